Context: an optimization exercise on an open-source flow, tuned for a short achievable clock period and few clock cycles. The choices shown serve that exercise and are no tape-out recipe. In this exercise RTL edits were held to simulation tests only and were not proved equivalent to the original. Order is by start time. A run may have started before the one above it ended, and the first run may already hold edits. Some runs may be left out. An edit can pass the tests and still lose a function that they never use. No activity file was given, so power comes from the tool's default toggle rates.

==> design/flow/design.v <==
module dummydecoder(
    input [31:0] instr,       
    output reg [5:0] op,      
    output reg [4:0] rs1,     
    output reg [4:0] rs2,     
    output reg [4:0] rd,      
    input  [31:0] r_rv2,      
    output reg [31:0] rv2,    
    output reg we             
);
    always @* begin
        case({instr[14:12], instr[6:0]})
            10'b0000010011 : begin op = 0; rv2 = {{20{instr[31]}},instr[31:20]}; we = 1;end			 
            10'b0100010011 : begin op = 1; rv2 = {{20{instr[31]}},instr[31:20]}; we = 1;end			 
            10'b0110010011 : begin op = 2; rv2 = {{20{instr[31]}},instr[31:20]}; we = 1;end			 
            10'b1000010011 : begin op = 3; rv2 = {{20{instr[31]}},instr[31:20]}; we = 1;end			 
            10'b1100010011 : begin op = 4; rv2 = {{20{instr[31]}},instr[31:20]}; we = 1;end			 
            10'b1110010011 : begin op = 5; rv2 = {{20{instr[31]}},instr[31:20]}; we = 1;end			 
            10'b0010010011 : begin op = 6; rv2 = {{20{instr[31]}},instr[31:20]}; we = 1;end			 
            10'b1010010011 : begin op = instr[30] ? 8 : 7;  rv2 = instr[24:20]; we = 1;end	 
            10'b0000110011 : begin op = instr[30] ? 10 : 9; rv2 = r_rv2; we = 1;end	 
		    10'b0010110011 : begin op = 11; rv2 = r_rv2; we = 1;end			    
		    10'b0100110011 : begin op = 12; rv2 = r_rv2; we = 1;end			    
		    10'b0110110011 : begin op = 13; rv2 = r_rv2; we = 1;end			    
		    10'b1000110011 : begin op = 14; rv2 = r_rv2; we = 1;end			    
            10'b1010110011 : begin op = instr[30] ? 16 : 15; rv2 = r_rv2; we = 1;end	 
		    10'b1100110011 : begin op = 17; rv2 = r_rv2; we = 1;end			    
		    10'b1110110011 : begin op = 18; rv2 = r_rv2; we = 1;end			    
            10'b0000000011 : begin op = 19; rv2 = r_rv2; we = 1;end             
            10'b0010000011 : begin op = 20; rv2 = r_rv2; we = 1;end             
            10'b0100000011 : begin op = 21; rv2 = r_rv2; we = 1;end             
            10'b1000000011 : begin op = 22; rv2 = r_rv2; we = 1;end             
            10'b1010000011 : begin op = 23; rv2 = r_rv2; we = 1;end             
            10'b0000100011 : begin op = 24; rv2 = r_rv2; we = 0;end             
            10'b0010100011 : begin op = 25; rv2 = r_rv2; we = 0;end             
            10'b0100100011 : begin op = 26; rv2 = r_rv2; we = 0;end             
            10'b0001100011 : begin op = 31; rv2 = r_rv2; we = 0;end             
            10'b0011100011 : begin op = 32; rv2 = r_rv2; we = 0;end             
            10'b1001100011 : begin op = 33; rv2 = r_rv2; we = 0;end             
            10'b1011100011 : begin op = 34; rv2 = r_rv2; we = 0;end             
            10'b1101100011 : begin op = 35; rv2 = r_rv2; we = 0;end             
            10'b1111100011 : begin op = 36; rv2 = r_rv2; we = 0;end             
            10'b0001100111 : begin op = 30; rv2 = r_rv2; we = 1;end             
            default:begin
                 case (instr[6:0])
            7'b1101111 : begin op = 29; rv2 = r_rv2; we = 1;end             
            7'b0110111 : begin op = 27; rv2 = r_rv2; we = 1;end             
            7'b0010111 : begin op = 28; rv2 = r_rv2; we = 1;end             
                     default:begin op = 0; we = 0;rv2=r_rv2; end
        endcase
            end
	endcase
     rs1 = instr [19:15];
     rs2 = instr [24:20];
     rd  = instr [11:7];
    end
endmodule
module alu32(
    input [5:0] op,       
    input [31:0] rv1,     
    input [31:0] rv2,     
    output reg [31:0] rvout,   
    input [31:0] drdata,
    output reg [31:0] dwdata,
    output reg [3:0] dwe,
    input [31:0] daddr,
    input [31:0] iaddr,
    input [31:0] instr
);
    always @* begin
        case(op)
            0 : begin rvout = rv1 + rv2; dwe = 0; dwdata = 0; end   
            1 : begin rvout = $signed(rv1) < $signed(rv2); dwe = 0; dwdata = 0;end  
            2 : begin rvout = rv1 < rv2; dwe = 0; dwdata = 0;end  
            3 : begin rvout = rv1 ^ rv2; dwe = 0; dwdata = 0;end  
            4 : begin rvout = rv1 | rv2; dwe = 0; dwdata = 0;end  
            5 : begin rvout = rv1 & rv2; dwe = 0; dwdata = 0;end  
            6 : begin rvout = rv1 << rv2[4:0]; dwe = 0; dwdata = 0;end  
            7 : begin rvout = rv1 >> rv2[4:0]; dwe = 0; dwdata = 0;end  
            8 : begin rvout = $signed(rv1) >>> rv2[4:0]; dwe = 0; dwdata = 0;end  
            9 : begin rvout = rv1 + rv2; dwe = 0; dwdata = 0;end  
            10: begin rvout = rv1 - rv2; dwe = 0; dwdata = 0;end  
            11: begin rvout = rv1 << rv2[4:0]; dwe = 0; dwdata = 0;end  
            12: begin rvout = $signed(rv1) < $signed(rv2); dwe = 0; dwdata = 0;end  
            13: begin rvout = rv1 < rv2; dwe = 0; dwdata = 0;end  
            14: begin rvout = rv1 ^ rv2; dwe = 0; dwdata = 0;end  
            15: begin rvout = rv1 >> rv2[4:0]; dwe = 0; dwdata = 0;end  
            16: begin rvout = $signed(rv1) >>> rv2[4:0]; dwe = 0; dwdata = 0;end  
            17: begin rvout = rv1 | rv2; dwe = 0; dwdata = 0;end  
            18: begin rvout = rv1 & rv2; dwe = 0; dwdata = 0;end  
            19 : begin dwe = 0;dwdata = 0;            
            case (daddr[1:0])
                2'b00: rvout = {{24{drdata[7]}}, drdata[7:0]};    
                2'b01: rvout = {{24{drdata[15]}}, drdata[15:8]};  
                2'b10: rvout = {{24{drdata[23]}}, drdata[23:16]};
                2'b11: rvout = {{24{drdata[31]}}, drdata[31:24]};
                default : rvout = {{24{drdata[7]}}, drdata[7:0]};
            endcase
                end                                                      
            20 : begin  dwe = 0; dwdata = 0;
                case (daddr[1:0])
                    2'b00: rvout = {{16{drdata[15]}}, drdata[15:0]};
                    2'b10: rvout = {{16{drdata[31]}}, drdata[31:16]};
                    default : rvout = {{16{drdata[15]}}, drdata[15:0]};
                endcase
                end                                                      
            21 : begin rvout = drdata; dwe = 0; dwdata = 0; end                          
            22 : begin dwe = 0;dwdata = 0; 
                case (daddr[1:0])
                    2'b00: rvout = {{24{1'b0}}, drdata[7:0]};
                    2'b01: rvout = {{24{1'b0}}, drdata[15:8]};
                    2'b10: rvout = {{24{1'b0}}, drdata[23:16]};
                    2'b11: rvout = {{24{1'b0}}, drdata[31:24]};
                    default : rvout = {{24{1'b0}}, drdata[7:0]};
                endcase
                end                                                      
            23 : begin dwe = 0; dwdata = 0; 
                case (daddr[1:0])
                    2'b00: rvout = {{16{1'b0}}, drdata[15:0]};
                    2'b10: rvout = {{16{1'b0}}, drdata[31:16]};
                    default : rvout = {{16{1'b0}}, drdata[15:0]};
                endcase
                end                                                     
            24 : begin dwdata = {4{rv2[7:0]}}; rvout = 0;
                case(daddr[1:0])
                    2'b00: dwe = 4'b0001;         
                    2'b01: dwe = 4'b0010;         
                    2'b10: dwe = 4'b0100;         
                    2'b11: dwe = 4'b1000;         
                    default : dwe = 4'b0001; 
                endcase 
            end                                                             
            25 : begin dwdata = {2{rv2[15:0]}}; rvout = 0;
                case(daddr[1:0])
                    2'b00: dwe = 4'b0011;        
                    2'b10: dwe = 4'b1100;
                    default : dwe = 4'b0011;
                endcase
            end                                                              
            26 : begin dwdata = rv2; dwe = 4'b1111; rvout = 0; end                      
            27: begin rvout = {instr[31:12],{12{1'b0}}}; dwe = 0; dwdata = 0;end  
            28: begin rvout = iaddr + {instr[31:12],{12{1'b0}}}; dwe = 0; dwdata = 0;end  
            29: begin rvout = iaddr +4; dwe = 0; dwdata = 0;end  
            30: begin rvout = iaddr +4; dwe = 0; dwdata = 0;end  
            31: begin dwe = 0; dwdata = 0; rvout = 0; end       
            32: begin dwe = 0; rvout = 0; dwdata = 0; end  
            33: begin dwe = 0; rvout = 0; dwdata = 0; end  
            34: begin dwe = 0; rvout = 0; dwdata = 0; end  
            35: begin dwe = 0; rvout = 0; dwdata = 0; end  
            36: begin dwe = 0; rvout = 0; dwdata = 0; end  
            default : begin rvout =0; dwe = 0; dwdata = 0; end 
        endcase
    end
endmodule
module regfile(
    input [4:0] rs1,      
    input [4:0] rs2,      
    input [4:0] rd,       
    input we,             
    input [31:0] wdata,   
    output reg [31:0] rv1,    
    output reg [31:0] rv2,    
    input clk,             
    input [5:0] op,
    input [31:0] instr,
    output reg [31:0] daddr,
    input [31:0] iaddr
);
    reg [31:0] memory [0:31];
    always @* begin
        rv1 = (rs1 == 0) ? 32'd0 : memory[rs1];
        rv2 = (rs2 == 0) ? 32'd0 : memory[rs2];
        case(op)
            19,20,21,22,
            23: daddr = rv1 + {{20{instr[31]}},instr[31:20]};
            24,25,
            26: daddr = rv1 + {{ 20{instr[31]}},instr[31:25],instr[11:7]};
            default : daddr = 0;   
        endcase 
    end
    always @(posedge clk) begin   
        if(we == 1 & rd!= 0) begin
            memory[rd] <= wdata;
         end
    end
endmodule
module cpu (
    input clk, 
    input reset,
    output reg [31:0] iaddr,
    input [31:0] idata,
    output reg [31:0] daddr,
    input [31:0] drdata,
    output reg [31:0] dwdata,
    output reg [3:0] dwe
);
    wire [31:0] daddr1, dwdata1;  
    wire [3:0] dwe1;
    wire [5:0] op;
    wire [31:0] rv1, rv2, rvout, r_rv2, wdata;
    wire [4:0] rs1, rs2, rd;
    wire we;
    alu32 u1(
        .op(op),
        .rv1(rv1),            
        .rv2(rv2),
        .rvout(rvout),
        .drdata(drdata),      
        .dwdata(dwdata1),     
        .dwe(dwe1),
        .daddr(daddr1),
        .iaddr(iaddr),
        .instr(idata)
    );
    regfile u2(
        .rs1(rs1),
        .rs2(rs2),
        .rd(rd),
        .we(we),
        .wdata(rvout),
        .rv1(rv1),
        .rv2(r_rv2),
        .clk(clk),
        .op(op),
        .instr(idata),
        .daddr(daddr1)
    );
    dummydecoder u3(
        .instr(idata),
        .op(op),
        .rs1(rs1),
        .rs2(rs2),
        .rd(rd),
        .r_rv2(r_rv2),
        .rv2(rv2),
        .we(we)
    );
    always @* begin
        if (reset) begin
           daddr = 0;
           dwdata = 0;
           dwe = 0;
        end
        else begin
           daddr = daddr1;
           dwdata = dwdata1;
           dwe = dwe1;
        end
    end
    wire [31:0] imm_j = {{12{idata[31]}},idata[19:12],idata[20],idata[30:21],1'b0};
    wire [31:0] imm_b = {{20{idata[31]}},idata[7],idata[30:25],idata[11:8],1'b0};
    wire [31:0] jalr_t = rv1 + {{20{idata[31]}},idata[31:20]};
    reg  [31:0] pc_next;
    always @* begin  
        case(op)
            29 : pc_next = iaddr + imm_j;  
            30 : pc_next = {jalr_t[31:1], 1'b0};  
            31 : pc_next = (rv1 == rv2) ? iaddr + imm_b : iaddr + 4;  
            32 : pc_next = (rv1 != rv2) ? iaddr + imm_b : iaddr + 4;  
            33 : pc_next = ($signed(rv1) < $signed(rv2)) ? iaddr + imm_b : iaddr + 4;  
            34 : pc_next = ($signed(rv1) >= $signed(rv2)) ? iaddr + imm_b : iaddr + 4;  
            35 : pc_next = (rv1 < rv2) ? iaddr + imm_b : iaddr + 4;  
            36 : pc_next = (rv1 >= rv2) ? iaddr + imm_b : iaddr + 4;  
            default : pc_next = iaddr + 4;
        endcase
    end       
    always @(posedge clk) begin  
        if (reset) begin
            iaddr <= 0;
        end else begin
            iaddr <= pc_next;
        end
    end
endmodule
==> design/flow/run.sh <==
#!/bin/bash
# synth_recipe.tcl (not shown) runs the flow's synth.tcl, then flattens the netlist and writes it again
# the make line also repeats each setting of config.mk as NAME=value (left out here)
make -C /OpenROAD-flow-scripts/flow DESIGN_CONFIG=/design/flow/config.mk WORK_HOME=/design/flow/orfs CLKGATE_MAP_FILE= SYNTH_SCRIPT=/design/flow/synth_recipe.tcl finish
==> design/flow/config.mk <==
export PLATFORM = sky130hd
export DESIGN_NAME = cpu
export DESIGN_NICKNAME = cpu
export VERILOG_FILES = /design/flow/design.v
export SDC_FILE = /design/flow/constraint.sdc
export NUM_CORES = 4
export LEC_CHECK = 0
export CAP_MARGIN = 20
export CORE_MARGIN = 2
export CORE_UTILIZATION = 40
export PLACE_DENSITY = 0.6
export SLEW_MARGIN = 20
==> design/flow/constraint.sdc <==
create_clock -name core_clock -period 11.0 [get_ports {clk}]
set_input_delay 2.2000 -clock core_clock [delete_from_list [all_inputs] [get_ports {clk}]]
set_output_delay 2.2000 -clock core_clock [all_outputs]
set_load 0.01 [all_outputs]
==> results_dict.tcl, run 1 <==
set metrics [dict create \
    slowest_delay_ps 630 \
    gp_congestion 1.075 \
    cts_htree_levels 3 \
    critPathSlowestCell "buf_2" \
    finalSetupTns_ps 0 \
    synthArstFlopShare 0 \
    grt_max_degree 64 \
    finalCoreUtilization 0.4561 \
    synth_edf_count 1024 \
    area_growth_syn_to_layout_pct 13.40 \
    synth-seq-cells 1055 \
    antenna_found_initial 11 \
    cp-start-kind "input port" \
    tightest_slew_ps 1170 \
    post-cts-setup-buffers 0 \
    cts_buffer_depth 3 \
    required_ps 8800 \
    yosysWarnings 4 \
    grt_pass1_vias 50848 \
    die_y_um 413.8 \
    antenna_left 0 \
    die_w_um 413.8 \
    vias_per_cell 6.899 \
    cts_tree "built" \
    powerDensity_nw_per_um2 160.0 \
    hold_depth 2 \
    fin_skew_ps 80.22 \
    crit_chain "buf_2 > or3b_2 > buf_4 > buf_4 > o22ai_1 > or3_1 > a211oi_1 > nor4_2 > buf_4 > ha_1 > a21boi_0 > o21ai_0 > nand2b_1 > a21o_1 > a21oi_1 > o21ai_0 > a31oi_1 > o22ai_1 > mux2_2 > clkdlybuf4s50_1" \
    postLayoutSetupSlackWorst_ps 541.8 \
    reg2reg_to "u2.memory[27][26]" \
    min_period_ps 10460 \
    yosys-top-cells-area "edfxtp_1 46%, mux4_2 17%, mux2i_1 3.8%" \
    start_util 0.4022 \
    ir_worst_vdd_mv 0.1345 \
    multi_input_area_um2 34010 \
    root_buffer "clkbuf_16" \
    numCtsBuffers 110 \
    finalWirelength_um 296400 \
    numClockSinks 1055 \
    relSlewSlack 0.2100 \
    worstRegToRegCells 17 \
    detail_route.wl_per_cell_um 37.93 \
    avgSynthCellArea_um2 12.61 \
    cpMostUsedCell "buf_4" \
    yosysUniqueCellTypes 101 \
    grt_overflow 0 \
    outcome "timing/DRC/antenna clean" \
    first_pass_iters 8 \
    synth_flop_cell "edfxtp_1" \
    crit_arrival_ps 8260 \
    seq_area_frac_synth 0.4670 \
    path_buf_inv 5 \
    post-place-ws_ps 793.1 \
    pin_count 166 \
    setup_viol 0 \
    rows 150 \
    path_class "input port to output pin" \
    die_area_um2 171200 \
    cpLargestDelayFamily "compound AO/OA/AOI/OAI gates" \
    synth_compound_area_frac 0.1379 \
    synth_area_um2 67180 \
    yosys.area.top_type_share 0.4577 \
    clkTransAtPathRegs_ps 60 \
    synthCells 5329 \
    max_freq_mhz 95.62 \
    synth-simple-area-share 0.08446 \
    reg2reg_from "u2.memory[16][10]" \
    power.total_mw 12.19 \
    post_cts_resized 0 \
    rsz0062_at_grt "no" \
    yosysTopAreaCell "edfxtp_1" \
    fillCellCount 14961 \
    cp-end-kind "output pin" \
    ctsHoldBuffers 0 \
    coreArea_um2 167000 \
    synth_top_family_by_area "multiplexers" \
    drc_errors 0 \
    area.sequential_um2 31370 \
    crit_fanout 21 \
    nets 5775 \
    vias 53910 \
    finalMaxSlewViolations 0 \
    hold_path_end "iaddr[1]" \
    hp-class "flop to flop" \
    synth_mux_area_frac 0.2200 \
    hold_ws_ps 811.1 \
    synth_xor_area_frac 0.01799 \
    grt_pass1_wl_um 407100 \
    dp_hpwl_um 206600 \
    drv_cap 0 \
    r2r_slack_ps 3290 \
    clk_latency_ps 760 \
    drt_iter0_drc 8154 \
    hold_start "iaddr[1]" \
    power.leakage_nw 26.13 \
    min_period_over_period 0.9507 \
    hold_viol 0 \
    synth_fa_ha_area_frac 0.03725 \
    drive_above_1_share 0.2049 \
    io_buffer_count 164 \
    grt_util_all_layers 0.3402 \
]
metrics by stage:
| stage | cells | area [µm²] |
|---|---|---|
| floorplan | 5361 | 67300 |
| global placement | 7605 | 72610 |
| detailed placement | 7606 | 72620 |
| CTS | 7812 | 76180 |
| global route | 7812 | 76180 |
| finish | 7814 | 76180 |
registers in the layout, summed over array words and instances, names as in the netlist:
register and cells:
iaddr 31, u2.memory 1024
placed cells by master, fill, tap and decap left out, types with 53 or more instances in the layout:
cell,n
a211oi_1,81
clkbuf_16,111
ha_1,188
buf_4,263
a21o_1,87
a221oi_1,78
xnor2_1,85
mux2i_1,257
mux4_2,511
nor2b_1,57
o21ai_0,225
nand3_1,100
nand2_1,307
mux2_2,62
xor2_1,53
nor3_1,67
clkdlybuf4s50_1,153
o22ai_1,82
edfxtp_1,1024
nor2_1,321
a21oi_1,386
inv_1,131
Yosys cell counts (17+ instances only):
master,instances
inv_1,134
nor2b_1,58
a31oi_1,33
nor4_1,31
o211ai_1,29
dfxtp_1,31
mux2i_1,257
mux4_2,511
and3_1,30
or2_2,17
nand4_1,38
a211oi_1,83
o21a_1,22
clkbuf_1,232
a21oi_1,386
edfxtp_1,1024
o22ai_1,82
buf_2,112
mux2_2,62
xnor2_1,85
nor3_1,74
buf_4,22
nand2_1,308
buf_1,20
nor2_1,356
nand2b_1,30
o21ai_0,230
a21o_1,87
a211o_1,40
o2111ai_1,18
or3_1,33
a221o_1,18
o21bai_1,35
a22oi_1,44
xor2_1,53
and2_1,25
nand3_1,101
ha_1,188
o221ai_1,18
a221oi_1,78
o31ai_1,20
routing by layer:
layer,vias to the layer above,share of wire,global-route usage
met2,3672,0.44,0.5134
met3,685,0.11,0.05905
li1,21832,-,-
met4,0,0.063,0.1803
met5,-,0,0
met1,27721,0.39,0.4695
cell families (layout without fill, tap and decap cells):
family,count (synthesis),count (layout)
DFF,1055,1055
muxes,830,830
adders and majority gates,196,196
AOI/OAI and AO/OA,1388,1388
other,1,35
xor gates and xnor gates,138,138
buffers and inverters,541,788
and+or+nand+nor,1180,1180
cell type report:
type	count	share of cell area
flip-flops and latches	1055	0.4118
clock inverters	73	0.009148
inverters	138	0.006865
repair buffers	444	0.05201
well taps	2204	0.03620
multi-input cells	3765	0.4464
clock buffers	133	0.03754
diodes	2	0.00006569
how the worst max path moves through the flow:
stage | from | end | slack, ps | cells past startpoint
CTS | idata[18] | daddr[28] | 760 | 20
detailed placement | idata[18] | daddr[28] | 790 | 20
global route | idata[15] | daddr[30] | 360 | 16
floorplan | idata[17] | daddr[28] | 1970 | 23
finish | idata[18] | daddr[28] | 540 | 20
global placement | idata[15] | daddr[30] | 700 | 16
report_power, final:
part / switching (mW) / internal, mW
clock: 1.63 / 2.09
combinational: 2.39 / 1.05
sequential: 0.0499 / 4.97
worst register-to-register path, stage by stage (launching register included):
cell and delay [ps]:
edfxtp_1 400, mux4_2 490, mux4_2 490, mux2i_1 530
o21ai_0 550, ha_1 760, nor3_1 150, a221o_1 470
and2_1 240, or3_1 630, a311oi_1 700, o21bai_1 130
a21o_1 270, a2111oi_0 580, o211ai_1 170, o21ai_0 240
nand4_1 250, buf_4 310
Testbench counts, summed over its fixed seeds: cycles 23,803.
==> run 2, diff against run 1 <==
==> design/flow/design.v (replaced) <==
module cpu (
    input clk,
    input reset,
    output [31:0] iaddr,
    input [31:0] idata,
    output [31:0] daddr,
    input [31:0] drdata,
    output [31:0] dwdata,
    output [3:0] dwe
);
    reg [31:0] pc;
    assign iaddr = pc;
    reg        d_valid;
    reg [31:0] d_ir;
    reg [31:0] d_pc;
    reg        e_we;         
    reg [4:0]  e_rd;
    reg        e_load, e_store, e_branch, e_jalr, e_const_sel, e_pred;
    reg [2:0]  e_f3;
    reg [3:0]  e_alu;
    reg        e_use_imm;
    reg        e_fwd_a, e_fwd_b;
    reg [31:0] e_a, e_b, e_imm, e_const, e_tgt, e_pc4;
    reg        m_we, m_load;
    reg [4:0]  m_rd;
    reg [2:0]  m_f3;
    reg [31:0] m_res, m_wdata;
    reg [3:0]  m_dwe;
    reg        w_we, w_load;
    reg [4:0]  w_rd;
    reg [2:0]  w_f3;
    reg [31:0] w_res, w_ld;
    reg [31:0] rf [0:31];
    reg [31:0] w_lval;
    always @* begin
        case (w_f3)
            3'b000: case (w_res[1:0])
                        2'd0: w_lval = {{24{w_ld[7]}},  w_ld[7:0]};
                        2'd1: w_lval = {{24{w_ld[15]}}, w_ld[15:8]};
                        2'd2: w_lval = {{24{w_ld[23]}}, w_ld[23:16]};
                        default: w_lval = {{24{w_ld[31]}}, w_ld[31:24]};
                    endcase
            3'b001: w_lval = (w_res[1:0] == 2'd2) ? {{16{w_ld[31]}}, w_ld[31:16]} : {{16{w_ld[15]}}, w_ld[15:0]};
            3'b100: case (w_res[1:0])
                        2'd0: w_lval = {24'd0, w_ld[7:0]};
                        2'd1: w_lval = {24'd0, w_ld[15:8]};
                        2'd2: w_lval = {24'd0, w_ld[23:16]};
                        default: w_lval = {24'd0, w_ld[31:24]};
                    endcase
            3'b101: w_lval = (w_res[1:0] == 2'd2) ? {16'd0, w_ld[31:16]} : {16'd0, w_ld[15:0]};
            default: w_lval = w_ld;
        endcase
    end
    wire [31:0] w_val = w_load ? w_lval : w_res;
    always @(posedge clk)
        if (w_we) rf[w_rd] <= w_val;
    wire [6:0] d_opc = d_ir[6:0];
    wire [2:0] d_f3  = d_ir[14:12];
    wire [4:0] d_rs1 = d_ir[19:15];
    wire [4:0] d_rs2 = d_ir[24:20];
    wire [4:0] d_rdf = d_ir[11:7];
    wire d_lui    = d_opc[6:2] == 5'b01101;
    wire d_auipc  = d_opc[6:2] == 5'b00101;
    wire d_jal    = d_opc[6:2] == 5'b11011;
    wire d_jalr   = d_opc[6:2] == 5'b11001 && d_f3 == 3'b000;
    wire d_br     = d_opc[6:2] == 5'b11000 && d_f3[2:1] != 2'b01;
    wire d_ld     = d_opc[6:2] == 5'b00000 && (d_f3 == 3'b000 || d_f3 == 3'b001 || d_f3 == 3'b010 || d_f3 == 3'b100 || d_f3 == 3'b101);
    wire d_st     = d_opc[6:2] == 5'b01000 && (d_f3 == 3'b000 || d_f3 == 3'b001 || d_f3 == 3'b010);
    wire d_opi    = d_opc[6:2] == 5'b00100;
    wire d_op     = d_opc[6:2] == 5'b01100;
    wire d_writes = d_lui | d_auipc | d_jal | d_jalr | d_ld | d_opi | d_op;
    wire [4:0] d_rd = (d_valid && d_writes) ? d_rdf : 5'd0;
    wire d_use1 = d_jalr | d_br | d_ld | d_st | d_opi | d_op;
    wire d_use2 = d_br | d_st | d_op;
    wire [31:0] imm_i = {{20{d_ir[31]}}, d_ir[31:20]};
    wire [31:0] imm_s = {{20{d_ir[31]}}, d_ir[31:25], d_ir[11:7]};
    wire [31:0] imm_b = {{20{d_ir[31]}}, d_ir[7], d_ir[30:25], d_ir[11:8], 1'b0};
    wire [31:0] imm_u = {d_ir[31:12], 12'd0};
    wire [31:0] imm_j = {{12{d_ir[31]}}, d_ir[19:12], d_ir[20], d_ir[30:21], 1'b0};
    wire [31:0] d_imm = d_st ? imm_s : (d_opi && d_f3[1:0] == 2'b01) ? {27'd0, d_ir[24:20]} : imm_i;
    wire [31:0] d_tgt = d_pc + (d_jal ? imm_j : imm_b);
    wire [31:0] d_pc4 = d_pc + 32'd4;
    wire [31:0] d_const = d_lui ? imm_u : d_auipc ? (d_pc + imm_u) : d_pc4;
    localparam A_ADD = 4'd0, A_SUB = 4'd1, A_SLL = 4'd2, A_SLT = 4'd3, A_SLTU = 4'd4,
               A_XOR = 4'd5, A_SRL = 4'd6, A_SRA = 4'd7, A_OR = 4'd8, A_AND = 4'd9;
    reg [3:0] d_alu;
    always @* begin
        d_alu = A_ADD;
        if (d_op | d_opi) begin
            case (d_f3)
                3'b000: d_alu = (d_op && d_ir[30]) ? A_SUB : A_ADD;
                3'b001: d_alu = A_SLL;
                3'b010: d_alu = A_SLT;
                3'b011: d_alu = A_SLTU;
                3'b100: d_alu = A_XOR;
                3'b101: d_alu = d_ir[30] ? A_SRA : A_SRL;
                3'b110: d_alu = A_OR;
                default: d_alu = A_AND;
            endcase
        end
    end
    wire [31:0] rf1 = rf[d_rs1];
    wire [31:0] rf2 = rf[d_rs2];
    wire m_byp1 = m_we && !m_load && m_rd == d_rs1;
    wire m_byp2 = m_we && !m_load && m_rd == d_rs2;
    wire w_byp1 = w_we && w_rd == d_rs1;
    wire w_byp2 = w_we && w_rd == d_rs2;
    wire [31:0] d_a = (d_rs1 == 5'd0) ? 32'd0 : m_byp1 ? m_res : w_byp1 ? w_val : rf1;
    wire [31:0] d_b = (d_rs2 == 5'd0) ? 32'd0 : m_byp2 ? m_res : w_byp2 ? w_val : rf2;
    wire e_hit1 = e_we && e_rd == d_rs1;
    wire e_hit2 = e_we && e_rd == d_rs2;
    wire ld_stall = d_valid && (
        (d_use1 && d_rs1 != 5'd0 && ((e_we && e_load && e_rd == d_rs1) || (m_we && m_load && m_rd == d_rs1))) ||
        (d_use2 && d_rs2 != 5'd0 && ((e_we && e_load && e_rd == d_rs2) || (m_we && m_load && m_rd == d_rs2))));
    wire d_pred  = d_br && d_ir[31];                    
    wire d_redir = d_valid && !ld_stall && (d_jal || d_pred);
    wire [31:0] ea = e_fwd_a ? m_res : e_a;
    wire [31:0] eb = e_fwd_b ? m_res : e_b;
    wire [31:0] op2 = e_use_imm ? e_imm : eb;
    wire [31:0] sum  = ea + op2;
    wire [31:0] diff = ea - op2;
    wire eq   = ea == op2;
    wire lt   = $signed(ea) < $signed(op2);
    wire ltu  = ea < op2;
    reg [31:0] alu;
    always @* begin
        case (e_alu)
            A_ADD:  alu = sum;
            A_SUB:  alu = diff;
            A_SLL:  alu = ea << op2[4:0];
            A_SLT:  alu = {31'd0, lt};
            A_SLTU: alu = {31'd0, ltu};
            A_XOR:  alu = ea ^ op2;
            A_SRL:  alu = ea >> op2[4:0];
            A_SRA:  alu = $signed(ea) >>> op2[4:0];
            A_OR:   alu = ea | op2;
            default: alu = ea & op2;
        endcase
    end
    wire [31:0] e_res = e_const_sel ? e_const : alu;
    reg taken;
    always @* begin
        case (e_f3)
            3'b000: taken = eq;
            3'b001: taken = !eq;
            3'b100: taken = lt;
            3'b101: taken = !lt;
            3'b110: taken = ltu;
            default: taken = !ltu;
        endcase
    end
    wire e_redir = e_jalr || (e_branch && (taken != e_pred));
    wire [31:0] e_rtgt = e_jalr ? {sum[31:1], 1'b0} : (taken ? e_tgt : e_pc4);
    reg [3:0] e_dwe;
    reg [31:0] e_wd;
    always @* begin
        e_dwe = 4'd0;
        e_wd = eb;
        if (e_store) begin
            case (e_f3[1:0])
                2'b00: begin e_wd = {4{eb[7:0]}};  e_dwe = 4'b0001 << sum[1:0]; end
                2'b01: begin e_wd = {2{eb[15:0]}}; e_dwe = (sum[1:0] == 2'd2) ? 4'b1100 : 4'b0011; end
                default: begin e_wd = eb; e_dwe = 4'b1111; end
            endcase
        end
    end
    always @(posedge clk) begin
        if (reset) begin
            pc <= 32'd0;
            d_valid <= 1'b0;
            e_we <= 1'b0; e_rd <= 5'd0; e_load <= 1'b0; e_store <= 1'b0; e_branch <= 1'b0; e_jalr <= 1'b0;
            m_we <= 1'b0; m_rd <= 5'd0; m_load <= 1'b0;
            w_we <= 1'b0; w_rd <= 5'd0; w_load <= 1'b0;
        end else begin
            if (e_redir) begin
                pc <= e_rtgt;
                d_valid <= 1'b0;
            end else if (ld_stall) begin
            end else if (d_redir) begin
                pc <= d_tgt;
                d_valid <= 1'b0;
            end else begin
                pc <= pc + 32'd4;
                d_valid <= 1'b1;
                d_ir <= idata;
                d_pc <= pc;
            end
            if (e_redir || ld_stall || !d_valid) begin
                e_we <= 1'b0; e_rd <= 5'd0; e_load <= 1'b0; e_store <= 1'b0; e_branch <= 1'b0; e_jalr <= 1'b0;
            end else begin
                e_we <= d_rd != 5'd0; e_rd <= d_rd;
                e_load <= d_ld; e_store <= d_st; e_branch <= d_br; e_jalr <= d_jalr;
            end
            m_we <= e_we; m_rd <= e_rd; m_load <= e_load;
            w_we <= m_we; w_rd <= m_rd; w_load <= m_load;
        end
    end
    always @(posedge clk) begin
        if (!ld_stall) begin
            e_a <= d_a; e_b <= d_b; e_imm <= d_imm;
            e_const <= d_const; e_tgt <= d_tgt; e_pc4 <= d_pc4;
            e_alu <= d_alu; e_f3 <= d_f3; e_pred <= d_pred;
            e_use_imm <= !(d_op || d_br);
            e_const_sel <= d_lui | d_auipc | d_jal | d_jalr;
            e_fwd_a <= e_hit1 && !e_redir;
            e_fwd_b <= e_hit2 && !e_redir;
        end
        m_res <= e_res; m_f3 <= e_f3; m_wdata <= e_wd;
        w_res <= m_res; w_f3 <= m_f3; w_ld <= drdata;
    end
    always @(posedge clk or posedge reset) begin
        if (reset) m_dwe <= 4'd0;
        else m_dwe <= e_dwe;
    end
    assign daddr = m_res;
    assign dwdata = m_wdata;
    assign dwe = m_dwe;
endmodule
==> run 2 against run 1 <==
  * Still clean
  * Flip-flop and latch count grew 419
  * Global-route usage shrank 6.2 points
  * Count of clock-buffer cells in the layout grew 80
  * Design area grew 16%
  * Wire length shrank 5.5%
  * Total power grew 38%
  * Maximum frequency grew 36%
  * Register-to-register slack is essentially flat
  * First-iteration DRC count shrank 11%
==> results_dict.tcl, run 2 <==
set metrics [dict create \
    outcome "timing/DRC/antenna clean" \
    synth_compound_area_frac 0.08884 \
    top_register "rf" \
    route.met3.wl_um 25020 \
    cts_htree_levels 4 \
    synth-simple-area-share 0.07142 \
    synth_top_family_by_area "multiplexers" \
    cts_tree "built" \
    drc_errors 0 \
    ir_worst_vdd_mv 0.1443 \
    grt_util_all_layers 0.2786 \
    cp-start-kind "flop" \
    hold_path_end "w_f3[2]" \
    post-cts-setup-buffers 0 \
    synthCells 5570 \
    swShare 0.3225 \
    detail_route.wl_per_cell_um 33.74 \
    synth_area_um2 77740 \
    crit_fanout 52 \
    yosysMostFrequentCell "edfxtp_1" \
    cts_buffer_depth 3 \
    final_cell_mix "1,269 x edfxtp_1, 642 x mux4_2, 441 x nor2_1, 325 x a21oi_1, 298 x nand2_1" \
    drv_cap 0 \
    relSlewSlack 0.2011 \
    routed.top_layer "met5" \
    synth-seq-cells 1474 \
    clkTransAtPathRegs_ps 60 \
    grt_pass1_wl_um 391100 \
    first_pass_iters 7 \
    drt_iter0_drc 7226 \
    rsz0062_at_grt "no" \
    fin_skew_ps 60.21 \
    power.leakage_nw 29.96 \
    grt_max_degree 111 \
    hold_ws_ps 336.2 \
    pwr-share-clk 0.326 \
    path_class "flop to flop" \
    powerDensity_nw_per_um2 190.6 \
    finalWirelength_um 280200 \
    fillCellCount 16844 \
    avgSynthCellArea_um2 13.96 \
    yosysTopAreaCell "edfxtp_1" \
    yosys.area.top_type_share 0.4902 \
    hold_viol 0 \
    required_ps 11760 \
    numClockSinks 1474 \
    seq_area_frac_synth 0.5432 \
    met1Wirelength_um 105100 \
    combPwrFrac 0.238 \
    synth_fa_ha_area_frac 0.02485 \
    met2_length_um 130400 \
    yosys-top-cells-area "edfxtp_1 49%, mux4_2 19%, dfxtp_1 5.2%" \
    synthArstFlopShare 0.002714 \
    die_w_um 444.9 \
    netSwitchingPower_mw 5.413 \
    synth_edf_count 1269 \
    die_area_um2 197900 \
    setup_viol 0 \
    nets 5862 \
    synth_xor_area_frac 0.01780 \
    internal-power_mw 11.37 \
    die_y_um 444.9 \
    hold_depth 0 \
    root_buffer "clkbuf_16" \
    io_buffer_count 163 \
    largest_reg_flops 1024 \
    finalMaxSlewViolations 0 \
    antenna_left 0 \
    min_period_ps 7706 \
    start_util 0.4033 \
    numCtsBuffers 162 \
    pin_count 166 \
    worstRegToRegCells 20 \
    drive_above_1_share 0.2191 \
    post_cts_resized 0 \
    dp_hpwl_um 180400 \
    rows 161 \
    cp-end-kind "flop" \
    sequentialPowerShare 0.436 \
    crit_arrival_ps 8470 \
    hp-class "flop to flop" \
    grt_overflow 0 \
    synth_mux_area_frac 0.2271 \
    coreArea_um2 192800 \
    finalSetupTns_ps 0 \
    vias_per_cell 6.412 \
    yosysUniqueCellTypes 91 \
    max_freq_mhz 129.8 \
    netlist_top_cells_count "1,269 x edfxtp_1, 642 x mux4_2, 477 x nor2_1" \
    reg2reg_to "pc[12]" \
    yosysWarnings 1 \
    gp_congestion 1.002 \
    area_growth_syn_to_layout_pct 13.29 \
    tightest_slew_ps 1198 \
    hold_start "m_f3[2]" \
    mostFrequentLayoutCell "edfxtp_1" \
    ctsHoldBuffers 0 \
    reg2reg_from "e_use_imm" \
    synth_flop_cell "edfxtp_1" \
    r2r_slack_ps 3290 \
    vias 53263 \
    clk_latency_ps 840 \
    grt_pass1_vias 51700 \
    antenna_found_initial 8 \
    min_period_over_period 0.7006 \
]
run 2: cell count changes after synthesis, sizes merged, moves of 32 or more:
cell    previous run  this run
edfxtp          1024      1269
dfxtp             31       201
mux4             511       642
nor2             356       479
a221oi            79        15
clkbuf           233       292
buf              170       113
mux2i            257       203
o22ai             83        37
mux2              62       103
ha               188       148
a21oi            386       350
a21o              87        55
a22oi             45        13
run 2: through the flow:
| stage | total power [mW] | instances | util | setup slack (ps) | instance area (µm²) |
|---|---|---|---|---|---|
| after global routing | 17.29 | 8303 | 0.4568 | 2889 | 88070 |
| after global placement | 11.27 | 8005 | 0.4288 | 3427 | 82670 |
| after detailed placement | 11.31 | 8005 | 0.4289 | 3390 | 82680 |
| after CTS | 16.77 | 8302 | 0.4567 | 3329 | 88040 |
| after floorplan | 9.480 | 5570 | - | 2321 | 77740 |
| final | 16.79 | 8307 | 0.4569 | 3294 | 88080 |
run 2: logic make-up after synthesis:
family                   Yosys count
adder cells (fa/ha/maj)          152
AND/OR/NAND/NOR                 1205
XOR/XNOR                         158
AO/OA/AOI/OAI                   1095
buffers and inverters            538
flip-flops                      1474
multiplexers                     948
run 2: area by class of cell:
cell class / instances / area (µm²) / share of cell area
sequential: 1474 / 42270 / 0.4799
clock buffer: 213 / 4464 / 0.05069
tap: 2526 / 3161 / 0.03588
multi-input combinational: 3558 / 33940 / 0.3853
inverter: 133 / 499.2 / 0.005668
clock inverter: 84 / 892.1 / 0.01013
timing repair buffer: 315 / 2843 / 0.03228
antenna: 4 / 10.01 / 0.0001136
run 2: how the worst max path moves through the flow:
| stage | startpoint | endpoint | depth (start not counted) |
|---|---|---|---|
| global placement | e_use_imm | pc[12] | 20 |
| detailed placement | e_use_imm | pc[12] | 20 |
| finish | e_use_imm | pc[12] | 20 |
| global route | e_use_imm | pc[12] | 20 |
| CTS | e_use_imm | pc[12] | 20 |
| floorplan | d_ir[24] | pc[15] | 12 |
run 2: worst max-delay path: stages (launching register included):
cell,delay [ps]
edfxtp_1,790
buf_4,440
nand2b_1,330
o21ai_4,120
buf_4,540
inv_1,90
buf_4,340
ha_1,350
fa_1,440
nand3b_1,210
a21oi_2,190
o2111ai_1,200
a2111oi_4,560
nor2_2,80
a31o_1,250
a211oi_4,350
buf_4,560
mux2i_1,390
nand3_1,760
o221ai_1,480
a21o_1,120
run 2: power groups by stage:
stage	clock network, mW	logic [mW]	registers (mW)
floorplan	0	2.28	7.20
finish	5.47	3.99	7.32
global placement	0	3.85	7.42
global route	5.77	4.19	7.33
detailed placement	0	3.89	7.43
CTS	5.56	3.90	7.32
run 2: per-layer routing:
| layer | up-vias | global-route usage |
|---|---|---|
| met3 | 650 | 0.05064 |
| li1 | 22202 | - |
| met2 | 3021 | 0.4375 |
| met1 | 27384 | 0.3598 |
| met5 | - | 0 |
| met4 | 6 | 0.1706 |
Testbench counts for the RTL of run 2, summed over its fixed seeds: cycles 29,075.
==> run 3, diff against run 2 <==
==> design/flow/design.v (replaced) <==
module cpu (
    input clk,
    input reset,
    output [31:0] iaddr,
    input [31:0] idata,
    output [31:0] daddr,
    input [31:0] drdata,
    output [31:0] dwdata,
    output [3:0] dwe
);
    reg [31:0] pc;
    assign iaddr = pc;
    reg        e_we;         
    reg [4:0]  e_rd;
    reg        e_load, e_store, e_branch, e_jalr, e_const_sel, e_pred;
    reg [2:0]  e_f3;
    reg [3:0]  e_alu;
    reg        e_use_imm;
    reg        e_fwd_a, e_fwd_b;
    reg [31:0] e_a, e_b, e_imm, e_const, e_tgt, e_pc4;
    reg        m_we, m_load;
    reg [4:0]  m_rd;
    reg [2:0]  m_f3;
    reg [31:0] m_res, m_wdata;
    reg [3:0]  m_dwe;
    reg [31:0] rf [0:31];
    reg [31:0] m_lval;
    always @* begin
        case (m_f3)
            3'b000: case (m_res[1:0])
                        2'd0: m_lval = {{24{drdata[7]}},  drdata[7:0]};
                        2'd1: m_lval = {{24{drdata[15]}}, drdata[15:8]};
                        2'd2: m_lval = {{24{drdata[23]}}, drdata[23:16]};
                        default: m_lval = {{24{drdata[31]}}, drdata[31:24]};
                    endcase
            3'b001: m_lval = (m_res[1:0] == 2'd2) ? {{16{drdata[31]}}, drdata[31:16]} : {{16{drdata[15]}}, drdata[15:0]};
            3'b100: case (m_res[1:0])
                        2'd0: m_lval = {24'd0, drdata[7:0]};
                        2'd1: m_lval = {24'd0, drdata[15:8]};
                        2'd2: m_lval = {24'd0, drdata[23:16]};
                        default: m_lval = {24'd0, drdata[31:24]};
                    endcase
            3'b101: m_lval = (m_res[1:0] == 2'd2) ? {16'd0, drdata[31:16]} : {16'd0, drdata[15:0]};
            default: m_lval = drdata;
        endcase
    end
    wire [31:0] m_val = m_load ? m_lval : m_res;
    always @(posedge clk)
        if (m_we) rf[m_rd] <= m_val;
    wire [31:0] ir = idata;
    wire [6:0] d_opc = ir[6:0];
    wire [2:0] d_f3  = ir[14:12];
    wire [4:0] d_rs1 = ir[19:15];
    wire [4:0] d_rs2 = ir[24:20];
    wire [4:0] d_rdf = ir[11:7];
    wire d_lui    = d_opc[6:2] == 5'b01101;
    wire d_auipc  = d_opc[6:2] == 5'b00101;
    wire d_jal    = d_opc[6:2] == 5'b11011;
    wire d_jalr   = d_opc[6:2] == 5'b11001 && d_f3 == 3'b000;
    wire d_br     = d_opc[6:2] == 5'b11000 && d_f3[2:1] != 2'b01;
    wire d_ld     = d_opc[6:2] == 5'b00000 && (d_f3 == 3'b000 || d_f3 == 3'b001 || d_f3 == 3'b010 || d_f3 == 3'b100 || d_f3 == 3'b101);
    wire d_st     = d_opc[6:2] == 5'b01000 && (d_f3 == 3'b000 || d_f3 == 3'b001 || d_f3 == 3'b010);
    wire d_opi    = d_opc[6:2] == 5'b00100;
    wire d_op     = d_opc[6:2] == 5'b01100;
    wire d_writes = d_lui | d_auipc | d_jal | d_jalr | d_ld | d_opi | d_op;
    wire [4:0] d_rd = d_writes ? d_rdf : 5'd0;
    wire d_use1 = d_jalr | d_br | d_ld | d_st | d_opi | d_op;
    wire d_use2 = d_br | d_st | d_op;
    wire [31:0] imm_i = {{20{ir[31]}}, ir[31:20]};
    wire [31:0] imm_s = {{20{ir[31]}}, ir[31:25], ir[11:7]};
    wire [31:0] imm_b = {{20{ir[31]}}, ir[7], ir[30:25], ir[11:8], 1'b0};
    wire [31:0] imm_u = {ir[31:12], 12'd0};
    wire [31:0] imm_j = {{12{ir[31]}}, ir[19:12], ir[20], ir[30:21], 1'b0};
    wire [31:0] d_imm = d_st ? imm_s : (d_opi && d_f3[1:0] == 2'b01) ? {27'd0, ir[24:20]} : imm_i;
    localparam A_ADD = 4'd0, A_SUB = 4'd1, A_SLL = 4'd2, A_SLT = 4'd3, A_SLTU = 4'd4,
               A_XOR = 4'd5, A_SRL = 4'd6, A_SRA = 4'd7, A_OR = 4'd8, A_AND = 4'd9;
    reg [3:0] d_alu;
    always @* begin
        d_alu = A_ADD;
        if (d_op | d_opi) begin
            case (d_f3)
                3'b000: d_alu = (d_op && ir[30]) ? A_SUB : A_ADD;
                3'b001: d_alu = A_SLL;
                3'b010: d_alu = A_SLT;
                3'b011: d_alu = A_SLTU;
                3'b100: d_alu = A_XOR;
                3'b101: d_alu = ir[30] ? A_SRA : A_SRL;
                3'b110: d_alu = A_OR;
                default: d_alu = A_AND;
            endcase
        end
    end
    wire [31:0] rf1 = rf[d_rs1];
    wire [31:0] rf2 = rf[d_rs2];
    wire m_byp1 = m_we && m_rd == d_rs1;
    wire m_byp2 = m_we && m_rd == d_rs2;
    wire [31:0] d_a = (d_rs1 == 5'd0) ? 32'd0 : m_byp1 ? m_val : rf1;
    wire [31:0] d_b = (d_rs2 == 5'd0) ? 32'd0 : m_byp2 ? m_val : rf2;
    wire e_hit1 = e_we && e_rd == d_rs1;
    wire e_hit2 = e_we && e_rd == d_rs2;
    wire ld_stall = e_load && ((d_use1 && e_hit1) || (d_use2 && e_hit2));
    wire [31:0] ea = e_fwd_a ? m_res : e_a;
    wire [31:0] eb = e_fwd_b ? m_res : e_b;
    wire [31:0] op2 = e_use_imm ? e_imm : eb;
    wire [31:0] sum  = ea + op2;
    wire [31:0] diff = ea - op2;
    wire eq   = ea == op2;
    wire lt   = $signed(ea) < $signed(op2);
    wire ltu  = ea < op2;
    reg [31:0] alu;
    always @* begin
        case (e_alu)
            A_ADD:  alu = sum;
            A_SUB:  alu = diff;
            A_SLL:  alu = ea << op2[4:0];
            A_SLT:  alu = {31'd0, lt};
            A_SLTU: alu = {31'd0, ltu};
            A_XOR:  alu = ea ^ op2;
            A_SRL:  alu = ea >> op2[4:0];
            A_SRA:  alu = $signed(ea) >>> op2[4:0];
            A_OR:   alu = ea | op2;
            default: alu = ea & op2;
        endcase
    end
    wire [31:0] e_res = e_const_sel ? e_const : alu;
    reg taken;
    always @* begin
        case (e_f3)
            3'b000: taken = eq;
            3'b001: taken = !eq;
            3'b100: taken = lt;
            3'b101: taken = !lt;
            3'b110: taken = ltu;
            default: taken = !ltu;
        endcase
    end
    wire e_redir = e_jalr || (e_branch && (taken != e_pred));
    wire [31:0] e_rtgt = e_jalr ? {sum[31:1], 1'b0} : taken ? e_tgt : e_pc4;
    reg [3:0] e_dwe;
    reg [31:0] e_wd;
    always @* begin
        e_dwe = 4'd0;
        e_wd = eb;
        if (e_store) begin
            case (e_f3[1:0])
                2'b00: begin e_wd = {4{eb[7:0]}};  e_dwe = 4'b0001 << sum[1:0]; end
                2'b01: begin e_wd = {2{eb[15:0]}}; e_dwe = (sum[1:0] == 2'd2) ? 4'b1100 : 4'b0011; end
                default: begin e_wd = eb; e_dwe = 4'b1111; end
            endcase
        end
    end
    wire [31:0] d_jtgt = pc + imm_j;
    wire [31:0] d_btgt = pc + imm_b;
    wire d_pred = d_br && ir[31];
    wire kill = e_redir;               
    always @(posedge clk) begin
        if (reset) begin
            pc <= 32'd0;
            e_we <= 1'b0; e_rd <= 5'd0; e_load <= 1'b0; e_store <= 1'b0; e_branch <= 1'b0; e_jalr <= 1'b0;
            m_we <= 1'b0; m_rd <= 5'd0; m_load <= 1'b0;
        end else begin
            if (e_redir) pc <= e_rtgt;
            else if (ld_stall) pc <= pc;
            else if (d_jal) pc <= d_jtgt;
            else if (d_pred) pc <= d_btgt;
            else pc <= pc + 32'd4;
            if (kill || ld_stall) begin
                e_we <= 1'b0; e_rd <= 5'd0; e_load <= 1'b0; e_store <= 1'b0; e_branch <= 1'b0; e_jalr <= 1'b0;
            end else begin
                e_we <= d_rd != 5'd0; e_rd <= d_rd;
                e_load <= d_ld; e_store <= d_st; e_branch <= d_br; e_jalr <= d_jalr;
            end
            m_we <= e_we; m_rd <= e_rd; m_load <= e_load;
        end
    end
    always @(posedge clk) begin
        e_a <= d_a; e_b <= d_b; e_imm <= d_imm;
        e_const <= d_lui ? imm_u : d_auipc ? (pc + imm_u) : (pc + 32'd4);
        e_tgt <= d_btgt; e_pc4 <= pc + 32'd4;
        e_alu <= d_alu; e_f3 <= d_f3; e_pred <= d_pred;
        e_use_imm <= !(d_op || d_br);
        e_const_sel <= d_lui | d_auipc | d_jal | d_jalr;
        e_fwd_a <= e_hit1;
        e_fwd_b <= e_hit2;
        m_res <= e_res; m_f3 <= e_f3; m_wdata <= e_wd;
    end
    always @(posedge clk or posedge reset) begin
        if (reset) m_dwe <= 4'd0;
        else m_dwe <= e_dwe;
    end
    assign daddr = m_res;
    assign dwdata = m_wdata;
    assign dwe = m_dwe;
endmodule
==> design/flow/flow/run.sh (new file) <==
#!/bin/bash
set -euo pipefail
bash standard.sh SETUP_SLACK_MARGIN=7.5 finish > flow_make.log 2>&1
==> design/flow/standard.sh (new file) <==
#!/bin/bash
# synth_recipe.tcl (not shown) runs the flow's synth.tcl, then flattens the netlist and writes it again
# the make line also repeats each setting of config.mk as NAME=value (left out here)
make -C /OpenROAD-flow-scripts/flow DESIGN_CONFIG=/design/flow/config.mk WORK_HOME=/design/flow/orfs CLKGATE_MAP_FILE= SYNTH_SCRIPT=/design/flow/synth_recipe.tcl "${@:-finish}"
removed: design/flow/run.sh
==> run 3 against run 2 <==
  * Critical endpoint is now pc[26]
  * First-iteration DRC count is 9.2% higher
  * Final cell count is 2.4% higher
  * Die area is 7.0% lower
  * Flip-flop and latch count decreased by 147
  * Register-to-register slack gained 3100 ps
  * Total power decreased by 9.7%
  * Sequential share of layout area shrank 8.9 points
==> results_dict.tcl, run 3 <==
set metrics [dict create \
    outcome "timing/DRC/antenna clean" \
    finalCoreUtilization 0.5297 \
    synth_edf_count 1024 \
    hp-class "flop to flop" \
    coreArea_um2 179000 \
    met3_usage 0.07651 \
    hold_depth 1 \
    finalSetupTns_ps 0 \
    min_period_over_period 0.4198 \
    post-place-ws_ps 4472 \
    die_area_um2 184000 \
    cp-end-kind "flop" \
    min_period_ps 4618 \
    cp-start-kind "input port" \
    drt_iter0_drc 7890 \
    reg2reg_from "e_fwd_b" \
    use_met2 0.5164 \
    clkTransAtPathRegs_ps 60 \
    tightest_slew_ps 1144 \
    drive_above_1_share 0.4236 \
    worstRegToRegCells 15 \
    io_buffer_count 163 \
    mostFrequentLayoutCell "edfxtp_1" \
    setup_viol 0 \
    top_register "rf" \
    yosysWarnings 1 \
    synth_flop_cell "edfxtp_1" \
    hold_viol 0 \
    grt-busiest-layer "met2" \
    drc_errors 0 \
    cts_buffer_depth 3 \
    max_freq_mhz 216.6 \
    synthArstFlopShare 0.003014 \
    grt_util_all_layers 0.3279 \
    seq_area_frac_synth 0.5100 \
    die_y_um 428.9 \
    nets 6247 \
    synth_area_um2 72230 \
    finalWirelength_um 314300 \
    crit_path_end "pc[26]" \
    dp_hpwl_um 183000 \
    rows 155 \
    clk_latency_ps 840 \
    crit_arrival_ps 5330 \
    numCtsBuffers 142 \
    root_buffer "clkbuf_16" \
    reg2reg_to "pc[26]" \
    postLayoutSetupSlackWorst_ps 6382 \
    relSlewSlack 0.2360 \
    cts_htree_levels 4 \
    yosysMostFrequentCell "edfxtp_1" \
    required_ps 11710 \
    yosysUniqueCellTypes 103 \
    area_growth_syn_to_layout_pct 31.28 \
    path_class "input port to flop" \
    power.total_mw 15.15 \
    synth-seq-cells 1327 \
    gp_congestion 1.022 \
    r2r_slack_ps 6400 \
    powerDensity_nw_per_um2 159.8 \
    first_pass_iters 6 \
    final_cell_mix "1,024 x edfxtp_1, 641 x mux4_2, 451 x buf_4, 310 x nand2_1, 293 x nor2_1" \
    avgSynthCellArea_um2 13.39 \
    finalMaxSlewViolations 0 \
    vias 56833 \
    cts_tree "built" \
    power.leakage_nw 33.46 \
    die_w_um 428.9 \
    numClockSinks 1327 \
    rsz0062_at_grt "yes" \
    multi_input_area_um2 38210 \
    start_util 0.4035 \
    yosysTopAreaCell "edfxtp_1" \
    crit_fanout 21 \
    largest_reg_flops 1024 \
    pin_count 166 \
    netlist_top_cells_count "1,024 x edfxtp_1, 641 x mux4_2, 360 x nor2_1" \
    detail_route.wl_per_cell_um 36.94 \
    area.sequential_um2 37090 \
    yosys-top-cells-area "edfxtp_1 43%, mux4_2 20%, dfxtp_1 8.3%" \
    grt_pass1_wl_um 426100 \
    grt_pass1_vias 54072 \
    drv_cap 0 \
    use_met1 0.4018 \
    fillCellCount 14620 \
    antenna_found_initial 21 \
    ir_worst_vdd_mv 0.1359 \
    vias_per_cell 6.679 \
    grt_max_degree 60 \
    fin_skew_ps 71.41 \
    antenna_left 0 \
    critPathLaunch "idata[24]" \
    synthCells 5393 \
    yosys.area.top_type_share 0.4257 \
    grt_overflow 0 \
]
## run 3: cell types whose count changed in the layout (fill, tap and decap cells not counted), sizes merged, moves of 69 or more
cell / before / now
a21oi: 350 / 281
nor2: 479 / 361
dfxtp: 201 / 299
clkdlybuf4s50: 163 / 30
edfxtp: 1269 / 1024
buf: 152 / 812
## run 3: per-stage QoR
stage          instances  hold WS, ps  area (µm²)
6_report            8509        463.3       94820
5_1_grt             8503        469.9       94800
4_1_cts             8300        455.9       91200
3_5_place_dp        7623        389.4       77680
3_3_place_gp        7623        387.1       77680
2_1_floorplan       5393        329.0       74620
## run 3: timing repair
item                                    in CTS  in global routing
pin swaps                                  175                201
setup buffers                              321                178
endpoints found under the setup margin    1131                708
gates resized for setup                   1471                353
cloned                                      91                 21
hold buffers                                 0                  0
## run 3: power by group
| part | total, mW | switching [mW] | internal [mW] |
|---|---|---|---|
| Clock | 4.83 | 2.15 | 2.68 |
| Sequential | 6.10 | 0.154 | 5.95 |
| Combinational | 4.21 | 2.51 | 1.70 |
## run 3: logic make-up after synthesis
logic type                 Yosys count  share of synthesized area
xor gates and xnor gates           143                    0.01734
adders and majority gates          157                    0.02772
muxes                              866                     0.2325
buffers and inverters              588                    0.03163
and+or+nand+nor                   1134                    0.07312
DFF                               1327                     0.5100
AOI/OAI and AO/OA                 1178                     0.1077
## run 3: how the worst min path moves through the flow
stage                 start       end  slack [ps]
finish                pc[0]  e_pc4[0]         460
floorplan           e_f3[0]   m_f3[0]         330
global route          pc[0]  e_pc4[0]         470
CTS                   pc[0]  e_pc4[0]         460
global placement      pc[0]  e_pc4[0]         390
detailed placement    pc[0]  e_pc4[0]         390
## run 3: routing by layer
metal / share of wire / up-vias
li1: - / 22686
met1: 0.34 / 28884
met2: 0.46 / 4133
met3: 0.11 / 1122
met4: 0.087 / 8
met5: 0.00018 / -
## run 3: layout make-up
cell class / instances / share of cell area
Timing Repair Buffer: 897 / 0.1171
Multi-Input combinational cell: 3484 / 0.4030
Inverter: 167 / 0.007772
Timing Repair inverter: 5 / 0.0003827
Sequential cell: 1327 / 0.3912
Antenna cell: 9 / 0.0002375
Clock inverter: 72 / 0.007983
Clock buffer: 193 / 0.04132
Tap cell: 2355 / 0.03108
## run 3: critical path, cell delays in order
cell	delay [ps]
buf_12	250
ha_1	330
o21ai_2	110
o21bai_4	120
a32o_2	310
a2111oi_4	320
o21ai_2	140
a221oi_4	300
buf_12	170
nand2_1	80
a211oi_2	220
o22ai_1	160
a2111oi_0	410
o21bai_1	180
Testbench counts for the RTL of run 3, summed over its fixed seeds: cycles 25,586.
==> run 4, diff against run 3 <==
==> design/flow/design.v (replaced) <==
module ksadd #(parameter W = 32, parameter L = 5) (
    input  [W-1:0] a,
    input  [W-1:0] b,
    input          cin,
    output [W-1:0] s,
    output         cout
);
    wire [W-1:0] p0 = a ^ b;
    wire [W-1:0] g [0:L];
    wire [W-1:0] p [0:L];
    assign g[0] = (a & b) | {{(W-1){1'b0}}, p0[0] & cin};
    assign p[0] = p0;
    genvar k, i;
    generate
        for (k = 0; k < L; k = k + 1) begin : lvl
            for (i = 0; i < W; i = i + 1) begin : bit_
                if (i >= (1 << k)) begin : c
                    assign g[k+1][i] = g[k][i] | (p[k][i] & g[k][i-(1<<k)]);
                    assign p[k+1][i] = p[k][i] & p[k][i-(1<<k)];
                end else begin : n
                    assign g[k+1][i] = g[k][i];
                    assign p[k+1][i] = p[k][i];
                end
            end
        end
    endgenerate
    assign s = p0 ^ {g[L][W-2:0], cin};
    assign cout = g[L][W-1];
endmodule
module cmp32 (
    input  [31:0] a,
    input  [31:0] b,
    output        eq,
    output        lt,
    output        ltu
);
    wire [31:0] l0 = {1'b0, ~a[30:0] & b[30:0]};
    wire [31:0] e0 = {1'b1, ~(a[30:0] ^ b[30:0])};
    wire [15:0] l1, e1;
    wire [7:0]  l2, e2;
    wire [3:0]  l3, e3;
    wire [1:0]  l4, e4;
    genvar i;
    generate
        for (i = 0; i < 16; i = i + 1) begin : g1
            assign l1[i] = l0[2*i+1] | (e0[2*i+1] & l0[2*i]);
            assign e1[i] = e0[2*i+1] & e0[2*i];
        end
        for (i = 0; i < 8; i = i + 1) begin : g2
            assign l2[i] = l1[2*i+1] | (e1[2*i+1] & l1[2*i]);
            assign e2[i] = e1[2*i+1] & e1[2*i];
        end
        for (i = 0; i < 4; i = i + 1) begin : g3
            assign l3[i] = l2[2*i+1] | (e2[2*i+1] & l2[2*i]);
            assign e3[i] = e2[2*i+1] & e2[2*i];
        end
        for (i = 0; i < 2; i = i + 1) begin : g4
            assign l4[i] = l3[2*i+1] | (e3[2*i+1] & l3[2*i]);
            assign e4[i] = e3[2*i+1] & e3[2*i];
        end
    endgenerate
    wire lt31 = l4[1] | (e4[1] & l4[0]);
    wire eq31 = e4[1] & e4[0];
    wire e_msb = ~(a[31] ^ b[31]);
    assign eq  = eq31 & e_msb;
    assign ltu = (~a[31] & b[31]) | (e_msb & lt31);
    assign lt  = (a[31] & ~b[31]) | (e_msb & lt31);
endmodule
module cpu (
    input clk,
    input reset,
    output [31:0] iaddr,
    input [31:0] idata,
    output [31:0] daddr,
    input [31:0] drdata,
    output [31:0] dwdata,
    output [3:0] dwe
);
    localparam NB = 8;        
    localparam IB = 3;        
    reg [31:0] pc;
    assign iaddr = pc;
    reg [NB-1:0]     bt_v;
    reg [29-IB:0]    bt_tag [0:NB-1];
    reg [29:0]       bt_tgt [0:NB-1];
    reg        e_we;         
    reg [4:0]  e_rd;
    reg        e_load, e_store, e_branch, e_jal, e_jalr, e_haz, e_pred;
    reg [1:0]  e_sz;
    reg        e_sub;
    reg        e_sel_add, e_sel_slt, e_sel_sltu, e_sel_xor, e_sel_or, e_sel_and,
               e_sel_sll, e_sel_sr, e_sel_const, e_sel_auipc, e_arith;
    reg        e_br_eq, e_br_lt, e_br_ltu, e_br_inv;
    reg        e_fwd_a, e_fwd_b, e_fwd_o;
    reg [31:0] e_a, e_b, e_op2, e_imm, e_const, e_pc, e_pc4;
    reg [2:0]  e_lf3;
    reg        m_we, m_load;
    reg [4:0]  m_rd;
    reg [31:0] m_res, m_wdata;
    reg [3:0]  m_dwe;
    reg        m_lw, m_lh0, m_lh1, m_lb0, m_lb1, m_lb2, m_lb3, m_lsgn;
    reg [31:0] rf [0:31];
    wire [7:0] m_b0 = ({8{m_lw | m_lh0 | m_lb0}} & drdata[7:0]) | ({8{m_lb1}} & drdata[15:8]) |
                      ({8{m_lh1 | m_lb2}} & drdata[23:16]) | ({8{m_lb3}} & drdata[31:24]);
    wire       m_bs = (m_lb0 & drdata[7]) | (m_lb1 & drdata[15]) | (m_lb2 & drdata[23]) | (m_lb3 & drdata[31]);
    wire       m_hs = (m_lh0 & drdata[15]) | (m_lh1 & drdata[31]);
    wire       m_ext = m_lsgn & (m_bs | m_hs);
    wire [7:0] m_b1 = ({8{m_lw | m_lh0}} & drdata[15:8]) | ({8{m_lh1}} & drdata[31:24]) |
                      ({8{m_lb0 | m_lb1 | m_lb2 | m_lb3}} & {8{m_ext}});
    wire [15:0] m_hi = m_lw ? drdata[31:16] : {16{m_ext}};
    wire [31:0] m_lval = {m_hi, m_b1, m_b0};
    wire [31:0] m_val = m_load ? m_lval : m_res;
    always @(posedge clk)
        if (m_we) rf[m_rd] <= m_val;
    wire [31:0] ir = idata;
    wire [4:0] opc = ir[6:2];
    wire [2:0] f3  = ir[14:12];
    wire [4:0] rs1 = ir[19:15];
    wire [4:0] rs2 = ir[24:20];
    wire d_lui    = opc == 5'b01101;
    wire d_auipc  = opc == 5'b00101;
    wire d_jal    = opc == 5'b11011;
    wire d_jalr   = opc == 5'b11001 && f3 == 3'b000;
    wire d_br     = opc == 5'b11000 && f3[2:1] != 2'b01;
    wire d_ld     = opc == 5'b00000 && (f3 == 3'b000 || f3 == 3'b001 || f3 == 3'b010 || f3 == 3'b100 || f3 == 3'b101);
    wire d_st     = opc == 5'b01000 && (f3 == 3'b000 || f3 == 3'b001 || f3 == 3'b010);
    wire d_opi    = opc == 5'b00100;
    wire d_op     = opc == 5'b01100;
    wire d_alu    = d_opi | d_op;
    wire d_writes = d_lui | d_auipc | d_jal | d_jalr | d_ld | d_alu;
    wire [4:0] d_rd = d_writes ? ir[11:7] : 5'd0;
    wire d_use1 = d_jalr | d_br | d_ld | d_st | d_alu;
    wire d_use2 = d_br | d_st | d_op;
    wire [31:0] imm_i = {{20{ir[31]}}, ir[31:20]};
    wire [31:0] imm_s = {{20{ir[31]}}, ir[31:25], ir[11:7]};
    wire [31:0] imm_b = {{20{ir[31]}}, ir[7], ir[30:25], ir[11:8], 1'b0};
    wire [31:0] imm_u = {ir[31:12], 12'd0};
    wire [31:0] imm_j = {{12{ir[31]}}, ir[19:12], ir[20], ir[30:21], 1'b0};
    wire [31:0] d_imm = d_st ? imm_s : (d_opi && f3[1:0] == 2'b01) ? {27'd0, ir[24:20]} : imm_i;
    wire [31:0] pc4 = pc + 32'd4;
    wire [IB-1:0] f_idx = pc[IB+1:2];
    wire f_hit = bt_v[f_idx] && bt_tag[f_idx] == pc[31:IB+2];
    wire [31:0] f_tgt = {bt_tgt[f_idx], 2'b00};
    wire [31:0] rf1 = rf[rs1];
    wire [31:0] rf2 = rf[rs2];
    wire m_byp1 = m_we && m_rd == rs1;
    wire m_byp2 = m_we && m_rd == rs2;
    wire [31:0] d_a = (rs1 == 5'd0) ? 32'd0 : m_byp1 ? m_val : rf1;
    wire [31:0] d_b = (rs2 == 5'd0) ? 32'd0 : m_byp2 ? m_val : rf2;
    wire e_hit1 = e_we && e_rd == rs1;
    wire e_hit2 = e_we && e_rd == rs2;
    wire ld_haz = e_load && ((d_use1 && e_hit1) || (d_use2 && e_hit2));
    wire [31:0] ea  = e_fwd_a ? m_res : e_a;
    wire [31:0] eb  = e_fwd_b ? m_res : e_b;
    wire [31:0] ov  = e_fwd_o ? m_res : e_op2;
    wire [31:0] eo  = ov ^ {32{e_sub}};
    wire [31:0] sum; wire cout;
    ksadd #(32) aa (.a(ea), .b(eo), .cin(e_sub), .s(sum), .cout(cout));
    wire eq, lt, ltu;
    cmp32 cmp (.a(ea), .b(ov), .eq(eq), .lt(lt), .ltu(ltu));
    wire [31:0] shl = ea << eo[4:0];
    wire [31:0] shr = $signed({e_arith & ea[31], ea}) >>> eo[4:0];
    wire [31:0] e_tgt = e_pc + e_imm;        
    wire [31:0] e_res = ({32{e_sel_add}} & sum) |
                        {31'd0, (e_sel_slt & lt) | (e_sel_sltu & ltu)} |
                        ({32{e_sel_xor}} & (ea ^ eo)) |
                        ({32{e_sel_or}} & (ea | eo)) |
                        ({32{e_sel_and}} & (ea & eo)) |
                        ({32{e_sel_sll}} & shl) |
                        ({32{e_sel_sr}} & shr) |
                        ({32{e_sel_const}} & e_const) |
                        ({32{e_sel_auipc}} & e_tgt);
    wire cond = ((e_br_eq & eq) | (e_br_lt & lt) | (e_br_ltu & ltu)) ^ e_br_inv;
    wire taken = e_jal | (e_branch & cond);                   
    wire e_redir = e_haz || e_jalr || (e_branch && (cond != e_pred)) || (e_jal && !e_pred);
    wire [31:0] e_rtgt = e_haz ? e_pc : e_jalr ? {sum[31:1], 1'b0} : e_pred ? e_pc4 : e_tgt;
    wire [IB-1:0] e_idx = e_pc[IB+1:2];
    wire bt_wr = !e_haz && (e_branch || e_jal);
    wire [3:0] e_dwe = !e_store ? 4'd0 :
                       (e_sz == 2'd0) ? (4'b0001 << sum[1:0]) :
                       (e_sz == 2'd1) ? ((sum[1:0] == 2'd2) ? 4'b1100 : 4'b0011) : 4'b1111;
    wire [31:0] e_wd = (e_sz == 2'd0) ? {4{eb[7:0]}} : (e_sz == 2'd1) ? {2{eb[15:0]}} : eb;
    always @(posedge clk) begin
        if (reset) begin
            pc <= 32'd0;
            bt_v <= {NB{1'b0}};
            e_we <= 1'b0; e_rd <= 5'd0; e_load <= 1'b0; e_store <= 1'b0; e_branch <= 1'b0; e_jal <= 1'b0; e_jalr <= 1'b0; e_haz <= 1'b0;
            m_we <= 1'b0; m_rd <= 5'd0; m_load <= 1'b0;
        end else begin
            if (e_redir) pc <= e_rtgt;
            else if (f_hit) pc <= f_tgt;
            else pc <= pc4;
            if (bt_wr) bt_v[e_idx] <= taken;
            if (e_redir) begin
                e_we <= 1'b0; e_rd <= 5'd0; e_load <= 1'b0; e_store <= 1'b0; e_branch <= 1'b0; e_jal <= 1'b0; e_jalr <= 1'b0; e_haz <= 1'b0;
            end else begin
                e_we <= d_rd != 5'd0; e_rd <= d_rd;
                e_load <= d_ld; e_store <= d_st; e_branch <= d_br; e_jal <= d_jal; e_jalr <= d_jalr; e_haz <= ld_haz;
            end
            m_we <= e_we && !e_haz; m_rd <= e_rd; m_load <= e_load;
        end
    end
    always @(posedge clk)
        if (bt_wr) begin
            bt_tag[e_idx] <= e_pc[31:IB+2];
            bt_tgt[e_idx] <= e_tgt[31:2];
        end
    always @(posedge clk) begin
        e_a <= d_a; e_b <= d_b;
        e_op2 <= (d_op || d_br) ? d_b : d_imm;
        e_imm <= d_auipc ? imm_u : d_jal ? imm_j : imm_b;
        e_pc <= pc; e_pc4 <= pc4;
        e_pred <= f_hit;
        e_const <= d_lui ? imm_u : pc4;
        e_sz <= f3[1:0];
        e_lf3 <= f3;
        e_sub <= d_op && ir[30] && f3 == 3'b000;
        e_sel_add   <= (d_alu && f3 == 3'b000) || d_ld || d_st;
        e_sel_slt   <= d_alu && f3 == 3'b010;
        e_sel_sltu  <= d_alu && f3 == 3'b011;
        e_sel_xor   <= d_alu && f3 == 3'b100;
        e_sel_or    <= d_alu && f3 == 3'b110;
        e_sel_and   <= d_alu && f3 == 3'b111;
        e_sel_sll   <= d_alu && f3 == 3'b001;
        e_sel_sr    <= d_alu && f3 == 3'b101;
        e_arith     <= ir[30];
        e_sel_const <= d_lui | d_jal | d_jalr;
        e_sel_auipc <= d_auipc;
        e_br_eq   <= f3[2] == 1'b0;
        e_br_lt   <= f3[2:1] == 2'b10;
        e_br_ltu  <= f3[2:1] == 2'b11;
        e_br_inv  <= f3[0];
        e_fwd_a <= e_hit1;
        e_fwd_b <= e_hit2;
        e_fwd_o <= e_hit2 && (d_op || d_br);
        m_res <= e_res; m_wdata <= e_wd;
        m_lw  <= e_lf3[1:0] == 2'b10;
        m_lh0 <= e_lf3[1:0] == 2'b01 && sum[1:0] != 2'd2;
        m_lh1 <= e_lf3[1:0] == 2'b01 && sum[1:0] == 2'd2;
        m_lb0 <= e_lf3[1:0] == 2'b00 && sum[1:0] == 2'd0;
        m_lb1 <= e_lf3[1:0] == 2'b00 && sum[1:0] == 2'd1;
        m_lb2 <= e_lf3[1:0] == 2'b00 && sum[1:0] == 2'd2;
        m_lb3 <= e_lf3[1:0] == 2'b00 && sum[1:0] == 2'd3;
        m_lsgn <= !e_lf3[2];
    end
    always @(posedge clk or posedge reset) begin
        if (reset) m_dwe <= 4'd0;
        else m_dwe <= e_haz ? 4'd0 : e_dwe;
    end
    assign daddr = m_res;
    assign dwdata = m_wdata;
    assign dwe = m_dwe;
endmodule
==> design/flow/flow/run.sh (replaced) <==
#!/bin/bash
# The standard layout (standard.sh: unchanged synthesis, floorplan, placement, CTS, routing)
# with three resizer settings changed:
#  - SETUP_SLACK_MARGIN 7.5: repair_timing keeps improving paths well past the 11 ns clock;
#  - port buffers are buf_4 cells (every input and output still gets its own buffer);
#  - MATCH_CELL_FOOTPRINT 0: the resizer may swap a cell for any equivalent one.
# Each tool's full output is in the orfs/logs folder; make's output goes to flow_make.log.
set -euo pipefail
bash standard.sh SETUP_SLACK_MARGIN=7.5 "BUFFER_PORTS_ARGS=-buffer_cell sky130_fd_sc_hd__buf_4" \
    MATCH_CELL_FOOTPRINT=0 finish > flow_make.log 2>&1
--- a/design/flow/config.mk
+++ b/design/flow/config.mk
@@ -9,4 +9,4 @@
 export CORE_MARGIN = 2
-export CORE_UTILIZATION = 40
-export PLACE_DENSITY = 0.6
+export CORE_UTILIZATION = 55
+export PLACE_DENSITY = 0.7
 export SLEW_MARGIN = 20
==> run 4 against run 3 <==
  * Still clean
  * Critical path type is now flop to flop
  * Register-to-register slack better by 420 ps
  * Largest cell class is now flip-flops and latches
  * Flip-flop and latch count rose by 531
  * Critical path depth rose by 3
  * Design area up 16%
  * Clock power rose by 36%
  * Wire length increased by 9.1%
  * First-iteration DRC count is 31% higher
==> results_dict.tcl, run 4 <==
set metrics [dict create \
    synthCells 5816 \
    postLayoutSetupSlackWorst_ps 6815 \
    vias_per_cell 7.346 \
    grt_pass1_wl_um 459800 \
    cts_buffer_depth 3 \
    nets 6607 \
    antenna_found_initial 10 \
    powerDensity_nw_per_um2 158.0 \
    synth-seq-cells 1858 \
    cp-end-kind "flop" \
    finalMaxSlewViolations 0 \
    crit_fanout 4 \
    mostFrequentLayoutCell "edfxtp_1" \
    clk_latency_ps 880 \
    final_cell_mix "1,480 x edfxtp_1, 691 x mux4_2, 431 x buf_4, 327 x nor2_1, 303 x nand2_1" \
    sequentialPowerShare 0.449 \
    post_layout_nonfiller_instances 8658 \
    power.total_mw 17.41 \
    numClockSinks 1858 \
    pin_count 166 \
    netSwitchingPower_mw 4.769 \
    max_freq_mhz 239.0 \
    r2r_slack_ps 6820 \
    yosysUniqueCellTypes 84 \
    yosysWarnings 2 \
    largest_registers "rf x1024, bt_tgt x240, bt_tag x216" \
    synth_edf_count 1480 \
    yosys.area.top_type_share 0.5034 \
    drc_errors 0 \
    finalWirelength_um 342900 \
    coreArea_um2 160000 \
    numCtsBuffers 188 \
    hold_path_end "m_lsgn" \
    internal-power_mw 12.65 \
    io_buffer_count 163 \
    reg2reg_from "e_fwd_o" \
    reg2reg_to "pc[16]" \
    final_cell_area_um2 110200 \
    dp_hpwl_um 182900 \
    grt_max_degree 65 \
    hp-class "flop to flop" \
    drive_above_1_share 0.3851 \
    root_buffer "clkbuf_16" \
    power.leakage_nw 38.71 \
    yosys-top-cells-area "edfxtp_1 50%, mux4_2 18%, dfxtp_1 8.5%" \
    critPathSlowestCell "a222oi_1" \
    min_period_over_period 0.3804 \
    die_y_um 404.6 \
    clkTransAtPathRegs_ps 60 \
    die_w_um 404.6 \
    crit_chain "buf_12 > buf_8 > buf_6 > and3b_2 > a211oi_4 > nand2_1 > fa_2 > a21o_1 > a221oi_4 > o21ai_4 > o21a_1 > nor2_4 > o21ai_2 > a31oi_2 > xnor2_2 > a222oi_1 > a211oi_1" \
    start_util 0.5517 \
    hold_depth 1 \
    outcome "timing/DRC/antenna clean" \
    seq_area_frac_synth 0.5894 \
    rsz0062_at_grt "yes" \
    yosysMostFrequentCell "edfxtp_1" \
    tightest_slew_ps 1202 \
    min_period_ps 4185 \
    grt_pass1_vias 59957 \
    worstRegToRegCells 17 \
    antenna_left 0 \
    fin_skew_ps 56.88 \
    slowest_delay_ps 520 \
    vias 63598 \
    ctsHoldBuffers 0 \
    hold_viol 0 \
    pwr-share-clk 0.378 \
    cp-start-kind "flop" \
    drt_iter0_drc 10360 \
    setup_viol 0 \
    yosysTopAreaCell "edfxtp_1" \
    fillCellCount 10294 \
    synthArstFlopShare 0.002153 \
    path_class "flop to flop" \
    synth_area_um2 88280 \
    place_area_um2 92950 \
    first_pass_iters 9 \
    avgSynthCellArea_um2 15.18 \
    post-place-ws_ps 4795 \
    dp_cells 7791 \
    cts_htree_levels 4 \
    gp_congestion 1.033 \
    required_ps 11700 \
    finalSetupTns_ps 0 \
    cts_tree "built" \
    grt_util_all_layers 0.4064 \
    critPathLaunch "e_fwd_o" \
    hold_start "e_lf3[2]" \
    synth_flop_cell "edfxtp_1" \
    netlist_top_cells_count "1,480 x edfxtp_1, 691 x mux4_2, 388 x nor2_1" \
    grt_overflow 0 \
    relSlewSlack 0.1956 \
    swShare 0.2738 \
    area_growth_syn_to_layout_pct 24.85 \
    rows 147 \
    die_area_um2 163700 \
    ir_worst_vdd_mv 0.1981 \
    top_register "rf" \
    detail_route.wl_per_cell_um 39.60 \
    combPwrFrac 0.173 \
    crit_arrival_ps 4890 \
    drv_cap 0 \
    largest_reg_flops 1024 \
]
## run 4: cell types whose count changed after synthesis, sizes merged, moves of 50 or more
cell,delta
mux2i,+188
nor2b,-50
edfxtp,+456
dfxtp,+75
o21ai,-110
mux4,+50
## run 4: cells by family after synthesis
| logic type | Yosys count | share of synthesized area |
|---|---|---|
| DFF | 1858 | 0.5894 |
| muxes | 1092 | 0.2227 |
| AOI/OAI and AO/OA | 1010 | 0.07686 |
| and+or+nand+nor | 991 | 0.04996 |
| buffers and inverters | 565 | 0.02540 |
| xor gates and xnor gates | 166 | 0.01655 |
| adders and majority gates | 134 | 0.01916 |
## run 4: through the flow
step                      utilization  hold WS, ps
after detailed placement       0.5809        351.5
after global placement         0.5808        347.1
after global routing           0.6888        386.8
after floorplan                     -        337.9
after CTS                      0.6674        369.4
final                          0.6888        371.7
## run 4: power groups by stage
stage	combinational (mW)	clock, mW	sequential, mW
after floorplan	1.40	0	7.91
after global placement	2.07	0	7.98
after detailed placement	2.09	0	7.98
after CTS	2.66	6.58	7.82
after global routing	3.07	6.86	7.82
final	3.01	6.58	7.83
## run 4: layout make-up
type / count / area [µm²] / share of cell area
multi-input cells: 3419 / 38960 / 0.3535
clock inverters: 112 / 1279 / 0.01160
repair buffers: 792 / 9403 / 0.08531
clock buffers: 240 / 5015 / 0.04550
well taps: 2086 / 2610 / 0.02368
inverters: 148 / 605.6 / 0.005494
diodes: 3 / 7.507 / 0.00006811
flip-flops and latches: 1858 / 52340 / 0.4749
## run 4: worst max path at each step
stage | to | slack [ps] | depth (start not counted)
4_1_cts | pc[9] | 6990 | 17
5_1_grt | pc[16] | 6830 | 17
3_5_place_dp | e_op2[17] | 4790 | 7
3_3_place_gp | e_op2[17] | 4770 | 7
6_report | pc[16] | 6820 | 17
2_1_floorplan | e_op2[26] | 6930 | 8
## run 4: worst max-delay path: cells and delay by family (launching register included)
family          cells  cell delay [ps]
compound gates      9             2220
simple gates        3              490
buf+inv             3              410
flops               1              380
fa+ha+maj           1              360
xor+xnor            1              190
## run 4: repair_timing
item                       in CTS  in global routing
gates cloned                  104                 20
setup endpoints to repair     822                323
gates resized for setup       879                291
setup buffers                 218                167
pin swaps                     121                151
## run 4: routing by layer
metal / part of all wire / global-route usage / vias up
met4: 0.093 / 0.2885 / 10
met5: 0.00017 / 0.001784 / -
met1: 0.33 / 0.5030 / 31979
li1: - / - / 24505
met2: 0.45 / 0.6143 / 5620
met3: 0.13 / 0.1206 / 1484
Testbench counts for the RTL of run 4, summed over its fixed seeds: cycles 25,882.
==> run 5, diff against run 4 <==
--- a/design/flow/design.v
+++ b/design/flow/design.v
@@ -78,4 +78,4 @@
 );
-    localparam NB = 8;        
-    localparam IB = 3;        
+    localparam NB = 16;       
+    localparam IB = 4;        
     reg [31:0] pc;
@@ -93,3 +93,4 @@
     reg        e_br_eq, e_br_lt, e_br_ltu, e_br_inv;
-    reg        e_fwd_a, e_fwd_b, e_fwd_o;
+    reg        e_fwd_a, e_fwd_b, e_fwd_o, e_dead;
+    reg [31:0] e_jimm;
     reg [31:0] e_a, e_b, e_op2, e_imm, e_const, e_pc, e_pc4;
@@ -149,4 +150,5 @@
     wire [31:0] d_b = (rs2 == 5'd0) ? 32'd0 : m_byp2 ? m_val : rf2;
-    wire e_hit1 = e_we && e_rd == rs1;
-    wire e_hit2 = e_we && e_rd == rs2;
+    wire e_live = !e_dead;
+    wire e_hit1 = e_live && e_we && e_rd == rs1;
+    wire e_hit2 = e_live && e_we && e_rd == rs2;
     wire ld_haz = e_load && ((d_use1 && e_hit1) || (d_use2 && e_hit2));
@@ -174,7 +176,9 @@
     wire taken = e_jal | (e_branch & cond);                   
-    wire e_redir = e_haz || e_jalr || (e_branch && (cond != e_pred)) || (e_jal && !e_pred);
-    wire [31:0] e_rtgt = e_haz ? e_pc : e_jalr ? {sum[31:1], 1'b0} : e_pred ? e_pc4 : e_tgt;
+    wire e_redir = e_live && (e_haz || e_jalr || (e_branch && (cond != e_pred)) || (e_jal && !e_pred));
+    wire [31:0] jt;
+    ksadd #(32) ajt (.a(ea), .b(e_jimm), .cin(1'b0), .s(jt), .cout());
+    wire [31:0] e_rtgt = e_haz ? e_pc : e_jalr ? {jt[31:1], 1'b0} : e_pred ? e_pc4 : e_tgt;
     wire [IB-1:0] e_idx = e_pc[IB+1:2];
-    wire bt_wr = !e_haz && (e_branch || e_jal);
-    wire [3:0] e_dwe = !e_store ? 4'd0 :
+    wire bt_wr = e_live && !e_haz && (e_branch || e_jal);
+    wire [3:0] e_dwe = !(e_store && e_live && !e_haz) ? 4'd0 :
                        (e_sz == 2'd0) ? (4'b0001 << sum[1:0]) :
@@ -186,3 +190,3 @@
             bt_v <= {NB{1'b0}};
-            e_we <= 1'b0; e_rd <= 5'd0; e_load <= 1'b0; e_store <= 1'b0; e_branch <= 1'b0; e_jal <= 1'b0; e_jalr <= 1'b0; e_haz <= 1'b0;
+            e_dead <= 1'b1;
             m_we <= 1'b0; m_rd <= 5'd0; m_load <= 1'b0;
@@ -193,9 +197,4 @@
             if (bt_wr) bt_v[e_idx] <= taken;
-            if (e_redir) begin
-                e_we <= 1'b0; e_rd <= 5'd0; e_load <= 1'b0; e_store <= 1'b0; e_branch <= 1'b0; e_jal <= 1'b0; e_jalr <= 1'b0; e_haz <= 1'b0;
-            end else begin
-                e_we <= d_rd != 5'd0; e_rd <= d_rd;
-                e_load <= d_ld; e_store <= d_st; e_branch <= d_br; e_jal <= d_jal; e_jalr <= d_jalr; e_haz <= ld_haz;
-            end
-            m_we <= e_we && !e_haz; m_rd <= e_rd; m_load <= e_load;
+            e_dead <= e_redir;
+            m_we <= e_live && e_we && !e_haz; m_rd <= e_rd; m_load <= e_load;
         end
@@ -208,2 +207,5 @@
     always @(posedge clk) begin
+        e_we <= d_rd != 5'd0; e_rd <= d_rd;
+        e_load <= d_ld; e_store <= d_st; e_branch <= d_br; e_jal <= d_jal; e_jalr <= d_jalr; e_haz <= ld_haz;
+        e_jimm <= imm_i;
         e_a <= d_a; e_b <= d_b;
@@ -247,3 +249,3 @@
         if (reset) m_dwe <= 4'd0;
-        else m_dwe <= e_haz ? 4'd0 : e_dwe;
+        else m_dwe <= e_dwe;
     end
==> run 5 against run 4 <==
  * Still clean on timing, DRC and antenna
  * Sequential power grew 25%
  * Synthesized area up 22%
  * Hold slack lost 6.0 ps
  * Worst setup slack got worse by 110 ps
  * Largest cell class unchanged
==> results_dict.tcl, run 5 <==
set metrics [dict create \
    mostFrequentLayoutCell "edfxtp_1" \
    vias 72807 \
    pwr-share-clk 0.374 \
    start_util 0.5523 \
    routed.top_layer "met5" \
    root_buffer "clkbuf_16" \
    r2r_slack_ps 6700 \
    netSwitchingPower_mw 5.598 \
    hold_start "e_lf3[2]" \
    grt_util_all_layers 0.4005 \
    path_buf_inv 2 \
    synth_area_um2 107400 \
    detail_route.wl_per_cell_um 39.83 \
    nets 7616 \
    cts_htree_levels 4 \
    die_area_um2 198800 \
    drc_errors 0 \
    met2_length_um 185600 \
    swShare 0.2676 \
    synth-seq-cells 2317 \
    yosys-top-cells-area "edfxtp_1 54%, mux4_2 17%, dfxtp_1 7.3%" \
    min_period_over_period 0.3906 \
    rsz0062_at_grt "yes" \
    cp-start-kind "flop" \
    final_cell_mix "1,920 x edfxtp_1, 818 x mux4_2, 451 x buf_4, 415 x nor2_1, 319 x mux2i_1" \
    drive_above_1_share 0.3509 \
    crit_path_end "m_res[30]" \
    met1Wirelength_um 133400 \
    crit_fanout 6 \
    yosys.area.top_type_share 0.5370 \
    die_y_um 445.8 \
    combPwrFrac 0.159 \
    synthArstFlopShare 0.001726 \
    critPathSlowestCell "a2111o_1" \
    largest_reg_flops 1024 \
    ir_worst_vdd_mv 0.2002 \
    hold_viol 0 \
    worstRegToRegCells 13 \
    drt_iter0_drc 11011 \
    cts_buffer_depth 3 \
    yosysMostFrequentCell "edfxtp_1" \
    largest_registers "rf x1024, bt_tgt x480, bt_tag x416" \
    cpLargestDelayFamily "compound AO/OA/AOI/OAI gates" \
    die_w_um 445.8 \
    path_class "flop to flop" \
    power.leakage_nw 44.67 \
    hp-class "flop to flop" \
    finalWirelength_um 403500 \
    powerDensity_nw_per_um2 160.5 \
    cp-end-kind "flop" \
    synthCells 6774 \
    yosysUniqueCellTypes 87 \
    outcome "timing/DRC/antenna clean" \
    reg2reg_to "m_res[30]" \
    numCtsBuffers 229 \
    fillCellCount 12888 \
    max_freq_mhz 232.8 \
    critPathLaunch "e_fwd_a" \
    dp_cells 9221 \
    seq_area_frac_synth 0.6112 \
    grt_max_degree 65 \
    finalSetupTns_ps 0 \
    grt_pass1_wl_um 547700 \
    synth_edf_count 1920 \
    post_layout_nonfiller_instances 10130 \
    top_register "rf" \
    coreArea_um2 194400 \
    avgSynthCellArea_um2 15.85 \
    slowest_delay_ps 530 \
    drv_cap 0 \
    yosysTopAreaCell "edfxtp_1" \
    clk_latency_ps 940 \
    yosysWarnings 2 \
    internal-power_mw 15.32 \
    vias_per_cell 7.187 \
    first_pass_iters 6 \
    setup_viol 0 \
    finalMaxSlewViolations 0 \
    cp_num_cells 13 \
    crit_chain "buf_12 > mux2i_4 > clkinvlp_4 > ha_4 > or4_4 > a211oi_4 > nor3_4 > o211a_1 > o41a_1 > a211o_1 > a21oi_2 > mux2i_2 > a2111o_1" \
    tightest_slew_ps 1413 \
    ctsHoldBuffers 0 \
    area_growth_syn_to_layout_pct 21.37 \
    clkTransAtPathRegs_ps 70 \
    min_period_ps 4296 \
    rows 162 \
    reg2reg_from "e_fwd_a" \
    antenna_left 0 \
    fin_skew_ps 102.6 \
    dp_hpwl_um 220200 \
    gp_congestion 0.9868 \
    route.met3.wl_um 48810 \
    grt_overflow 0 \
    numClockSinks 2317 \
    cts_tree "built" \
    relSlewSlack 0.05473 \
    synth_flop_cell "edfxtp_1" \
    hold_ws_ps 365.7 \
    pin_count 166 \
    sequentialPowerShare 0.467 \
    final_cell_area_um2 130300 \
    crit_arrival_ps 5040 \
    antenna_found_initial 20 \
    netlist_top_cells_count "1,920 x edfxtp_1, 818 x mux4_2, 474 x nor2_1" \
    required_ps 11740 \
    io_buffer_count 163 \
    grt_pass1_vias 69879 \
    place_area_um2 112800 \
]
## run 5: how the worst min path moves through the flow
| stage | end | slack [ps] | cells after the start |
|---|---|---|---|
| 2_1_floorplan | m_lsgn | 340 | 1 |
| 3_3_place_gp | m_lsgn | 350 | 1 |
| 3_5_place_dp | m_lsgn | 340 | 1 |
| 4_1_cts | m_lsgn | 360 | 1 |
| 5_1_grt | m_lsgn | 380 | 1 |
| 6_report | m_lsgn | 370 | 1 |
## run 5: layer usage
layer	vias up	global-route usage
met5	-	0
met4	10	0.2751
met3	1470	0.1064
met2	5642	0.6197
met1	37007	0.4954
li1	28678	-
## run 5: cells by family (layout without fill, tap and decap cells)
logic type               count (synthesis)  in the layout  share of synthesized area
multiplexers                          1248           1248                     0.2120
buffers and inverters                  607           1384                    0.02274
AO/OA/AOI/OAI                         1153           1177                    0.07391
other                                    0             10                          0
XOR/XNOR                               170            170                    0.01394
flip-flops                            2317           2317                     0.6112
AND/OR/NAND/NOR                       1112           1115                    0.04657
adder cells (fa/ha/maj)                167            167                    0.01967
## run 5: repair_timing
| item | in CTS | in global routing |
|---|---|---|
| pin swaps | 101 | 95 |
| setup buffers | 234 | 110 |
| gates resized for setup | 818 | 225 |
| setup endpoints to repair | 952 | 586 |
| cloned | 109 | 18 |
## run 5: per-stage QoR
step           utilization  setup slack [ps]  power, mW
2_1_floorplan            -              6949      11.57
3_3_place_gp        0.5803              4782      12.48
3_5_place_dp        0.5804              4764      12.49
4_1_cts             0.6574              6844      20.66
5_1_grt             0.6703              6733      21.36
6_report            0.6704              6704      20.92
## run 5: power by group through the flow
stage	Clock (mW)	Sequential [mW]	Combinational, mW
global placement	0	9.95	2.52
global route	8.18	9.76	3.42
finish	7.82	9.76	3.33
CTS	7.83	9.75	3.08
floorplan	0	9.89	1.67
detailed placement	0	9.96	2.54
## run 5: area by class of cell
type | count | area [µm²] | share of cell area
diodes | 10 | 25.02 | 0.0001920
clock buffers | 294 | 6121 | 0.04697
clock inverters | 132 | 1359 | 0.01043
inverters | 157 | 676.9 | 0.005195
multi-input cells | 3877 | 43510 | 0.3339
flip-flops and latches | 2317 | 65940 | 0.5060
well taps | 2542 | 3181 | 0.02441
repair buffers | 801 | 9495 | 0.07287
Testbench counts for the RTL of run 5, summed over its fixed seeds: cycles 25,760.

-- afterwards: timing with drivers on the ports --
In the flow no input, the clock included, has a driving cell. The finished layouts below were timed again as built, in two steps. Step 1: set_driving_cell puts a clkbuf_16 on clk and a buf_2 on each other input, an assumption about the parent block. Step 2, shift: input delay + t, output delay - t, t = (earliest + latest rising clock arrival at the registers) / 2. This alone moves slack from input paths to output paths. Slacks: no drivers / after step 1 / after step 2; pairs: no drivers / after step 1.
| run | t (ns) | setup slack, ns | worst setup path after step 2 |
|---|---|---|---|
| run 1 | 0.800 | 0.542 / 0.430 / 0.378 | input to register |
| run 2 | 0.897 | 3.294 / 3.294 / 3.294 | register to register |
| run 3 | 0.887 | 6.382 / 6.304 / 5.417 | input to register |
| run 4 | 0.935 | 6.815 / 6.815 / 5.902 | input to register |
| run 5 | 0.984 | 6.704 / 6.704 / 5.967 | input to register |
After both steps every run listed still meets setup and hold. For run 3, which loses most, drivers alone change the setup slack by -0.078 ns; drivers and shift together by -0.965 ns.
